This is an optimization exercise on Yosys and OpenROAD, whose aim is small area, not a production implementation. The RTL was checked by simulation tests, not by an equivalence proof against the original design. Runs are listed by start time; runs that overlapped did not see each other's results, and the first one shown may already differ from the original design. Not every run is shown, and edits may drop behaviour that the tests do not exercise. The clock cells of runs 9 to 11 come from the design's own scripts or RTL, not from TritonCTS. No driver is modelled on the clock port, so clock power and skew are understated where the tree is cut down; a real chip needs a root buffer or a tree. No activity file was given, so power comes from the tool's default toggle rates.

<file path="run.sh">
#!/bin/bash
# synth_recipe.tcl (not shown) runs the flow's synth.tcl, then flattens the netlist and writes it again
# the make line also repeats each setting of config.mk as NAME=value (left out here)
make -C /OpenROAD-flow-scripts/flow DESIGN_CONFIG=/design/flow/config.mk WORK_HOME=/design/flow/orfs CLKGATE_MAP_FILE= SYNTH_SCRIPT=/design/flow/synth_recipe.tcl finish
</file>
<file path="config.mk">
export PLATFORM = sky130hd
export DESIGN_NAME = game_logic_top
export DESIGN_NICKNAME = game_logic_top
export VERILOG_FILES = /design/flow/design.v
export SDC_FILE = /design/flow/constraint.sdc
export NUM_CORES = 4
export LEC_CHECK = 0
export CAP_MARGIN = 20
export CORE_MARGIN = 2
export CORE_UTILIZATION = 30
export SLEW_MARGIN = 20
</file>
<file path="constraint.sdc">
create_clock -name core_clock -period 10.0 [get_ports {clk}]
set_input_delay 2.0000 -clock core_clock [delete_from_list [all_inputs] [get_ports {clk}]]
set_output_delay 2.0000 -clock core_clock [all_outputs]
set_load 0.01 [all_outputs]
</file>
<file path="design.v">
module x_register(
	input clk,		 
	input sync,		 
	input resetn,	 
	input enable,	 
	input load_x,
	input load_direction,
	input new_direction,
	input [7:0] new_x_position,
	output reg [7:0] curr_x_position
	);
	reg direction;
	localparam X_MAX = 8'b10010000,						 
		   	   LEFT  = 1'b0,							 
		   	   RIGHT = 1'b1;
	always @(posedge clk) begin
		if (!resetn) begin					             
			curr_x_position <= 8'b0;
			direction <= 1'b1;
		end
		else begin
			if (load_x)
				curr_x_position <= new_x_position;
			else 
				curr_x_position <= curr_x_position;
			if (load_direction)
				direction <= new_direction;
			else
				direction <= direction;
			if (sync) begin							 
				if (enable) begin
					if (curr_x_position == 8'b0) begin   		 
						if (direction == LEFT)
							direction <= RIGHT;
						else
							direction <= direction;
						curr_x_position <= curr_x_position + 1'b1;
					end
					else if (curr_x_position == X_MAX) begin     
						if (direction == RIGHT)
							direction <= LEFT;
						else
							direction <= direction;
						curr_x_position <= curr_x_position - 1'b1;
					end
					else begin
						if (direction == LEFT)
							curr_x_position <= curr_x_position - 1'b1;
						else
							curr_x_position <= curr_x_position + 1'b1;
					end
				end
				else begin
					curr_x_position <= curr_x_position;
					direction <= direction;
				end
			end
		end
	end
endmodule
module y_register(
    input clk,                       
    input resetn,                    
    input load,                      
    input [6:0] new_y_position,      
    output reg [6:0] curr_y_position
    );
    localparam Y_INIT     = 7'b1101000,   
               UNIT_BLOCK = 5'b10000;     
    always @(posedge clk) begin
        if (!resetn)
            curr_y_position <= Y_INIT;
        else if (load)
            curr_y_position <= new_y_position;
        else
            curr_y_position <= curr_y_position;
    end
endmodule  
module overlap_detector(
	input clk,
	input resetn,
	input [7:0] curr_x_position,
	input [7:0] prev_x_position,
	output reg q
	);
	always @(posedge clk) begin
		if (!resetn)
			q <= 1'b0;
		else begin
			if (curr_x_position > prev_x_position) begin
				if ((curr_x_position - prev_x_position) <= 10)
					q <= 1'b1;
				else
					q <= 1'b0;
			end
			else if (prev_x_position > curr_x_position) begin
				if ((prev_x_position - curr_x_position) <= 10)
					q <= 1'b1;
				else
					q <= 1'b0;
			end
			else 
				if (prev_x_position == curr_x_position)
					q <= 1'b1;
				else
					q <= 1'b0;
		end
	end
endmodule  
module row_counter(
    input clk,
    input resetn,
    input inc_row,
    output reg [2:0] difficulty,
    output reg new_direction,
    output reg [6:0] new_y_position,
    output reg [7:0] new_x_position
    );
    reg [4:0] r;
    localparam Y_ROW_0 = 7'd104,
               Y_ROW_1 = 7'd88,
               Y_ROW_2 = 7'd72,
               Y_ROW_3 = 7'd56,
               Y_ROW_4 = 7'd40,
               Y_ROW_5 = 7'd24,
               Y_ROW_6 = 7'd8;
    localparam LOW_DIFF  = 3'd4,
               MID_DIFF  = 3'd3,
               HIGH_DIFF = 3'd2,
               MAX_DIFF  = 3'd1;
    localparam X_INIT   = 8'b0,
               X_END    = 8'd144,
               GO_LEFT  = 1'b0,
               GO_RIGHT = 1'b1;
    always @(posedge clk) begin
        if (!resetn)
            r <= 5'b0;
        else begin
            if (inc_row)
                r <= r + 1'b1;
            else
                r <= r;
        end
    end
    always @(*) begin
        case (r)
            5'd0: begin
                    new_y_position = Y_ROW_0;
                    new_x_position = X_INIT;
                    new_direction  = GO_RIGHT;
                    difficulty     = MID_DIFF;
                  end
            5'd1: begin
                    new_direction  = GO_LEFT;
                    new_x_position = X_END;
                    new_y_position = Y_ROW_1;
                    difficulty     = MID_DIFF;
                  end
            5'd2: begin
                    new_direction  = GO_RIGHT;
                    new_x_position = X_INIT;
                    new_y_position = Y_ROW_2;
                    difficulty     = MID_DIFF;
                  end
            5'd3: begin
                    new_direction  = GO_LEFT;                            
                    new_x_position = X_END;
                    new_y_position = Y_ROW_3;
                    difficulty     = MID_DIFF;
                  end
            5'd4: begin
                    new_direction  = GO_RIGHT;                            
                    new_x_position = X_INIT;
                    new_y_position = Y_ROW_4;
                    difficulty     = MID_DIFF;
                  end
            5'd5: begin
                    new_direction  = GO_LEFT;                            
                    new_x_position = X_END;
                    new_y_position = Y_ROW_5;
                    difficulty     = MID_DIFF;
                  end
            5'd6: begin
                    new_direction  = GO_RIGHT;                            
                    new_x_position = X_INIT;
                    new_y_position = Y_ROW_6;
                    difficulty     = MID_DIFF;
                  end
            default: begin
				        new_direction  = GO_RIGHT;                            
                    new_x_position = X_INIT;
						  new_y_position = Y_ROW_0;
                    difficulty     = MID_DIFF;
						end
        endcase
    end
endmodule  
module game_speed_counter(
	input clk,
	input resetn,
   input load,
   input [2:0] difficulty,
	output q
	);
	localparam D = 26'd199;
	reg [25:0] count;
	always @(posedge clk) begin
		if (!resetn)
			count <= D;
		else if (load)
			count <= difficulty * D;
		else begin
			if (count == 5'b0)
				count <= difficulty * D;
			else
				count <= count - 1'b1;
		end
	end
	assign q = ~{|count};
endmodule  
module gameplay_control(
    input  clk,
    input  resetn,
    input  s,
    input  c,
    input  p,
    input  o,
    output reg ld_x,
    output reg ld_y,
    output reg ld_d,
    output reg ld_df,
    output reg enable,
    output reg save_x,
    output reg inc_row,
    output reg inc_score,
    output reg dec_chances,
    output reg [1:0] game_status
    );
    reg [4:0] curr_state, next_state;
    localparam ROW_0_PREP = 4'd0,
               ROW_0      = 4'd1,
               ROW_0_HOLD = 4'd2,
               PREP_NEXT  = 4'd3,
               NEXT_ROW   = 4'd4,
               ROW_HOLD   = 4'd5,
               JUDGE      = 4'd6,
               ROW_FAIL   = 4'd7,
               END        = 4'd8,
					ROW_SUCCESS= 4'd9;
    always @(*) begin
        case (curr_state)
            ROW_0_PREP : next_state = ROW_0;
            ROW_0      : next_state = s ? ROW_0 : ROW_0_HOLD;
            ROW_0_HOLD : next_state = s ? ROW_SUCCESS : ROW_0_HOLD;
            PREP_NEXT  : next_state = NEXT_ROW;
            NEXT_ROW   : begin
                            if (~c)
                                next_state = END;
                            else
                                next_state = s ? NEXT_ROW : ROW_HOLD;
                         end
            ROW_HOLD   : next_state = s ? JUDGE : ROW_HOLD;
            JUDGE      : next_state = o ? ROW_SUCCESS : ROW_FAIL;
            ROW_FAIL   : next_state = NEXT_ROW;
				ROW_SUCCESS: next_state = PREP_NEXT;
				END 	     : next_state = END;
            default    : next_state = ROW_0_PREP;
        endcase
    end  
    always @(*) begin
        ld_x        = 0;                     
        ld_y        = 0;                     
        ld_d        = 0;                     
		  ld_df		  = 0;
        enable      = 0;                     
        save_x      = 0;                     
        inc_row     = 0;                     
        inc_score   = 0;                     
        dec_chances = 0;                     
        game_status = 2'b01;
        case (curr_state)
            ROW_0_PREP : begin
                            ld_x = 1'b1;
                            ld_y = 1'b1;
                            ld_d = 1'b1;
                            ld_df = 1'b1;
                         end
            ROW_0      : enable = 1'b1;
            ROW_0_HOLD : enable = 1'b1;
            PREP_NEXT  : begin
                            ld_x = 1'b1;
                            ld_y = 1'b1;
                            ld_d = 1'b1;
                            ld_df = 1'b1;
                         end
            NEXT_ROW   : enable = 1'b1;
            ROW_HOLD   : enable = 1'b1;
            ROW_FAIL   : begin
                            ld_x = 1'b1;
                            ld_y = 1'b1;
                            ld_d = 1'b1;
                            dec_chances = 1'b1;
                         end
            ROW_SUCCESS: begin
                            save_x = 1'b1;
                            inc_row = 1'b1;
                            inc_score = 1'b1;
                            dec_chances = 1'b1;
                         end
            END        : game_status = 2'b10;
			default    : game_status = 2'b10;
        endcase
    end
    always @(posedge clk) begin
        if (!resetn)
            curr_state <= ROW_0_PREP;
        else
            curr_state <= next_state;
    end
endmodule  
module gameplay_datapath(
    input clk,                           
    input resetn,                        
    input enable,                        
    input save_x,
    input ld_x,                          
    input ld_y,                          
    input ld_d,
	 input ld_df,
    input inc_row,
    input inc_score,
    input dec_chances,
    output sync,
    output o,                            
    output reg c,                        
    output [7:0] curr_x_position,        
    output [7:0] out_prev_x_position,    
    output [6:0] curr_y_position,        
    output reg [3:0] chances,
    output reg [3:0] score
    );
    wire new_direction;
    wire difficulty;
    wire [7:0] new_x_position;
    wire [6:0] new_y_position;
    reg [7:0] prev_x_position;
    assign out_prev_x_position = prev_x_position;
    localparam CHANCES = 4'b1010;
    x_register x(
        .clk(clk),
        .sync(sync),
        .resetn(resetn),
        .enable(enable),
        .load_x(ld_x),
        .load_direction(ld_d),
        .new_direction(new_direction),
        .new_x_position(new_x_position),
        .curr_x_position(curr_x_position)
    );
    y_register y(
        .clk(clk),                               
        .resetn(resetn),                         
        .load(ld_y),
        .new_y_position(new_y_position),
        .curr_y_position(curr_y_position)
    );
    overlap_detector o0(
        .clk(clk),
        .resetn(resetn),
        .curr_x_position(curr_x_position),
        .prev_x_position(prev_x_position),
        .q(o)
	);
    row_counter r0(
        .clk(clk),
        .resetn(resetn),
        .inc_row(inc_row),
        .new_y_position(new_y_position),
        .new_x_position(new_x_position),
        .new_direction(new_direction),
        .difficulty(difficulty)
    );
    game_speed_counter g0(
        .clk(clk),
        .resetn(resetn),
        .load(ld_df),
        .difficulty(difficulty),
        .q(sync)
    );
    always @(posedge clk) begin
        if (!resetn) begin
            prev_x_position <= 0;
            chances <= CHANCES;
            score <= 0;
        end
        else begin
            if (save_x)
                prev_x_position <= curr_x_position;
            else
                prev_x_position <= prev_x_position;
            if (dec_chances) begin
                if (chances > 0)
                    chances <= chances - 1'b1;
                else
                    chances <= 0;
            end
            else chances <= chances;
            if (inc_score)
                score <= score + 1'b1;         
            else
                score <= score;
            if (chances > 0)
                c <= 1;
            else
                c <= 0;
        end
    end
endmodule  
module game_logic_top(
    input clk,
    input resetn,
    input KEY,
    output sync,
    output w_o,
	output bypass_erase,
    output [7:0] prev_x,
    output [7:0] x,
    output [6:0] y,
    output [3:0] score,
    output [3:0] chances,
    output [1:0] game_status
    );
    wire w_c, w_p;
    wire w_ld_x, w_ld_y, w_ld_d, w_ld_df;
    wire w_enable, w_save_x;
    wire w_inc_row, w_inc_score, w_dec_chances;
	assign bypass_erase = w_inc_row;
    gameplay_control c0(
        .clk(clk),
        .resetn(resetn),
        .s(KEY),
        .c(w_c),
        .p(w_p),
        .o(w_o),
        .ld_x(w_ld_x),
        .ld_y(w_ld_y),
        .ld_d(w_ld_d),
		  .ld_df(w_ld_df),
        .enable(w_enable),
        .save_x(w_save_x),
        .inc_row(w_inc_row),
        .inc_score(w_inc_score),
        .dec_chances(w_dec_chances),
        .game_status(game_status)
    );
    gameplay_datapath d0(
        .clk(clk),
        .resetn(resetn),
        .enable(w_enable),
        .save_x(w_save_x),
        .ld_x(w_ld_x),
        .ld_y(w_ld_y),
        .ld_d(w_ld_d),
		  .ld_df(w_ld_df),
        .inc_row(w_inc_row),
        .inc_score(w_inc_score),
        .dec_chances(w_dec_chances),
        .sync(sync),
        .o(w_o),    
        .c(w_c),
        .curr_x_position(x),
        .out_prev_x_position(prev_x),                
        .curr_y_position(y),
        .chances(chances),
        .score(score)
    );
endmodule  
</file>
==> summary.txt, run 1 <==
Power and ir drop
  • Sequential share of power: 0.447
  • Maximum vdd ir drop: slightly above 80 uV
  • Combinational group share of total power: 0.052
  • Total net switching power: between 150 and 200 uW
  • Internal Dissipation: 525 uW
  • Leakage power summed over all cells: 0.00187 uW
  • Proportion of power drawn by the clock network: 0.501
  • Power density over cell area: between 100 and 150 mW/mm^2
  • Final Power: a little under 700 uW
  • Switching share of power: 0.223

Synth
  • Share of flip-flops with an asynchronous set or reset: 0
  • Avg Cell Area, Syn: between 8 and 9 um^2
  • Sequential cell area fraction in the yosys report: 0.338
  • Primary FF master, synth: sky130_fd_sc_hd__dfxtp_1
  • Dominant cell by count in the synthesized netlist: sky130_fd_sc_hd__dfxtp_1
  • Number of flops mapped to enable cells by yosys: 1
  • List of most frequent post-synthesis cells: sky130_fd_sc_hd__dfxtp_1, sky130_fd_sc_hd__nor2_1, sky130_fd_sc_hd__nand2_1
  • Combined area of all synthesized cells: roughly 0.0043 mm^2
  • Total number of yosys warnings: 9
  • Cells taking the most area after synthesis: sky130_fd_sc_hd__dfxtp_1, sky130_fd_sc_hd__ha_1, sky130_fd_sc_hd__nor2_1, sky130_fd_sc_hd__mux2i_1, sky130_fd_sc_hd__xnor2_1
  • Number of storage elements in the synthesis netlist: 72
  • Post-synthesis cell type count: slightly above 60
  • Portion of synthesized cell area occupied by the leading cell type: 0.331
  • Post-synthesis instance total: around 520
  • Yosys top cell by area: sky130_fd_sc_hd__dfxtp_1

Finish
  • Fill cell instance count of the final layout: 1,388
  • Number of diodes: 0
  • Multi-input logic area: 0.00259 mm^2
  • Total area of sequential cells: between 0.001 and 0.0015 mm^2
  • Number of standard cells in the layout, taps in and fillers out: approximately 720
  • Fraction of final layout cells sized beyond drive strength 1: 0.0551
  • Area Overhead vs Synth: 17.4%
  • Final nets: 573

Global routing
  • Aggregate global routing overflow: 0
  • Pin count of the biggest net entering global routing: 28
  • Number of antenna violations at the first check in global routing: 0
  • Number of global-route vias before repair: about 3,400
  • Overall global routing resource usage: 0.132
  • Wire length of the first global-routing pass: 16.1 mm

Floorplanning
  • Core outline area: ~0.014 mm^2
  • Die width: approximately 120 um
  • DIE AREA: 0.0153 mm^2
  • Effective utilization at floorplan: 0.308
  • Total number of placement rows: 43
  • Die span in y: 124 um
  • IO Pins: 39

Timing
  • Final max-slew violation count: 0
  • Slew margin rel.: 0.354
  • Final clock period utilization by the worst path: 0.493
  • Max Clk Rate: just over 200 MHz
  • Clock Skews: 0.00474 ns
  • Final setup violation count: 0
  • Setup repair after global routing missed its margin: false
  • Worst setup slack after layout: 5.07 ns
  • Final count of hold timing violations: 0
  • Total Negative Setup Slacks: 0 ns
  • Tmin final: ~4.9 ns
  • Transition time at the pin with the least slew margin: roughly 0.97 ns

Worst hold path
  • Hold Crit Start: d0.g0.count[0]
  • Worst Hold Class: reg -> reg

CTS
  • Longest Clk Path Bufs: 2
  • Count of H-tree levels built during CTS: 3
  • CTS Buf Count: 9
  • Worst skew pair latency: 0.33 ns
  • Buffers inserted by post-CTS timing repair: 0
  • Clock sink total: roughly 70
  • Post-cts resize count: 0
  • Clock-pin slew reported for the worst setup and hold paths after clock tree synthesis: 0.06 ns
  • Clock root buffer master: sky130_fd_sc_hd__clkbuf_16
  • TritonCTS clock tree: yes
  • CTS hold repair buffers: 0

Setup path
  • WP data required: between 10 and 15 ns
  • Beginning of the critical path: resetn
  • Sort of element at the end of the critical path: flop
  • Largest fanout on the critical path: 27
  • Worst reg2reg path startpoint: d0.g0.count[19]
  • Worst setup SP type: primary input
  • CP arrival: slightly above 5 ns
  • Category of the critical setup timing path: in -> reg

Routing
  • Number of vias per cell: roughly 5
  • WL final: 9.65 mm
  • Average wire length per cell after detail routing: 13.3 um
  • Number of design-rule violations left by the first detailed-router iteration: 161
  • Number of DRC violations after detailed routing: 0
  • Final ANT Viol Nets: 0
  • 1st-pass router iterations: 4
  • Number of vias after detailed routing: 3,576

Placement
  • Gpl congestion: 0.931
  • Port Buffers: 34
  • Placed insts: approximately 710
  • Worst slack, placed: around 4.7 ns
  • HPWL reported at the end of detailed placement: between 6 and 7 mm

Job
  • Max-cap violations: 0

Run status
  • Run status: complete, no violations
==> final timing paths <==
| path | endpoint | slack [ns] | cells past startpoint |
|---|---|---|---|
| max | d0.g0.count[14] | 5.07 | 4 |
| max reg2reg | d0.g0.count[10] | 7.36 | 5 |
| min | d0.g0.count[0] | 0.39 | 1 |
| min reg2reg | d0.g0.count[0] | 0.39 | 1 |
==> state kept, by name, summed over array words and instances (netlist names) <==
name,flops
d0.x.direction,1
c0.enable,1
c0.curr_state,4
d0.prev_x_position,8
c0.dec_chances,1
c0.ld_df,1
c0.inc_score,1
d0.y.curr_y_position,3
d0.score,4
d0.c,1
game_status,2
d0.chances,4
d0.r0.r,5
c0.ld_y,1
d0.o0.q,1
d0.g0.count,26
d0.x.curr_x_position,8
==> worst max-delay path: stages <==
cell and delay (ns):
sky130_fd_sc_hd__clkdlybuf4s50_1 1.05, sky130_fd_sc_hd__clkinv_1 0.94, sky130_fd_sc_hd__or3_1 0.93, sky130_fd_sc_hd__a21oi_1 0.25
==> per-layer routing <==
layer	wire length, um	vias up	GRT usage	part of all wire
li1	-	1839	-	-
met1	4570	1668	0.171	0.47
met2	4620	60	0.216	0.48
met3	355	9	0.0302	0.037
met4	108	0	0.0469	0.011
met5	0	-	0	0
==> cells by family (layout without fill, tap and decap cells) <==
group                      after synthesis  count (layout)  share of synthesized area
AOI/OAI and AO/OA                       94              94                      0.141
xor gates and xnor gates                33              33                     0.0674
adders and majority gates               31              31                     0.0939
buffers and inverters                   62              82                     0.0604
DFF                                     72              72                      0.338
muxes                                   18              18                     0.0420
other                                    2               4                    0.00175
and+or+nand+nor                        210             210                      0.255
==> through the flow <==
step | utilization | hold slack [ns] | cell area, um^2
after floorplan | - | 0.366 | 4300
after global placement | 0.339 | 0.372 | 4720
final | 0.362 | 0.395 | 5040
after detailed placement | 0.339 | 0.380 | 4720
after CTS | 0.362 | 0.394 | 5040
after global routing | 0.362 | 0.414 | 5040
==> cell usage in the layout, fill, tap and decap left out, types with 9 or more instances in the layout <==
master | synthesis | routed
sky130_fd_sc_hd__dfxtp_1 | 71 | 71
sky130_fd_sc_hd__nor2_1 | 67 | 67
sky130_fd_sc_hd__nand2_1 | 34 | 34
sky130_fd_sc_hd__clkdlybuf4s50_1 | 0 | 34
sky130_fd_sc_hd__inv_1 | 31 | 31
sky130_fd_sc_hd__ha_1 | 29 | 29
sky130_fd_sc_hd__a21oi_1 | 25 | 25
sky130_fd_sc_hd__nor3_1 | 20 | 20
sky130_fd_sc_hd__xnor2_1 | 20 | 20
sky130_fd_sc_hd__o21ai_0 | 19 | 19
sky130_fd_sc_hd__mux2i_1 | 18 | 18
sky130_fd_sc_hd__nand3_1 | 15 | 15
sky130_fd_sc_hd__xor2_1 | 13 | 13
sky130_fd_sc_hd__nor2b_1 | 12 | 12
sky130_fd_sc_hd__clkbuf_16 | 0 | 9
==> power groups by stage <==
| stage | Sequential, uW | Combinational, uW | Clock, uW |
|---|---|---|---|
| 2_1_floorplan | 304 | 30.4 | 0 |
| 3_3_place_gp | 308 | 34.4 | 0 |
| 3_5_place_dp | 308 | 35.3 | 0 |
| 4_1_cts | 302 | 35.5 | 347 |
| 5_1_grt | 303 | 40.4 | 360 |
| 6_report | 302 | 35.3 | 338 |
==> area by class of cell <==
class,instances,area share
Timing Repair Buffer,34,0.0675
Sequential cell,72,0.288
Tap cell,180,0.0447
Clock buffer,11,0.0462
Inverter,32,0.0238
Clock inverter,5,0.0161
Multi-Input combinational cell,390,0.514
==> run 2: changes to the inputs <==
==> design.v (replaced) <==
module game_logic_top(
    input clk,
    input resetn,
    input KEY,
    output sync,
    output w_o,
    output bypass_erase,
    output [7:0] prev_x,
    output [7:0] x,
    output [6:0] y,
    output [3:0] score,
    output [3:0] chances,
    output [1:0] game_status
    );
    localparam PREP  = 3'd0,
               ROW   = 3'd1,
               ROWX  = 3'd3,
               HOLD  = 3'd5,
               JUDGE = 3'd4,
               FAIL  = 3'd2,
               SUCC  = 3'd6,
               DONE  = 3'd7;
    localparam [7:0] FR_START = 8'd9,
                     FR_END   = 8'd10;
    reg [2:0] st;
    reg [7:0] xr;
    reg       dir;
    reg       ov;
    reg [7:0] fr;
    reg [7:0] px;
    reg [3:0] ch;
    reg [3:0] sc;
    wire first   = ch[3] & ch[1];           
    wire tick    = (fr == FR_END);
    wire s_prep  = (st == PREP);
    wire s_fail  = (st == FAIL);
    wire s_succ  = (st == SUCC);
    wire moving  = (st == ROW) | (st == ROWX) | (st == HOLD);
    wire ld_odd  = sc[0] & ~sc[3] & ~(sc[2] & sc[1]);
    wire [3:0] yr = (s_prep & (sc != 4'd0)) ? sc - 4'd1 : sc;
    wire [2:0] yk = (yr > 4'd6) ? 3'd6 : 3'd6 - yr[2:0];
    wire at1     = (xr == 8'd1);
    wire at143   = xr[7] & xr[3] & xr[2] & xr[1] & xr[0];
    wire [8:0] cc;
    wire [7:0] zz;
    wire [7:0] pn = ~px;
    assign cc[0] = 1'b1;
    genvar gi;
    generate
        for (gi = 0; gi < 8; gi = gi + 1) begin : gsub
            assign zz[gi]     = xr[gi] ^ pn[gi] ^ cc[gi];
            assign cc[gi + 1] = (xr[gi] & pn[gi]) | ((xr[gi] ^ pn[gi]) & cc[gi]);
        end
    endgenerate
    wire near = (cc[8] & ~|zz[7:4] & (zz[3:0] <= 4'd10)) |
                (~cc[8] & &zz[7:4] & (zz[3:0] >= 4'd6));
    always @(posedge clk) begin
        if (!resetn) begin
            st  <= PREP;
            xr  <= 8'd0;
            dir <= 1'b1;
            ov  <= 1'b0;
            fr  <= FR_START;
            px  <= 8'd0;
            ch  <= 4'd10;
            sc  <= 4'd0;
        end else begin
            ov <= near;
            fr <= (s_prep | tick) ? FR_START : {fr[6:0], fr[7] ^ fr[2]};
            case (st)
                PREP:  st <= ROW;
                ROW:   st <= (ch == 4'd0) ? DONE : (KEY ? ROW : HOLD);
                ROWX:  st <= KEY ? ROW : HOLD;
                HOLD:  st <= KEY ? (first ? SUCC : JUDGE) : HOLD;
                JUDGE: st <= ov ? SUCC : FAIL;
                FAIL:  st <= (ch == 4'd1) ? ROWX : ROW;
                SUCC:  st <= PREP;
                default: st <= DONE;
            endcase
            if ((s_prep | s_fail) & ~tick) begin
                xr  <= {ld_odd, 2'b00, ld_odd, 4'b0000};
                dir <= ~ld_odd;
            end else if (moving & tick) begin
                xr  <= dir ? xr + 8'd1 : xr - 8'd1;
                dir <= dir ? ~at143 : at1;
            end
            if (s_succ) begin
                px <= xr;
                sc <= sc + 4'd1;
            end
            if ((s_succ | s_fail) & (ch != 4'd0))
                ch <= ch - 4'd1;
        end
    end
    assign sync         = tick;
    assign w_o          = ov;
    assign bypass_erase = s_succ;
    assign prev_x       = px;
    assign x            = xr;
    assign y            = {yk, 4'b1000};
    assign score        = sc;
    assign chances      = ch;
    assign game_status  = ((st == JUDGE) | (st == DONE)) ? 2'b10 : 2'b01;
endmodule
==> flow/run.sh (new file) <==
#!/bin/bash
# Standard layout, with these changes:
#  - synthesis maps the logic with an area-oriented ABC script and no
#    full/half-adder extraction (registers are mapped exactly as in the
#    standard synthesis);
#  - the port buffers are the smallest buffer cell;
#  - clock tree synthesis adds no dummy loads.
set -o pipefail
here=$(pwd)
export AREA_ABC_SCRIPT=$here/flow/abc.script
bash standard.sh \
  "SYNTH_SCRIPT=$here/flow/synth.tcl" \
  "ADDER_MAP_FILE=" \
  "BUFFER_PORTS_ARGS=-buffer_cell sky130_fd_sc_hd__buf_1" \
  "CTS_ARGS=-sink_clustering_enable -repair_clock_nets -dont_use_dummy_load -sink_clustering_size 30 -buf_list sky130_fd_sc_hd__clkbuf_4" \
  finish > standard.log 2>&1
==> flow/abc.script (new file) <==
strash
&get -n
&deepsyn -T 60
&put
dch -f
amap
==> flow/synth.tcl (new file) <==
# The standard flow's synthesis script (synth_recipe.tcl), except that the ABC step runs
# an area-oriented script (abc.script beside this file) in place of ORFS's.
proc synth {args} { yosys synth -nofsm -noshare {*}$args }
proc abc {args} {
  set i [lsearch -exact $args -script]
  if { $i >= 0 } { lset args [expr { $i + 1 }] $::env(AREA_ABC_SCRIPT) }
  yosys abc {*}$args
}
source $::env(SCRIPTS_DIR)/synth.tcl
# left out here: clear keep_hierarchy, flatten, clean up, hide names made inside functions, write 1_2_yosys.v
==> standard.sh (new file) <==
#!/bin/bash
# synth_recipe.tcl (not shown) runs the flow's synth.tcl, then flattens the netlist and writes it again
# the make line also repeats each setting of config.mk as NAME=value (left out here)
make -C /OpenROAD-flow-scripts/flow DESIGN_CONFIG=/design/flow/config.mk WORK_HOME=/design/flow/orfs CLKGATE_MAP_FILE= SYNTH_SCRIPT=/design/flow/synth_recipe.tcl "${@:-finish}"
--- a/config.mk
+++ b/config.mk
@@ -6,6 +6,7 @@
 export NUM_CORES = 4
 export LEC_CHECK = 0
+export ABC_AREA = 1
 export CAP_MARGIN = 20
-export CORE_MARGIN = 2
-export CORE_UTILIZATION = 30
+export CORE_AREA = 2 2 60 60
+export DIE_AREA = 0 0 62 62
 export SLEW_MARGIN = 20
removed: run.sh
==> run 2 against run 1 <==
Utilization increased by 23 points. Sequential power decreased by 49%. Clock skew is 0.040 ns higher. Combinational power decreased by 45%. Critical path depth is 1 higher. Design area down 61%. Die area is 75% lower. Synthesized cell count is 54% lower.
==> summary.txt, run 2 <==
Run status
  • Run status: complete, no violations (unchanged)

CTS
  • CTS Buf Count: 5 (was 9)
  • Clock-pin slew reported for the worst setup and hold paths after clock tree synthesis: 0.12 ns (was 0.06 ns)
  • CTS hold repair buffers: 0 (unchanged)
  • Clock root buffer master: sky130_fd_sc_hd__clkbuf_4 (was sky130_fd_sc_hd__clkbuf_16)
  • TritonCTS clock tree: yes (unchanged)
  • Count of H-tree levels built during CTS: 2 (was 3)
  • Post-cts resize count: 0 (unchanged)
  • Longest Clk Path Bufs: 2 (unchanged)
  • Clock sink total: 37 (was 72)
  • Worst skew pair latency: 0.35 ns (was 0.33 ns)
  • Buffers inserted by post-CTS timing repair: 0 (unchanged)

Synth
  • Share of flip-flops with an asynchronous set or reset: 0 (unchanged)
  • Sequential cell area fraction in the yosys report: 0.423 (was 0.338)
  • Yosys top cell by area: sky130_fd_sc_hd__dfxtp_1 (unchanged)
  • Post-synthesis cell type count: 27 (was 61)
  • Dominant cell by count in the synthesized netlist: sky130_fd_sc_hd__nor2_1 (was sky130_fd_sc_hd__dfxtp_1)
  • Portion of synthesized cell area occupied by the leading cell type: 0.423 (was 0.331)
  • Number of storage elements in the synthesis netlist: 37 (was 72)
  • Combined area of all synthesized cells: 0.00175 mm^2 (was 0.00429 mm^2)
  • Cells taking the most area after synthesis: sky130_fd_sc_hd__dfxtp_1, sky130_fd_sc_hd__nor2_1, sky130_fd_sc_hd__clkinv_1, sky130_fd_sc_hd__o22ai_1, sky130_fd_sc_hd__o21ai_0 (was sky130_fd_sc_hd__dfxtp_1, sky130_fd_sc_hd__ha_1, sky130_fd_sc_hd__nor2_1, sky130_fd_sc_hd__mux2i_1, sky130_fd_sc_hd__xnor2_1)
  • List of most frequent post-synthesis cells: sky130_fd_sc_hd__nor2_1, sky130_fd_sc_hd__clkinv_1, sky130_fd_sc_hd__dfxtp_1 (was sky130_fd_sc_hd__dfxtp_1, sky130_fd_sc_hd__nor2_1, sky130_fd_sc_hd__nand2_1)
  • Total number of yosys warnings: 1 (was 9)
  • Number of flops mapped to enable cells by yosys: 0 (was 1)
  • Avg Cell Area, Syn: 7.30 um^2 (was 8.22 um^2)
  • Primary FF master, synth: sky130_fd_sc_hd__dfxtp_1 (unchanged)
  • Post-synthesis instance total: 240 (was 522)

Power and ir drop
  • Internal Dissipation: 181 uW (was 525 uW)
  • Final Power: 243 uW (was 675 uW)
  • Maximum vdd ir drop: 70.8 uV (was 81.0 uV)
  • Switching share of power: 0.253 (was 0.223)
  • Combinational group share of total power: 0.079 (was 0.052)
  • Total net switching power: 61.6 uW (was 151 uW)
  • Power density over cell area: 124 mW/mm^2 (was 134 mW/mm^2)
  • Sequential share of power: 0.639 (was 0.447)
  • Leakage power summed over all cells: 0.000661 uW (was 0.00187 uW)
  • Proportion of power drawn by the clock network: 0.281 (was 0.501)

Setup path
  • Endpoint of the worst setup timing path: y[4] (was d0.g0.count[14])
  • WP data required: 8.00 ns (was 10.25 ns)
  • Worst reg2reg setup slack: 7.61 ns (was 7.36 ns)
  • Maximum single-stage delay on the critical path: 0.48 ns (was 1.05 ns)
  • CP arrival: 1.78 ns (was 5.18 ns)
  • Sort of element at the end of the critical path: output pin (was flop)
  • Worst setup SP type: flop (was primary input)
  • Beginning of the critical path: st[0] (was resetn)
  • Category of the critical setup timing path: reg -> out (was in -> reg)
  • Largest fanout on the critical path: 6 (was 27)
  • Worst reg2reg path startpoint: fr[7] (was d0.g0.count[19])
  • Slowest CP cell: sky130_fd_sc_hd__nor3_1 (was sky130_fd_sc_hd__clkdlybuf4s50_1)
  • Critical path, cell by cell: nor3_1 > o21a_1 > nor2_1 > a211oi_1 > buf_1 (was clkdlybuf4s50_1 > clkinv_1 > or3_1 > a21oi_1)
  • Endpoint of the worst register-to-register path: xr[5] (was d0.g0.count[10])
  • R2r worst-path depth: 8 (was 5)

Global routing
  • Number of global-route vias before repair: 1,342 (was 3,408)
  • Overall global routing resource usage: 0.213 (was 0.132)
  • Number of antenna violations at the first check in global routing: 0 (unchanged)
  • Pin count of the biggest net entering global routing: 14 (was 28)
  • Wire length of the first global-routing pass: 5.98 mm (was 16.1 mm)
  • Aggregate global routing overflow: 0 (unchanged)

Finish
  • Largest registers ranked by flip-flop count: fr: 8 flops, px: 8 flops, xr: 8 flops (was d0.g0.count: 26 flops, d0.prev_x_position: 8 flops, d0.x.curr_x_position: 8 flops)
  • Number of diodes: 0 (unchanged)
  • Final std cell area, no fill: 0.00195 mm^2 (was 0.00504 mm^2)
  • Fraction of final layout cells sized beyond drive strength 1: 0.0181 (was 0.0551)
  • Final nets: 282 (was 573)
  • Number of standard cells in the layout, taps in and fillers out: 323 (was 724)
  • Most common library cell in the layout ignoring fill and taps: sky130_fd_sc_hd__nor2_1 (was sky130_fd_sc_hd__dfxtp_1)
  • Area Overhead vs Synth: 11.4% (was 17.4%)
  • Leading cell types in the layout, fill and taps excluded: sky130_fd_sc_hd__nor2_1, sky130_fd_sc_hd__clkinv_1, sky130_fd_sc_hd__dfxtp_1 (was sky130_fd_sc_hd__dfxtp_1, sky130_fd_sc_hd__nor2_1, sky130_fd_sc_hd__nand2_1, sky130_fd_sc_hd__clkdlybuf4s50_1, sky130_fd_sc_hd__inv_1)
  • Fill cell instance count of the final layout: 318 (was 1,388)

Floorplanning
  • IO Pins: 39 (unchanged)
  • Core outline area: 0.00328 mm^2 (was 0.0139 mm^2)
  • Total number of placement rows: 21 (was 43)
  • DIE AREA: 0.00384 mm^2 (was 0.0153 mm^2)
  • Effective utilization at floorplan: 0.533 (was 0.308)
  • Die span in y: 62 um (was 124 um)
  • Die width: 62 um (was 124 um)

Routing
  • Average wire length per cell after detail routing: 11.7 um (was 13.3 um)
  • 1st-pass router iterations: 4 (unchanged)
  • Number of design-rule violations left by the first detailed-router iteration: 131 (was 161)
  • Number of vias per cell: 5.33 (was 4.94)
  • WL final: 3.80 mm (was 9.65 mm)
  • Number of vias after detailed routing: 1,721 (was 3,576)
  • Final ANT Viol Nets: 0 (unchanged)
  • Number of DRC violations after detailed routing: 0 (unchanged)

Timing
  • Final max-slew violation count: 0 (unchanged)
  • Final setup violation count: 0 (unchanged)
  • Setup repair after global routing missed its margin: false (unchanged)
  • Clock Skews: 0.0445 ns (was 0.00474 ns)
  • Final count of hold timing violations: 0 (unchanged)
  • Total Negative Setup Slacks: 0 ns (unchanged)
  • Transition time at the pin with the least slew margin: 0.755 ns (was 0.968 ns)
  • Max Clk Rate: 264 MHz (was 203 MHz)
  • Slew margin rel.: 0.492 (was 0.354)
  • Tmin final: 3.78 ns (was 4.93 ns)
  • Final clock period utilization by the worst path: 0.378 (was 0.493)

Placement
  • Cell area reported after detailed placement: 0.00191 mm^2 (was 0.00472 mm^2)
  • HPWL reported at the end of detailed placement: 2.85 mm (was 6.97 mm)
  • Placed insts: 318 (was 708)
  • Gpl congestion: 0.796 (was 0.931)
  • Port Buffers: 34 (unchanged)

Job
  • Max-cap violations: 0 (unchanged)

Worst hold path
  • Worst Hold Class: reg -> reg (unchanged)
## run 2: power groups by stage
stage,registers [uW],logic (uW),clock network (uW)
final,155,19.3,68.4
after global routing,156,21.7,76.4
after CTS,155,19.5,70.2
after detailed placement,158,19.4,0
after global placement,159,19.4,0
after floorplan,159,14.4,0
## run 2: worst min path at each step
stage / from / end / cells past startpoint
floorplan: fr[5] / fr[6] / 2
global route: fr[1] / fr[2] / 2
global placement: fr[4] / fr[5] / 2
CTS: fr[1] / fr[2] / 2
detailed placement: fr[4] / fr[5] / 2
finish: fr[1] / fr[2] / 2
## run 2: worst max-delay path, delay by kind of cell, from the launching register on
family	cells	cell delay, ns
simple gates	2	0.52
flops	1	0.39
compound gates	2	0.36
buf+inv	1	0.17
## run 2: cells by family (layout without fill, tap and decap cells)
group / Yosys count / count (layout) / share of synthesized area
AOI/OAI and AO/OA: 62 / 62 / 0.226
buffers and inverters: 43 / 78 / 0.101
DFF: 37 / 37 / 0.423
other: 2 / 4 / 0.00429
and+or+nand+nor: 96 / 96 / 0.246
## run 2: area by class of cell
class	count	area, um^2	area share
well taps	46	57.6	0.0295
inverters	39	146	0.0750
clock buffers	5	37.5	0.0192
flip-flops and latches	37	741	0.379
repair buffers	34	128	0.0654
multi-input cells	162	842	0.431
## run 2: per-layer routing
layer,routed length (um),global-route usage
met5,0,0
met4,33,0.0669
met3,200,0.0621
met2,1580,0.301
met1,1990,0.312
## run 2: metrics by stage
stage / utilization / hold WS [ns] / setup slack, ns
after detailed placement: 0.583 / 0.419 / 6.16
after CTS: 0.594 / 0.407 / 6.18
final: 0.594 / 0.406 / 6.22
after global placement: 0.583 / 0.412 / 6.22
after floorplan: - / 0.403 / 6.82
after global routing: 0.594 / 0.424 / 6.02
==> run 3: changes to the inputs <==
--- a/flow/run.sh
+++ b/flow/run.sh
@@ -13,4 +13,4 @@
   "ADDER_MAP_FILE=" \
   "BUFFER_PORTS_ARGS=-buffer_cell sky130_fd_sc_hd__buf_1" \
-  "CTS_ARGS=-sink_clustering_enable -repair_clock_nets -dont_use_dummy_load -sink_clustering_size 30 -buf_list sky130_fd_sc_hd__clkbuf_4" \
+  "CTS_ARGS=-sink_clustering_enable -repair_clock_nets -dont_use_dummy_load -sink_clustering_size 40 -sink_clustering_max_diameter 100 -buf_list sky130_fd_sc_hd__clkbuf_8" \
   finish > standard.log 2>&1
==> run 3 against run 2 <==
Clock power grew 34%. Register-to-register slack gained 0.03 ns. Total power grew 9.7%. Die area is the same. Sequential share of layout area shrank 0.60 points. First-iteration DRC count shrank 20%. Via count grew 0.52%. Critical path depth is the same. Synthesized cell count is the same. Setup slack gained 0.074 ns. Sequential cell count is the same. Largest power group unchanged.
==> summary.txt, run 3 <==
Setup path
  • Worst setup SP type: flop (unchanged)
  • WP data required: 8.00 ns (about the same)
  • Worst reg2reg setup slack: 7.64 ns (was 7.61 ns)
  • Worst reg2reg path startpoint: fr[1] (was fr[7])
  • Category of the critical setup timing path: reg -> out (unchanged)
  • CP arrival: 1.71 ns (was 1.78 ns)
  • Sort of element at the end of the critical path: output pin (unchanged)
  • Largest fanout on the critical path: 6 (unchanged)
  • R2r worst-path depth: 7 (was 8)
  • Endpoint of the worst register-to-register path: xr[5] (unchanged)

Timing
  • Max Clk Rate: 270 MHz (was 264 MHz)
  • Total Negative Setup Slacks: 0 ns (unchanged)
  • Final setup violation count: 0 (unchanged)
  • Setup repair after global routing missed its margin: false (unchanged)
  • Final max-slew violation count: 0 (unchanged)
  • Worst hold slack: 0.416 ns (was 0.406 ns)
  • Slew margin rel.: 0.496 (was 0.492)
  • Transition time at the pin with the least slew margin: 0.750 ns (was 0.755 ns)
  • Tmin final: 3.71 ns (was 3.78 ns)
  • Final clock period utilization by the worst path: 0.371 (was 0.378)
  • Final count of hold timing violations: 0 (unchanged)
  • Clock Skews: 0.0270 ns (was 0.0445 ns)

Power and ir drop
  • Maximum vdd ir drop: 68.7 uV (was 70.8 uV)
  • Power density over cell area: 134 mW/mm^2 (was 124 mW/mm^2)
  • Leakage power summed over all cells: 0.000674 uW (was 0.000661 uW)

Synth
  • Simple logic cell fraction of the synthesized area: 0.246 (unchanged)
  • Number of storage elements in the synthesis netlist: 37 (unchanged)
  • Compound-gate portion of the synthesized area: 0.226 (unchanged)
  • Combinational family with the most area after synthesis: simple AND/OR/NAND/NOR gates (unchanged)
  • Share of synthesized area spent on multiplexers: 0 (unchanged)
  • Post-synthesis cell type count: 27 (unchanged)
  • Portion of synthesized cell area occupied by the leading cell type: 0.423 (unchanged)
  • Yosys top cell by area: sky130_fd_sc_hd__dfxtp_1 (unchanged)
  • Dominant cell by count in the synthesized netlist: sky130_fd_sc_hd__nor2_1 (unchanged)
  • Number of flops mapped to enable cells by yosys: 0 (unchanged)
  • Cells taking the most area after synthesis: sky130_fd_sc_hd__dfxtp_1, sky130_fd_sc_hd__nor2_1, sky130_fd_sc_hd__clkinv_1, sky130_fd_sc_hd__o22ai_1, sky130_fd_sc_hd__o21ai_0 (unchanged)
  • Synth Area in Adders: 0 (unchanged)
  • Share of flip-flops with an asynchronous set or reset: 0 (unchanged)
  • Post-synthesis instance total: 240 (unchanged)
  • Combined area of all synthesized cells: 0.00175 mm^2 (unchanged)
  • List of most frequent post-synthesis cells: sky130_fd_sc_hd__nor2_1, sky130_fd_sc_hd__clkinv_1, sky130_fd_sc_hd__dfxtp_1 (unchanged)
  • Avg Cell Area, Syn: 7.30 um^2 (unchanged)
  • Xor and xnor area share after synthesis: 0 (unchanged)
  • Sequential cell area fraction in the yosys report: 0.423 (unchanged)
  • Primary FF master, synth: sky130_fd_sc_hd__dfxtp_1 (unchanged)
  • Total number of yosys warnings: 1 (unchanged)

Placement
  • Gpl congestion: 0.796 (unchanged)
  • HPWL reported at the end of detailed placement: 2.85 mm (unchanged)
  • Port Buffers: 34 (unchanged)

Worst hold path
  • Worst Hold Path EP: fr[2] (unchanged)
  • Hold Crit Start: fr[1] (unchanged)
  • Worst Hold Class: reg -> reg (unchanged)
  • Worst hold stages: 2 (unchanged)

Finish
  • Leading cell types in the layout, fill and taps excluded: sky130_fd_sc_hd__nor2_1, sky130_fd_sc_hd__clkinv_1, sky130_fd_sc_hd__dfxtp_1 (unchanged)
  • Number of diodes: 0 (unchanged)
  • Area Overhead vs Synth: 13.2% (was 11.4%)
  • Largest registers ranked by flip-flop count: fr: 8 flops, px: 8 flops, xr: 8 flops (unchanged)
  • Final nets: 282 (unchanged)
  • Most common library cell in the layout ignoring fill and taps: sky130_fd_sc_hd__nor2_1 (unchanged)
  • Fraction of final layout cells sized beyond drive strength 1: 0.0181 (unchanged)

Floorplanning
  • DIE AREA: 0.00384 mm^2 (unchanged)
  • Die width: 62 um (unchanged)
  • IO Pins: 39 (unchanged)
  • Total number of placement rows: 21 (unchanged)
  • Die span in y: 62 um (unchanged)
  • Core outline area: 0.00328 mm^2 (unchanged)
  • Effective utilization at floorplan: 0.533 (unchanged)

Global routing
  • Routing usage on met3: 0.0559 (was 0.0621)
  • Wire length of the first global-routing pass: 6.01 mm (was 5.98 mm)
  • Pin count of the biggest net entering global routing: 14 (unchanged)
  • Met2 usage in global routing: 0.304 (was 0.301)
  • Aggregate global routing overflow: 0 (unchanged)
  • Overall global routing resource usage: 0.213 (about the same)
  • Highest-utilization routing layer at the global route stage: met1 (unchanged)
  • Grt met1 use: 0.312 (unchanged)
  • Number of antenna violations at the first check in global routing: 0 (unchanged)
  • Number of global-route vias before repair: 1,349 (was 1,342)

Routing
  • WL final: 3.80 mm (about the same)
  • Number of DRC violations after detailed routing: 0 (unchanged)
  • Final ANT Viol Nets: 0 (unchanged)
  • Number of design-rule violations left by the first detailed-router iteration: 105 (was 131)
  • Average wire length per cell after detail routing: 11.8 um (was 11.7 um)
  • Number of vias per cell: 5.36 (was 5.33)
  • 1st-pass router iterations: 4 (unchanged)
  • Number of vias after detailed routing: 1,730 (was 1,721)

CTS
  • Clock-pin slew reported for the worst setup and hold paths after clock tree synthesis: 0.08 ns (was 0.12 ns)
  • Buffers inserted by post-CTS timing repair: 0 (unchanged)
  • Clock root buffer master: sky130_fd_sc_hd__clkbuf_8 (was sky130_fd_sc_hd__clkbuf_4)
  • TritonCTS clock tree: yes (unchanged)
  • Post-cts resize count: 0 (unchanged)
  • Clock sink total: 37 (unchanged)
  • CTS Buf Count: 5 (unchanged)
  • Longest Clk Path Bufs: 2 (unchanged)
  • CTS hold repair buffers: 0 (unchanged)
  • Count of H-tree levels built during CTS: 2 (unchanged)
  • Worst skew pair latency: 0.29 ns (was 0.35 ns)

Run status
  • Run status: complete, no violations (unchanged)

Job
  • Max-cap violations: 0 (unchanged)
-- run 3: cell counts after synthesis --
Identical to the previous run, type by type.
-- run 3: worst max-delay path, cell delays in order, from the launching register on --
cell,delay (ns)
sky130_fd_sc_hd__dfxtp_1,0.37
sky130_fd_sc_hd__nor3_1,0.48
sky130_fd_sc_hd__o21a_1,0.20
sky130_fd_sc_hd__nor2_1,0.04
sky130_fd_sc_hd__a211oi_1,0.17
sky130_fd_sc_hd__buf_1,0.17
-- run 3: kinds of logic after synthesis --
| family | count (synthesis) |
|---|---|
| other cells | 2 |
| compound gates | 62 |
| buf+inv | 43 |
| simple gates | 96 |
| flops | 37 |
-- run 3: how the worst max path moves through the flow --
stage                      start     to  depth (start not counted)
after floorplan            st[2]   y[4]                          4
after global placement    resetn  sc[3]                          8
after detailed placement  resetn  sc[3]                          8
after CTS                  st[0]   y[4]                          5
after global routing       st[0]   y[4]                          5
final                      st[0]   y[4]                          5
-- run 3: metrics by stage --
stage	instance area, um^2	power (uW)	instances	setup slack [ns]	utilization
5_1_grt	1980	278	323	6.11	0.604
6_report	1980	266	323	6.29	0.604
2_1_floorplan	1760	173	242	6.82	-
3_3_place_gp	1910	178	318	6.22	0.583
4_1_cts	1980	268	323	6.27	0.604
3_5_place_dp	1910	178	318	6.16	0.583
-- run 3: final cells by class --
| class | instances | area [um^2] |
|---|---|---|
| clock buffer | 5 | 68.8 |
| timing repair buffer | 34 | 128 |
| tap | 46 | 57.6 |
| inverter | 39 | 146 |
| fill | 315 | 1300 |
| sequential | 37 | 741 |
| multi-input combinational | 162 | 842 |
-- run 3: where the power goes --
| part | switching [uW] | internal (uW) | total [uW] |
|---|---|---|---|
| logic | 13.4 | 5.86 | 19.3 |
| clock network | 47.1 | 44.8 | 91.9 |
| registers | 3.27 | 152 | 155 |
| total | 63.8 | 203 | 266 |
-- run 3: layer usage --
| layer | wire length [um] | vias to the layer above |
|---|---|---|
| met5 | 0 | - |
| met2 | 1590 | 42 |
| li1 | - | 913 |
| met4 | 49 | 0 |
| met3 | 203 | 5 |
| met1 | 1960 | 770 |
==> run 4: changes to the inputs <==
--- a/flow/run.sh
+++ b/flow/run.sh
@@ -13,4 +13,4 @@
   "ADDER_MAP_FILE=" \
   "BUFFER_PORTS_ARGS=-buffer_cell sky130_fd_sc_hd__buf_1" \
-  "CTS_ARGS=-sink_clustering_enable -repair_clock_nets -dont_use_dummy_load -sink_clustering_size 40 -sink_clustering_max_diameter 100 -buf_list sky130_fd_sc_hd__clkbuf_8" \
+  "CTS_ARGS=-sink_clustering_enable -repair_clock_nets -dont_use_dummy_load -sink_clustering_size 20 -root_buf sky130_fd_sc_hd__clkbuf_8 -buf_list sky130_fd_sc_hd__clkbuf_4" \
   finish > standard.log 2>&1
==> flow/abc.script (replaced) <==
strash
&get -n
&deepsyn -T 120
&put
dch -f
amap
==> run 4 against run 3 <==
Largest cell class unchanged. Die area unchanged. Clock skew is 0.0038 ns lower. Sequential cell count is the same. Setup slack better by 0.031 ns. Sequential share of layout area barely moved. Synthesized cell count increased by 0.83%. Largest power group unchanged. Clock-buffer cell count did not move. Area after synthesis hardly changed. Register-to-register slack worse by 0.03 ns. Via count decreased by 2.3%. Total power decreased by 2.7%.
==> summary.txt, run 4 <==
Run status
  • Run status: complete, no violations (unchanged)

Worst hold path
  • Worst Hold Class: reg -> reg (unchanged)

Placement
  • Cell area reported after detailed placement: 0.00192 mm^2 (was 0.00191 mm^2)
  • Worst slack, placed: 6.39 ns (was 6.16 ns)
  • Gpl congestion: 0.822 (was 0.796)
  • HPWL reported at the end of detailed placement: 2.86 mm (was 2.85 mm)
  • Port Buffers: 34 (unchanged)

Synth
  • Number of storage elements in the synthesis netlist: 37 (unchanged)
  • Primary FF master, synth: sky130_fd_sc_hd__dfxtp_1 (unchanged)
  • Portion of synthesized cell area occupied by the leading cell type: 0.423 (about the same)
  • Combined area of all synthesized cells: 0.00175 mm^2 (about the same)
  • Number of flops mapped to enable cells by yosys: 0 (unchanged)
  • Sequential cell area fraction in the yosys report: 0.423 (about the same)
  • Share of flip-flops with an asynchronous set or reset: 0 (unchanged)
  • Cells taking the most area after synthesis: sky130_fd_sc_hd__dfxtp_1, sky130_fd_sc_hd__nor2_1, sky130_fd_sc_hd__clkinv_1, sky130_fd_sc_hd__o21ai_0, sky130_fd_sc_hd__o22ai_1 (was sky130_fd_sc_hd__dfxtp_1, sky130_fd_sc_hd__nor2_1, sky130_fd_sc_hd__clkinv_1, sky130_fd_sc_hd__o22ai_1, sky130_fd_sc_hd__o21ai_0)
  • Post-synthesis cell type count: 28 (was 27)
  • Yosys top cell by area: sky130_fd_sc_hd__dfxtp_1 (unchanged)
  • List of most frequent post-synthesis cells: sky130_fd_sc_hd__nor2_1, sky130_fd_sc_hd__clkinv_1, sky130_fd_sc_hd__dfxtp_1 (unchanged)
  • Post-synthesis instance total: 242 (was 240)
  • Total number of yosys warnings: 1 (unchanged)
  • Dominant cell by count in the synthesized netlist: sky130_fd_sc_hd__nor2_1 (unchanged)
  • Avg Cell Area, Syn: 7.24 um^2 (was 7.30 um^2)

Routing
  • Number of vias after detailed routing: 1,690 (was 1,730)
  • 1st-pass router iterations: 4 (unchanged)
  • WL final: 3.72 mm (was 3.80 mm)
  • Number of design-rule violations left by the first detailed-router iteration: 133 (was 105)
  • Final ANT Viol Nets: 0 (unchanged)
  • Average wire length per cell after detail routing: 11.5 um (was 11.8 um)
  • Number of DRC violations after detailed routing: 0 (unchanged)
  • Number of vias per cell: 5.20 (was 5.36)

Timing
  • Final setup violation count: 0 (unchanged)
  • Max Clk Rate: 272 MHz (was 270 MHz)
  • Tmin final: 3.68 ns (was 3.71 ns)
  • Total Negative Setup Slacks: 0 ns (unchanged)
  • Worst setup slack after layout: 6.32 ns (was 6.29 ns)
  • Final clock period utilization by the worst path: 0.368 (was 0.371)
  • Slew margin rel.: 0.562 (was 0.496)
  • Transition time at the pin with the least slew margin: 0.650 ns (was 0.750 ns)
  • Clock Skews: 0.0232 ns (was 0.0270 ns)
  • Final max-slew violation count: 0 (unchanged)
  • Final count of hold timing violations: 0 (unchanged)
  • Setup repair after global routing missed its margin: false (unchanged)

Finish
  • Final std cell area, no fill: 0.00198 mm^2 (about the same)
  • Area Overhead vs Synth: 13.2% (about the same)
  • Number of diodes: 0 (unchanged)
  • Largest registers ranked by flip-flop count: fr: 8 flops, px: 8 flops, xr: 8 flops (unchanged)
  • Most common library cell in the layout ignoring fill and taps: sky130_fd_sc_hd__nor2_1 (unchanged)
  • Core Util, Final: 0.604 (about the same)
  • Final nets: 284 (was 282)
  • Leading cell types in the layout, fill and taps excluded: sky130_fd_sc_hd__nor2_1, sky130_fd_sc_hd__clkinv_1, sky130_fd_sc_hd__dfxtp_1 (unchanged)
  • Fraction of final layout cells sized beyond drive strength 1: 0.0179 (was 0.0181)

Global routing
  • Overall global routing resource usage: 0.221 (was 0.213)
  • Wire length of the first global-routing pass: 6.17 mm (was 6.01 mm)
  • Pin count of the biggest net entering global routing: 12 (was 14)
  • Number of global-route vias before repair: 1,362 (was 1,349)
  • Aggregate global routing overflow: 0 (unchanged)
  • Number of antenna violations at the first check in global routing: 0 (unchanged)

Floorplanning
  • Effective utilization at floorplan: 0.534 (was 0.533)
  • Core outline area: 0.00328 mm^2 (unchanged)
  • Total number of placement rows: 21 (unchanged)
  • Die span in y: 62 um (unchanged)
  • DIE AREA: 0.00384 mm^2 (unchanged)
  • Die width: 62 um (unchanged)
  • IO Pins: 39 (unchanged)

Setup path
  • Cell type with the highest occurrence count on the critical path: sky130_fd_sc_hd__clkinv_1
  • Maximum single-stage delay on the critical path: 0.40 ns (was 0.48 ns)
  • Largest fanout on the critical path: 5 (was 6)
  • Sort of element at the end of the critical path: output pin (unchanged)
  • WP data required: 8.00 ns (about the same)
  • Category of the critical setup timing path: reg -> out (unchanged)
  • Worst setup SP type: flop (unchanged)
  • Critical path, cell by cell: clkinv_1 > nand2_1 > clkinv_1 > nor3_1 > clkinv_1 > buf_1 (was nor3_1 > o21a_1 > nor2_1 > a211oi_1 > buf_1)
  • CP arrival: 1.68 ns (was 1.71 ns)
  • Slowest CP cell: sky130_fd_sc_hd__dfxtp_1 (was sky130_fd_sc_hd__nor3_1)

Power and ir drop
  • Maximum vdd ir drop: 122 uV (was 68.7 uV)
  • Total net switching power: 58.6 uW (was 63.8 uW)
  • Switching share of power: 0.226 (was 0.239)
  • Proportion of power drawn by the clock network: 0.349 (was 0.345)
  • Sequential share of power: 0.592 (was 0.583)
  • Leakage power summed over all cells: 0.000661 uW (was 0.000674 uW)
  • Internal Dissipation: 201 uW (was 203 uW)
  • Final Power: 259 uW (was 266 uW)
  • Power density over cell area: 131 mW/mm^2 (was 134 mW/mm^2)
  • Combinational group share of total power: 0.059 (was 0.072)

CTS
  • CTS Buf Count: 5 (unchanged)
  • Clock root buffer master: sky130_fd_sc_hd__clkbuf_8 (unchanged)
  • Longest Clk Path Bufs: 2 (unchanged)
  • TritonCTS clock tree: yes (unchanged)
  • Clock sink total: 37 (unchanged)
  • Post-cts resize count: 0 (unchanged)
  • Count of H-tree levels built during CTS: 2 (unchanged)
  • Buffers inserted by post-CTS timing repair: 0 (unchanged)
  • CTS hold repair buffers: 0 (unchanged)
  • Worst skew pair latency: 0.29 ns (about the same)
  • Clock-pin slew reported for the worst setup and hold paths after clock tree synthesis: 0.07 ns (was 0.08 ns)

Job
  • Max-cap violations: 0 (unchanged)
[run 4: per-stage QoR]
step,hold WS [ns],cells
after floorplan,0.403,244
after global placement,0.412,320
after detailed placement,0.413,320
after CTS,0.422,325
after global routing,0.435,325
final,0.419,325
[run 4: layer usage]
| metal | part of all wire | GRT usage | routed length, um |
|---|---|---|---|
| met1 | 0.47 | 0.287 | 1750 |
| met2 | 0.47 | 0.339 | 1740 |
| met4 | 0.012 | 0.0851 | 44 |
| met3 | 0.050 | 0.0725 | 187 |
| met5 | 0 | 0 | 0 |
[run 4: worst paths after layout]
path,startpoint,to,slack [ns],depth (start not counted)
worst max-delay path,st[0],game_status[0],6.32,6
worst min-delay path,fr[5],fr[6],0.42,2
worst max register to register,fr[3],xr[6],7.61,8
worst min register to register,fr[5],fr[6],0.42,2
[run 4: layout make-up]
class | count | area [um^2]
fill | 323 | 1300
multi-input combinational | 159 | 825
sequential | 37 | 741
inverter | 44 | 165
timing repair buffer | 34 | 128
clock buffer | 5 | 68.8
tap | 46 | 57.6
[run 4: cell families after synthesis]
group,count (synthesis),share of synthesized area
other,2,0.00428
flip-flops,37,0.423
AND/OR/NAND/NOR,95,0.241
AO/OA/AOI/OAI,60,0.221
buffers and inverters,48,0.111
[run 4: worst max-delay path: cells and delay by family (launching register included)]
family	cells	cell delay (ns)
DFF	1	0.40
buffers and inverters	4	0.57
and+or+nand+nor	2	0.42
[run 4: power by group through the flow]
stage / registers (uW) / logic [uW] / clock network [uW]
2_1_floorplan: 157 / 11.9 / 0
3_3_place_gp: 157 / 15.2 / 0
3_5_place_dp: 157 / 15.3 / 0
4_1_cts: 153 / 15.4 / 93.1
5_1_grt: 154 / 17.3 / 100
6_report: 153 / 15.2 / 90.5
==> run 5: changes to the inputs <==
--- a/flow/run.sh
+++ b/flow/run.sh
@@ -13,4 +13,4 @@
   "ADDER_MAP_FILE=" \
   "BUFFER_PORTS_ARGS=-buffer_cell sky130_fd_sc_hd__buf_1" \
-  "CTS_ARGS=-sink_clustering_enable -repair_clock_nets -dont_use_dummy_load -sink_clustering_size 20 -root_buf sky130_fd_sc_hd__clkbuf_8 -buf_list sky130_fd_sc_hd__clkbuf_4" \
+  "CTS_ARGS=-repair_clock_nets -dont_use_dummy_load -buf_list sky130_fd_sc_hd__clkbuf_4" \
   finish > standard.log 2>&1
==> run 5 against run 4 <==
Sequential power about the same. Register-to-register slack gained 0.02 ns. Final cell count unchanged. Still clean on timing, DRC and antenna. Clock-buffer cell count unchanged. Critical endpoint unchanged.
==> summary.txt, run 5 <==
CTS
  • Longest Clk Path Bufs: 2 (unchanged)
  • TritonCTS clock tree: yes (unchanged)
  • Post-cts resize count: 0 (unchanged)
  • Clock-pin slew reported for the worst setup and hold paths after clock tree synthesis: 0.10 ns (was 0.07 ns)
  • Count of H-tree levels built during CTS: 2 (unchanged)
  • Buffers inserted by post-CTS timing repair: 0 (unchanged)
  • Worst skew pair latency: 0.34 ns (was 0.29 ns)
  • CTS hold repair buffers: 0 (unchanged)
  • Clock sink total: 37 (unchanged)
  • Clock root buffer master: sky130_fd_sc_hd__clkbuf_4 (was sky130_fd_sc_hd__clkbuf_8)
  • CTS Buf Count: 5 (unchanged)

Power and ir drop
  • Final Power: 234 uW (was 259 uW)
  • Maximum vdd ir drop: 67.4 uV (was 122 uV)
  • Power density over cell area: 120 mW/mm^2 (was 131 mW/mm^2)
  • Leakage power summed over all cells: 0.000648 uW (was 0.000661 uW)

Setup path
  • CP arrival: 1.74 ns (was 1.68 ns)
  • Beginning of the critical path: st[0] (unchanged)
  • Category of the critical setup timing path: reg -> out (unchanged)
  • Worst reg2reg path startpoint: fr[3] (unchanged)
  • Largest fanout on the critical path: 5 (unchanged)
  • Sort of element at the end of the critical path: output pin (unchanged)
  • Worst setup SP type: flop (unchanged)
  • WP data required: 8.00 ns (about the same)

Routing
  • Final ANT Viol Nets: 0 (unchanged)
  • Number of DRC violations after detailed routing: 0 (unchanged)
  • Average wire length per cell after detail routing: 11.4 um (was 11.5 um)
  • Number of design-rule violations left by the first detailed-router iteration: 158 (was 133)
  • Number of vias after detailed routing: 1,701 (was 1,690)
  • WL final: 3.69 mm (was 3.72 mm)
  • 1st-pass router iterations: 4 (unchanged)
  • Number of vias per cell: 5.23 (was 5.20)

Floorplanning
  • Effective utilization at floorplan: 0.534 (unchanged)
  • Die span in y: 62 um (unchanged)
  • DIE AREA: 0.00384 mm^2 (unchanged)
  • Total number of placement rows: 21 (unchanged)
  • Die width: 62 um (unchanged)
  • IO Pins: 39 (unchanged)
  • Core outline area: 0.00328 mm^2 (unchanged)

Synth
  • Combined area of all synthesized cells: 0.00175 mm^2 (unchanged)
  • Post-synthesis cell type count: 28 (unchanged)
  • Share of flip-flops with an asynchronous set or reset: 0 (unchanged)
  • Avg Cell Area, Syn: 7.24 um^2 (unchanged)
  • Sequential cell area fraction in the yosys report: 0.423 (unchanged)
  • Total number of yosys warnings: 1 (unchanged)
  • Portion of synthesized cell area occupied by the leading cell type: 0.423 (unchanged)
  • Cells taking the most area after synthesis: sky130_fd_sc_hd__dfxtp_1, sky130_fd_sc_hd__nor2_1, sky130_fd_sc_hd__clkinv_1, sky130_fd_sc_hd__o21ai_0, sky130_fd_sc_hd__o22ai_1 (unchanged)
  • Number of flops mapped to enable cells by yosys: 0 (unchanged)
  • Primary FF master, synth: sky130_fd_sc_hd__dfxtp_1 (unchanged)
  • Number of storage elements in the synthesis netlist: 37 (unchanged)
  • Yosys top cell by area: sky130_fd_sc_hd__dfxtp_1 (unchanged)
  • Post-synthesis instance total: 242 (unchanged)
  • List of most frequent post-synthesis cells: sky130_fd_sc_hd__nor2_1, sky130_fd_sc_hd__clkinv_1, sky130_fd_sc_hd__dfxtp_1 (unchanged)
  • Dominant cell by count in the synthesized netlist: sky130_fd_sc_hd__nor2_1 (unchanged)

Finish
  • Number of diodes: 0 (unchanged)
  • Final nets: 284 (unchanged)
  • Fill cell instance count of the final layout: 326 (was 323)
  • Leading cell types in the layout, fill and taps excluded: sky130_fd_sc_hd__nor2_1, sky130_fd_sc_hd__clkinv_1, sky130_fd_sc_hd__dfxtp_1 (unchanged)
  • Largest registers ranked by flip-flop count: fr: 8 flops, px: 8 flops, xr: 8 flops (unchanged)
  • Most common library cell in the layout ignoring fill and taps: sky130_fd_sc_hd__nor2_1 (unchanged)
  • Area Overhead vs Synth: 11.4% (was 13.2%)
  • Fraction of final layout cells sized beyond drive strength 1: 0.0179 (unchanged)
  • Number of standard cells in the layout, taps in and fillers out: 325 (unchanged)
  • Core Util, Final: 0.595 (was 0.604)

Timing
  • Final count of hold timing violations: 0 (unchanged)
  • Total Negative Setup Slacks: 0 ns (unchanged)
  • Worst setup slack after layout: 6.26 ns (was 6.32 ns)
  • Final clock period utilization by the worst path: 0.374 (was 0.368)
  • Max Clk Rate: 267 MHz (was 272 MHz)
  • Clock Skews: 0.0381 ns (was 0.0232 ns)
  • Slew margin rel.: 0.566 (was 0.562)
  • Final max-slew violation count: 0 (unchanged)
  • Final setup violation count: 0 (unchanged)
  • Transition time at the pin with the least slew margin: 0.644 ns (was 0.650 ns)
  • Setup repair after global routing missed its margin: false (unchanged)
  • Tmin final: 3.74 ns (was 3.68 ns)

Placement
  • HPWL reported at the end of detailed placement: 2.86 mm (unchanged)
  • Placed insts: 320 (unchanged)
  • Gpl congestion: 0.822 (unchanged)
  • Worst slack, placed: 6.39 ns (unchanged)
  • Port Buffers: 34 (unchanged)

Global routing
  • Number of antenna violations at the first check in global routing: 0 (unchanged)
  • Aggregate global routing overflow: 0 (unchanged)
  • Wire length of the first global-routing pass: 6.15 mm (was 6.17 mm)
  • Overall global routing resource usage: 0.219 (was 0.221)
  • Number of global-route vias before repair: 1,361 (was 1,362)
  • Pin count of the biggest net entering global routing: 12 (unchanged)

Job
  • Max-cap violations: 0 (unchanged)

Worst hold path
  • Hold Crit Start: fr[5] (unchanged)
  • Worst Hold Class: reg -> reg (unchanged)

Run status
  • Run status: complete, no violations (unchanged)
## run 5: power breakdown
group | internal, uW | total, uW | switching [uW] | leakage (uW)
clock network | 23.5 | 65.6 | 42.1 | 0.0000230
registers | 151 | 153 | 2.37 | 0.000300
logic | 4.77 | 15.2 | 10.4 | 0.000324
## run 5: per-layer routing
metal	global-route usage	share of wire	up-vias
met5	0	0	-
met4	0.0821	0.013	0
met3	0.0663	0.049	7
met2	0.345	0.47	35
met1	0.282	0.47	753
li1	-	-	906
## run 5: cells by family (layout without fill, tap and decap cells)
family | Yosys count | count (layout) | synth area share
other cells | 2 | 4 | 0.00428
flops | 37 | 37 | 0.423
compound gates | 60 | 60 | 0.221
buf+inv | 48 | 83 | 0.111
simple gates | 95 | 95 | 0.241
## run 5: metrics by stage
stage               hold WS [ns]  instance area, um^2
global placement           0.412                 1920
detailed placement         0.413                 1920
floorplan                  0.403                 1760
CTS                        0.428                 1950
finish                     0.423                 1950
global route               0.441                 1950
## run 5: final timing paths
check | endpoint | slack (ns) | cells past startpoint
worst min register to register | fr[6] | 0.42 | 2
worst min-delay path | fr[6] | 0.42 | 2
worst max-delay path | game_status[0] | 6.26 | 6
worst max register to register | xr[6] | 7.63 | 8
## run 5: final cells by class
cell class / instances / area [um^2] / area share
Sequential cell: 37 / 741 / 0.379
Clock buffer: 5 / 37.5 / 0.0192
Inverter: 44 / 165 / 0.0846
Tap cell: 46 / 57.6 / 0.0295
Multi-Input combinational cell: 159 / 825 / 0.422
Timing Repair Buffer: 34 / 128 / 0.0653
## run 5: worst max-delay path: stages, from the launching register on
cell and delay (ns):
sky130_fd_sc_hd__dfxtp_1 0.41, sky130_fd_sc_hd__clkinv_1 0.14, sky130_fd_sc_hd__nand2_1 0.16, sky130_fd_sc_hd__clkinv_1 0.10, sky130_fd_sc_hd__nor3_1 0.27, sky130_fd_sc_hd__clkinv_1 0.17, sky130_fd_sc_hd__buf_1 0.16
==> run 6: changes to the inputs <==
--- a/design.v
+++ b/design.v
@@ -38,5 +38,5 @@
     wire moving  = (st == ROW) | (st == ROWX) | (st == HOLD);
     wire ld_odd  = sc[0] & ~sc[3] & ~(sc[2] & sc[1]);
-    wire [3:0] yr = (s_prep & (sc != 4'd0)) ? sc - 4'd1 : sc;
+    wire [3:0] yr = s_prep ? sc - 4'd1 : sc;
     wire [2:0] yk = (yr > 4'd6) ? 3'd6 : 3'd6 - yr[2:0];
     wire at1     = (xr == 8'd1);
@@ -59,5 +59,4 @@
             st  <= PREP;
             xr  <= 8'd0;
-            dir <= 1'b1;
             ov  <= 1'b0;
             fr  <= FR_START;
==> flow/run.sh (replaced) <==
#!/bin/bash
# Standard layout, with these changes:
#  - synthesis maps the logic with area-oriented ABC scripts (the smallest
#    result is kept), no full/half-adder extraction and no Kogge-Stone carry
#    lookahead; registers are mapped exactly as in the standard synthesis;
#  - the port buffers are the smallest buffer cell;
#  - clock tree synthesis adds no dummy loads.
set -o pipefail
here=$(pwd)
export AREA_ABC_SCRIPTS="$here/flow/abc1.script $here/flow/abc2.script $here/flow/abc3.script $here/flow/abc4.script"
bash standard.sh \
  "SYNTH_SCRIPT=$here/flow/synth.tcl" \
  "ADDER_MAP_FILE=" \
  "SYNTH_OPERATIONS_ARGS=-noshare" \
  "BUFFER_PORTS_ARGS=-buffer_cell sky130_fd_sc_hd__buf_1" \
  "CTS_ARGS=-sink_clustering_enable -repair_clock_nets -dont_use_dummy_load -sink_clustering_size 30 -buf_list sky130_fd_sc_hd__clkbuf_4" \
  finish > standard.log 2>&1
==> flow/abc1.script (new file) <==
strash
&get -n
&deepsyn -J 1000 -S 1
&put
dch -f
amap
==> flow/abc2.script (new file) <==
strash
&get -n
&deepsyn -I 20 -J 50 -S 1
&put
dch -f
amap
==> flow/abc3.script (new file) <==
strash
&get -n
&deepsyn -J 1000 -S 2
&put
dch -f
amap
==> flow/abc4.script (new file) <==
strash
&get -n
&deepsyn -J 300 -S 3
&put
dch -f
amap
==> flow/synth.tcl (replaced) <==
# The standard flow's synthesis script (synth_recipe.tcl), except for the ABC step: it
# maps the logic with each of the area-oriented ABC scripts listed in
# AREA_ABC_SCRIPTS (all deterministic) and keeps the smallest result.
# Registers are mapped before ABC runs, exactly as in the standard synthesis.
proc synth {args} { yosys synth -nofsm -noshare {*}$args }
proc abc {args} {
  set i [lsearch -exact $args -script]
  set lib [lindex $args [expr { [lsearch -exact $args -liberty] + 1 }]]
  yosys design -save pre_abc
  set best ""
  set best_area 0
  set k 0
  foreach script $::env(AREA_ABC_SCRIPTS) {
    yosys design -load pre_abc
    lset args [expr { $i + 1 }] $script
    yosys abc {*}$args
    set st [yosys tee -q -s result.string stat -liberty $lib]
    regexp {Chip area for module[^:]*:\s*([0-9.]+)} $st -> area
    puts "ABC script $script: area $area"
    yosys design -save abc_try_$k
    if { $best eq "" || $area < $best_area } {
      set best $k
      set best_area $area
    }
    incr k
  }
  puts "Keeping ABC result $best (area $best_area)"
  yosys design -load abc_try_$best
}
source $::env(SCRIPTS_DIR)/synth.tcl
# left out here: clear keep_hierarchy, flatten, clean up, hide names made inside functions, write 1_2_yosys.v
removed: flow/abc.script
==> run 6 against run 5 <==
Critical path depth decreased by 1. Total power increased by 1.8%. Design area decreased by 0.19%. Global-route usage unchanged. Sequential cell count unchanged. Largest cell class unchanged. Highest routed layer unchanged.
==> summary.txt, run 6 <==
Synth
  • Total number of yosys warnings: 1 (unchanged)
  • Portion of synthesized cell area occupied by the leading cell type: 0.414 (was 0.423)
  • Share of synthesized area spent on multiplexers: 0 (unchanged)
  • Yosys top cell by area: sky130_fd_sc_hd__dfxtp_1 (unchanged)
  • Sequential cell area fraction in the yosys report: 0.431 (was 0.423)
  • Xor and xnor area share after synthesis: 0 (unchanged)
  • Number of storage elements in the synthesis netlist: 37 (unchanged)
  • Cells taking the most area after synthesis: sky130_fd_sc_hd__dfxtp_1, sky130_fd_sc_hd__nor2_1, sky130_fd_sc_hd__clkinv_1, sky130_fd_sc_hd__o22ai_1, sky130_fd_sc_hd__o21ai_0 (was sky130_fd_sc_hd__dfxtp_1, sky130_fd_sc_hd__nor2_1, sky130_fd_sc_hd__clkinv_1, sky130_fd_sc_hd__o21ai_0, sky130_fd_sc_hd__o22ai_1)
  • Number of flops mapped to enable cells by yosys: 1 (was 0)
  • Combined area of all synthesized cells: 0.00174 mm^2 (was 0.00175 mm^2)
  • Post-synthesis instance total: 237 (was 242)
  • Synth Area in Adders: 0 (unchanged)
  • Combinational family with the most area after synthesis: simple AND/OR/NAND/NOR gates (unchanged)
  • Simple logic cell fraction of the synthesized area: 0.237 (was 0.241)
  • Share of flip-flops with an asynchronous set or reset: 0 (unchanged)
  • Dominant cell by count in the synthesized netlist: sky130_fd_sc_hd__nor2_1 (unchanged)
  • Primary FF master, synth: sky130_fd_sc_hd__dfxtp_1 (unchanged)
  • Avg Cell Area, Syn: 7.35 um^2 (was 7.24 um^2)
  • Post-synthesis cell type count: 33 (was 28)
  • Compound-gate portion of the synthesized area: 0.226 (was 0.221)
  • List of most frequent post-synthesis cells: sky130_fd_sc_hd__nor2_1, sky130_fd_sc_hd__clkinv_1, sky130_fd_sc_hd__dfxtp_1 (unchanged)

Floorplanning
  • Total number of placement rows: 21 (unchanged)
  • Die width: 62 um (unchanged)
  • Effective utilization at floorplan: 0.530 (was 0.534)
  • Core outline area: 0.00328 mm^2 (unchanged)
  • Die span in y: 62 um (unchanged)
  • IO Pins: 39 (unchanged)
  • DIE AREA: 0.00384 mm^2 (unchanged)

Setup path
  • Beginning of the critical path: st[0] (unchanged)
  • R2r worst-path depth: 8 (unchanged)
  • Top cell family by delay on the critical path: simple AND/OR/NAND/NOR gates (was buffers and inverters)
  • Largest fanout on the critical path: 6 (was 5)
  • Critical path, cell by cell: nor3_1 > nor3_1 > nor2_1 > o21ai_0 > buf_1 (was clkinv_1 > nand2_1 > clkinv_1 > nor3_1 > clkinv_1 > buf_1)
  • Category of the critical setup timing path: reg -> out (unchanged)
  • CP arrival: 1.69 ns (was 1.74 ns)
  • Worst reg2reg setup slack: 7.85 ns (was 7.63 ns)
  • Bufs and invs on worst path: 1 (was 4)
  • Sort of element at the end of the critical path: output pin (unchanged)
  • Worst setup SP type: flop (unchanged)
  • WP data required: 8.00 ns (about the same)
  • Cell type with the highest occurrence count on the critical path: sky130_fd_sc_hd__nor3_1 (was sky130_fd_sc_hd__clkinv_1)
  • Maximum single-stage delay on the critical path: 0.50 ns (was 0.41 ns)
  • Slowest CP cell: sky130_fd_sc_hd__nor3_1 (was sky130_fd_sc_hd__dfxtp_1)
  • Endpoint of the worst register-to-register path: xr[6] (unchanged)
  • Worst reg2reg path startpoint: fr[1] (was fr[3])

Finish
  • Largest registers ranked by flip-flop count: fr: 8 flops, px: 8 flops, xr: 8 flops (unchanged)
  • Final nets: 280 (was 284)
  • Fraction of final layout cells sized beyond drive strength 1: 0.0218 (was 0.0179)
  • Most common library cell in the layout ignoring fill and taps: sky130_fd_sc_hd__nor2_1 (unchanged)
  • Leading cell types in the layout, fill and taps excluded: sky130_fd_sc_hd__nor2_1, sky130_fd_sc_hd__clkinv_1, sky130_fd_sc_hd__dfxtp_1 (unchanged)
  • Number of diodes: 0 (unchanged)
  • Area Overhead vs Synth: 11.9% (was 11.4%)
  • Fill cell instance count of the final layout: 337 (was 326)
  • Final std cell area, no fill: 0.00195 mm^2 (about the same)

Placement
  • Port Buffers: 34 (unchanged)
  • HPWL reported at the end of detailed placement: 2.87 mm (was 2.86 mm)
  • Gpl congestion: 0.793 (was 0.822)
  • Cell area reported after detailed placement: 0.00191 mm^2 (was 0.00192 mm^2)

Timing
  • Final clock period utilization by the worst path: 0.369 (was 0.374)
  • Tmin final: 3.69 ns (was 3.74 ns)
  • Total Negative Setup Slacks: 0 ns (unchanged)
  • Final max-slew violation count: 0 (unchanged)
  • Transition time at the pin with the least slew margin: 0.670 ns (was 0.644 ns)
  • Final setup violation count: 0 (unchanged)
  • Final count of hold timing violations: 0 (unchanged)
  • Clock Skews: 0.0286 ns (was 0.0381 ns)
  • Setup repair after global routing missed its margin: false (unchanged)
  • Max Clk Rate: 271 MHz (was 267 MHz)
  • Slew margin rel.: 0.549 (was 0.566)

Routing
  • Number of vias per cell: 5.23 (about the same)
  • Final ANT Viol Nets: 0 (unchanged)
  • Number of DRC violations after detailed routing: 0 (unchanged)
  • WL final: 3.72 mm (was 3.69 mm)
  • Number of design-rule violations left by the first detailed-router iteration: 96 (was 158)
  • Number of vias after detailed routing: 1,678 (was 1,701)
  • 1st-pass router iterations: 4 (unchanged)
  • Average wire length per cell after detail routing: 11.6 um (was 11.4 um)

Power and ir drop
  • Maximum vdd ir drop: 79.5 uV (was 67.4 uV)
  • Combinational group share of total power: 0.072 (was 0.065)
  • Switching share of power: 0.242 (was 0.235)
  • Proportion of power drawn by the clock network: 0.281 (was 0.280)
  • Leakage power summed over all cells: 0.000674 uW (was 0.000648 uW)
  • Total net switching power: 57.7 uW (was 54.9 uW)
  • Sequential share of power: 0.646 (was 0.655)
  • Power density over cell area: 122 mW/mm^2 (was 120 mW/mm^2)
  • Internal Dissipation: 181 uW (was 179 uW)

CTS
  • CTS hold repair buffers: 0 (unchanged)
  • Clock-pin slew reported for the worst setup and hold paths after clock tree synthesis: 0.11 ns (was 0.10 ns)
  • Buffers inserted by post-CTS timing repair: 0 (unchanged)
  • Clock sink total: 37 (unchanged)
  • Longest Clk Path Bufs: 2 (unchanged)
  • Clock root buffer master: sky130_fd_sc_hd__clkbuf_4 (unchanged)
  • Post-cts resize count: 0 (unchanged)
  • Count of H-tree levels built during CTS: 2 (unchanged)
  • Worst skew pair latency: 0.34 ns (about the same)
  • CTS Buf Count: 5 (unchanged)
  • TritonCTS clock tree: yes (unchanged)

Global routing
  • Pin count of the biggest net entering global routing: 13 (was 12)
  • Number of antenna violations at the first check in global routing: 0 (unchanged)
  • Wire length of the first global-routing pass: 6.23 mm (was 6.15 mm)
  • Aggregate global routing overflow: 0 (unchanged)
  • Number of global-route vias before repair: 1,472 (was 1,361)
  • Overall global routing resource usage: 0.219 (unchanged)

Worst hold path
  • Worst Hold Path EP: fr[2] (was fr[6])
  • Worst hold stages: 2 (unchanged)
  • Hold Crit Start: fr[1] (was fr[5])
  • Worst Hold Class: reg -> reg (unchanged)

Job
  • Max-cap violations: 0 (unchanged)

Run status
  • Run status: complete, no violations (unchanged)
run 6: worst max-delay path by stage:
stage | end | slack (ns) | depth (start not counted)
2_1_floorplan | game_status[0] | 6.86 | 5
3_3_place_gp | fr[0] | 6.45 | 4
3_5_place_dp | fr[0] | 6.41 | 4
4_1_cts | y[5] | 6.27 | 5
5_1_grt | y[6] | 5.97 | 5
6_report | y[5] | 6.31 | 5
run 6: cells by family after synthesis:
logic type | after synthesis
buffers and inverters | 43
flip-flops | 37
AO/OA/AOI/OAI | 60
other | 2
AND/OR/NAND/NOR | 95
run 6: power by group through the flow:
| stage | Clock [uW] | Sequential, uW | Combinational, uW |
|---|---|---|---|
| floorplan | 0 | 157 | 13.5 |
| global placement | 0 | 157 | 17.4 |
| detailed placement | 0 | 157 | 17.3 |
| CTS | 70.8 | 154 | 17.4 |
| global route | 74.4 | 155 | 20.2 |
| finish | 67.0 | 154 | 17.2 |
run 6: per-stage QoR:
| stage | worst slack, ns | std cells | total power, uW | hold slack [ns] | util |
|---|---|---|---|---|---|
| after floorplan | 6.86 | 239 | 171 | 0.403 | - |
| after global placement | 6.45 | 316 | 175 | 0.418 | 0.582 |
| after detailed placement | 6.41 | 316 | 175 | 0.416 | 0.582 |
| after CTS | 6.27 | 321 | 242 | 0.421 | 0.594 |
| after global routing | 5.97 | 321 | 249 | 0.443 | 0.594 |
| final | 6.31 | 321 | 238 | 0.421 | 0.594 |
run 6: area by class of cell:
type                            count  area, um^2  share of cell area
Multi-Input combinational cell    159         822               0.422
Sequential cell                    37         751               0.385
Inverter                           39         146              0.0751
Timing Repair Buffer               35         135              0.0693
Tap cell                           46        57.6              0.0295
Clock buffer                        5        37.5              0.0193
run 6: routing by layer:
metal	track usage	vias to the layer above	part of all wire
li1	-	892	-
met1	0.277	738	0.47
met2	0.363	41	0.46
met3	0.0455	7	0.055
met4	0.0881	0	0.015
met5	0	-	0
run 6: worst register-to-register path: cells and delay by family, from the launching register on:
kind            cells  cell delay (ns)
simple gates        4             1.22
buf+inv             2             0.20
flops               1             0.33
compound gates      2             0.34
==> run 7: changes to the inputs <==
--- a/flow/run.sh
+++ b/flow/run.sh
@@ -8,5 +8,5 @@
 set -o pipefail
 here=$(pwd)
-export AREA_ABC_SCRIPTS="$here/flow/abc1.script $here/flow/abc2.script $here/flow/abc3.script $here/flow/abc4.script"
+export AREA_ABC_SCRIPTS="$(ls $here/flow/abc*.script | tr "\n" " ")"
 bash standard.sh \
   "SYNTH_SCRIPT=$here/flow/synth.tcl" \
==> flow/abc5.script (new file) <==
strash
&get -n
&deepsyn -J 300 -S 1
&put
dch -f
amap
==> flow/abc6.script (new file) <==
strash
&get -n
&deepsyn -J 1000 -S 3
&put
dch -f
amap
==> flow/abc7.script (new file) <==
strash
&get -n
&deepsyn -J 500 -S 4
&put
dch -f
amap
==> flow/abc8.script (new file) <==
strash
&get -n
&deepsyn -I 10 -J 100 -S 2
&put
dch -f
amap
==> flow/synth.tcl (replaced) <==
# The standard flow's synthesis script (synth_recipe.tcl), except for the ABC step: the
# logic is mapped with each of the area-oriented ABC scripts listed in
# AREA_ABC_SCRIPTS (all deterministic), run side by side in separate Yosys
# processes on a copy of the design, and the smallest result is kept.
# Registers are mapped before ABC runs, exactly as in the standard synthesis.
proc synth {args} { yosys synth -nofsm -noshare {*}$args }
proc abc {args} {
  set i [lsearch -exact $args -script]
  set lib [lindex $args [expr { [lsearch -exact $args -liberty] + 1 }]]
  set top $::env(DESIGN_NAME)
  set dir $::env(OBJECTS_DIR)/abc_tries
  file mkdir $dir
  yosys write_rtlil $dir/pre.il
  set k 0
  foreach script $::env(AREA_ABC_SCRIPTS) {
    set a $args
    lset a [expr { $i + 1 }] $script
    set f [open $dir/try_$k.ys w]
    puts $f "read_rtlil $dir/pre.il"
    puts $f "abc [join $a]"
    puts $f "tee -q -o $dir/area_$k.txt stat -liberty $lib"
    puts $f "select $top"
    puts $f "write_rtlil -selected $dir/res_$k.il"
    close $f
    incr k
  }
  set yosys_exe yosys
  if { [info exists ::env(YOSYS_EXE)] } { set yosys_exe $::env(YOSYS_EXE) }
  exec bash -c "for t in $dir/try_*.ys; do $yosys_exe -q -s \$t > \$t.log 2>&1 & done; wait"
  set best -1
  set best_area 0
  for { set j 0 } { $j < $k } { incr j } {
    if { ![file exists $dir/res_$j.il] } { puts "ABC try $j failed"; continue }
    set f [open $dir/area_$j.txt r]
    set st [read $f]
    close $f
    if { ![regexp {Chip area for module[^:]*:\s*([0-9.]+)} $st -> area] } { continue }
    puts "ABC try $j ([lindex $::env(AREA_ABC_SCRIPTS) $j]): area $area"
    if { $best < 0 || $area < $best_area } {
      set best $j
      set best_area $area
    }
  }
  if { $best < 0 } { error "no ABC try succeeded" }
  puts "Keeping ABC try $best (area $best_area)"
  yosys delete $top
  yosys read_rtlil $dir/res_$best.il
  yosys hierarchy -top $top
}
source $::env(SCRIPTS_DIR)/synth.tcl
# left out here: clear keep_hierarchy, flatten, clean up, hide names made inside functions, write 1_2_yosys.v
==> run 7 against run 6 <==
Still clean on timing, DRC and antenna. Fmax down 6.4%. Final cell count down 1.2%. Setup slack worse by 0.25 ns. Synthesized cell count down 1.7%. Die area unchanged. Global-route usage down 0.47 points.
==> summary.txt, run 7 <==
Run status
  • Run status: complete, no violations (unchanged)

Finish
  • Largest registers ranked by flip-flop count: fr: 8 flops, px: 8 flops, xr: 8 flops (unchanged)
  • Most common library cell in the layout ignoring fill and taps: sky130_fd_sc_hd__nor2_1 (unchanged)
  • Leading cell types in the layout, fill and taps excluded: sky130_fd_sc_hd__nor2_1, sky130_fd_sc_hd__clkinv_1, sky130_fd_sc_hd__dfxtp_1 (unchanged)
  • Number of diodes: 0 (unchanged)
  • Final std cell area, no fill: 0.00194 mm^2 (was 0.00195 mm^2)
  • Final nets: 276 (was 280)
  • Fill cell instance count of the final layout: 329 (was 337)
  • Fraction of final layout cells sized beyond drive strength 1: 0.0221 (was 0.0218)
  • Area Overhead vs Synth: 12.0% (was 11.9%)
  • Multi-input logic area: 816 um^2 (was 822 um^2)
  • Total area of sequential cells: 751 um^2 (unchanged)

Power and ir drop
  • Sequential share of power: 0.642 (was 0.646)
  • Power density over cell area: 124 mW/mm^2 (was 122 mW/mm^2)
  • Total net switching power: 59.7 uW (was 57.7 uW)
  • Internal Dissipation: 181 uW (about the same)
  • Maximum vdd ir drop: 45.6 uV (was 79.5 uV)
  • Switching share of power: 0.248 (was 0.242)
  • Proportion of power drawn by the clock network: 0.282 (was 0.281)
  • Leakage power summed over all cells: 0.000665 uW (was 0.000674 uW)
  • Combinational group share of total power: 0.076 (was 0.072)

Global routing
  • Wire length of the first global-routing pass: 5.90 mm (was 6.23 mm)
  • Overall global routing resource usage: 0.214 (was 0.219)
  • Pin count of the biggest net entering global routing: 13 (unchanged)
  • Number of global-route vias before repair: 1,361 (was 1,472)
  • Aggregate global routing overflow: 0 (unchanged)
  • Number of antenna violations at the first check in global routing: 0 (unchanged)

Synth
  • Sequential cell area fraction in the yosys report: 0.434 (was 0.431)
  • Share of flip-flops with an asynchronous set or reset: 0 (unchanged)
  • Portion of synthesized cell area occupied by the leading cell type: 0.416 (was 0.414)
  • Total number of yosys warnings: 1 (unchanged)
  • Avg Cell Area, Syn: 7.43 um^2 (was 7.35 um^2)
  • Post-synthesis cell type count: 31 (was 33)
  • Combined area of all synthesized cells: 0.00173 mm^2 (was 0.00174 mm^2)
  • Number of flops mapped to enable cells by yosys: 1 (unchanged)
  • Primary FF master, synth: sky130_fd_sc_hd__dfxtp_1 (unchanged)
  • Dominant cell by count in the synthesized netlist: sky130_fd_sc_hd__nor2_1 (unchanged)
  • Yosys top cell by area: sky130_fd_sc_hd__dfxtp_1 (unchanged)
  • Cells taking the most area after synthesis: sky130_fd_sc_hd__dfxtp_1, sky130_fd_sc_hd__nor2_1, sky130_fd_sc_hd__clkinv_1, sky130_fd_sc_hd__o22ai_1, sky130_fd_sc_hd__o21ai_0 (unchanged)
  • List of most frequent post-synthesis cells: sky130_fd_sc_hd__nor2_1, sky130_fd_sc_hd__clkinv_1, sky130_fd_sc_hd__dfxtp_1 (unchanged)
  • Post-synthesis instance total: 233 (was 237)
  • Number of storage elements in the synthesis netlist: 37 (unchanged)

Setup path
  • Critical path, cell by cell: nor3_1 > o21ai_0 > a221oi_1 > o22ai_1 > buf_1 (was nor3_1 > nor3_1 > nor2_1 > o21ai_0 > buf_1)
  • Bufs and invs on worst path: 1 (unchanged)
  • Largest fanout on the critical path: 6 (unchanged)
  • Worst setup SP type: flop (unchanged)
  • Worst reg2reg path startpoint: fr[3] (was fr[1])
  • Beginning of the critical path: st[2] (was st[0])
  • Slowest CP cell: sky130_fd_sc_hd__nor3_1 (unchanged)
  • Sort of element at the end of the critical path: output pin (unchanged)
  • Category of the critical setup timing path: reg -> out (unchanged)
  • CP arrival: 1.95 ns (was 1.69 ns)
  • Maximum single-stage delay on the critical path: 0.43 ns (was 0.50 ns)
  • Top cell family by delay on the critical path: compound AO/OA/AOI/OAI gates (was simple AND/OR/NAND/NOR gates)
  • WP data required: 8.00 ns (about the same)

Timing
  • Slew margin rel.: 0.577 (was 0.549)
  • Transition time at the pin with the least slew margin: 0.629 ns (was 0.670 ns)
  • Final clock period utilization by the worst path: 0.395 (was 0.369)
  • Tmin final: 3.95 ns (was 3.69 ns)
  • Clock Skews: 0.0279 ns (was 0.0286 ns)
  • Setup repair after global routing missed its margin: false (unchanged)
  • Final count of hold timing violations: 0 (unchanged)
  • Final setup violation count: 0 (unchanged)
  • Final max-slew violation count: 0 (unchanged)
  • Total Negative Setup Slacks: 0 ns (unchanged)
  • Max Clk Rate: 253 MHz (was 271 MHz)

Routing
  • Number of design-rule violations left by the first detailed-router iteration: 104 (was 96)
  • Final ANT Viol Nets: 0 (unchanged)
  • WL final: 3.76 mm (was 3.72 mm)
  • Number of DRC violations after detailed routing: 0 (unchanged)
  • 1st-pass router iterations: 4 (unchanged)
  • Number of vias after detailed routing: 1,681 (was 1,678)
  • Number of vias per cell: 5.30 (was 5.23)
  • Average wire length per cell after detail routing: 11.9 um (was 11.6 um)

CTS
  • TritonCTS clock tree: yes (unchanged)
  • Worst skew pair latency: 0.35 ns (was 0.34 ns)
  • CTS hold repair buffers: 0 (unchanged)
  • Clock root buffer master: sky130_fd_sc_hd__clkbuf_4 (unchanged)
  • Count of H-tree levels built during CTS: 2 (unchanged)
  • CTS Buf Count: 5 (unchanged)
  • Clock-pin slew reported for the worst setup and hold paths after clock tree synthesis: 0.11 ns (about the same)
  • Longest Clk Path Bufs: 2 (unchanged)
  • Buffers inserted by post-CTS timing repair: 0 (unchanged)
  • Post-cts resize count: 0 (unchanged)
  • Clock sink total: 37 (unchanged)

Floorplanning
  • Die width: 62 um (unchanged)
  • Effective utilization at floorplan: 0.527 (was 0.530)
  • DIE AREA: 0.00384 mm^2 (unchanged)
  • Total number of placement rows: 21 (unchanged)
  • IO Pins: 39 (unchanged)
  • Core outline area: 0.00328 mm^2 (unchanged)
  • Die span in y: 62 um (unchanged)

Placement
  • HPWL reported at the end of detailed placement: 2.85 mm (was 2.87 mm)
  • Port Buffers: 34 (unchanged)
  • Gpl congestion: 0.780 (was 0.793)
  • Cell area reported after detailed placement: 0.00190 mm^2 (was 0.00191 mm^2)

Job
  • Max-cap violations: 0 (unchanged)

Worst hold path
  • Hold Crit Start: fr[3] (was fr[1])
  • Worst Hold Class: reg -> reg (unchanged)
## run 7: area by class of cell
cell class	count	area share
Clock buffer	5	0.0194
Sequential cell	37	0.387
Inverter	38	0.0735
Tap cell	46	0.0297
Multi-Input combinational cell	156	0.421
Timing Repair Buffer	35	0.0697
## run 7: per-layer routing
metal  routed length (um)  track usage  share of wire
met1                 1760        0.252           0.47
met2                 1810        0.366           0.48
met3                  138       0.0621          0.037
met4                   54       0.0821          0.014
met5                    0            0              0
## run 7: worst paths after layout
check | slack (ns) | endpoint | cells past startpoint
max | 6.05 | y[6] | 5
max reg2reg | 7.71 | xr[7] | 10
min reg2reg | 0.44 | fr[4] | 2
min | 0.44 | fr[4] | 2
## run 7: worst register-to-register path, stage by stage, from the launching register on
cell and delay [ns]:
sky130_fd_sc_hd__dfxtp_1 0.33, sky130_fd_sc_hd__clkinv_1 0.07, sky130_fd_sc_hd__nor4_1 0.59, sky130_fd_sc_hd__nand2_1 0.23, sky130_fd_sc_hd__clkinv_1 0.14, sky130_fd_sc_hd__o221ai_1 0.14, sky130_fd_sc_hd__clkinv_1 0.09, sky130_fd_sc_hd__o21ai_0 0.13
sky130_fd_sc_hd__clkinv_1 0.11, sky130_fd_sc_hd__o221ai_1 0.14, sky130_fd_sc_hd__a211oi_1 0.24
## run 7: cell families (layout without fill, tap and decap cells)
kind of cell    count (synthesis)  count (layout)  synth area share
compound gates                 62              62             0.234
buf+inv                        42              78            0.0997
flops                          37              37             0.434
other cells                     2               4           0.00434
simple gates                   90              90             0.228
## run 7: stage by stage
step                utilization  hold slack, ns  worst slack [ns]  cells  total power (uW)
floorplan                     -           0.403              6.53    235               172
global placement          0.579           0.416              6.43    312               176
detailed placement        0.579           0.420              6.39    312               176
CTS                       0.590           0.437              6.02    317               245
global route              0.590           0.468              5.84    317               254
finish                    0.590           0.436              6.05    317               241
## run 7: power groups by stage
stage	Combinational (uW)	Sequential [uW]	Clock, uW
5_1_grt	21.0	155	77.7
3_5_place_dp	18.4	158	0
4_1_cts	18.4	155	71.7
6_report	18.2	155	68.0
2_1_floorplan	13.8	158	0
3_3_place_gp	18.3	158	0
==> run 8: changes to the inputs <==
==> flow/run.sh (replaced) <==
#!/bin/bash
# Standard layout, with these changes:
#  - synthesis maps the logic with area-oriented ABC scripts (the smallest
#    result is kept), no full/half-adder extraction and no Kogge-Stone carry
#    lookahead; registers are mapped exactly as in the standard synthesis;
#  - the port buffers are the smallest buffer cell;
#  - the clock tree is one level of four clkbuf_4 buffers driven by the
#    clock port (cts_hook.tcl), in place of TritonCTS's two-level tree.
set -o pipefail
here=$(pwd)
export AREA_ABC_SCRIPTS="$(ls $here/flow/abc*.script | tr "\n" " ")"
export CLOCK_BUF_CELL=sky130_fd_sc_hd__clkbuf_4
export CLOCK_GROUPS=4
bash standard.sh \
  "PRE_CTS_TCL=$here/flow/cts_hook.tcl" \
  "SYNTH_SCRIPT=$here/flow/synth.tcl" \
  "ADDER_MAP_FILE=" \
  "SYNTH_OPERATIONS_ARGS=-noshare" \
  "BUFFER_PORTS_ARGS=-buffer_cell sky130_fd_sc_hd__buf_1" \
  finish > standard.log 2>&1
==> flow/cts_hook.tcl (new file) <==
# Sourced before clock tree synthesis (PRE_CTS_TCL). Replaces TritonCTS with a
# one-level clock tree: the register clock pins are split by position into
# CLOCK_GROUPS groups and each group gets one CLOCK_BUF_CELL buffer, placed at
# its centre and driven by the clock port (so the port drives CLOCK_GROUPS
# pins). Every register sees the same kind of path: port -> buffer -> CLK.
rename clock_tree_synthesis tritoncts_clock_tree_synthesis
proc clock_tree_synthesis { args } {
  set cell $::env(CLOCK_BUF_CELL)
  set ngroups $::env(CLOCK_GROUPS)
  set block [ord::get_db_block]
  set net [$block findNet clk]
  set pins {}
  foreach it [$net getITerms] {
    set inst [$it getInst]
    set box [$inst getBBox]
    lappend pins [list [expr { ([$box xMin] + [$box xMax]) / 2 }] \
                       [expr { ([$box yMin] + [$box yMax]) / 2 }] \
                       [$inst getName]/[[$it getMTerm] getName]]
  }
  set xs [lmap p $pins { lindex $p 0 }]
  set ys [lmap p $pins { lindex $p 1 }]
  set w [expr { [tcl::mathfunc::max {*}$xs] - [tcl::mathfunc::min {*}$xs] }]
  set h [expr { [tcl::mathfunc::max {*}$ys] - [tcl::mathfunc::min {*}$ys] }]
  set key [expr { $w >= $h ? 0 : 1 }]
  set pins [lsort -integer -index $key $pins]
  set n [llength $pins]
  set dbu [$block getDbUnitsPerMicron]
  for { set g 0 } { $g < $ngroups } { incr g } {
    set grp [lrange $pins [expr { $g * $n / $ngroups }] [expr { ($g + 1) * $n / $ngroups - 1 }]]
    set sx 0
    set sy 0
    foreach p $grp {
      set sx [expr { $sx + [lindex $p 0] }]
      set sy [expr { $sy + [lindex $p 1] }]
    }
    set cx [expr { double($sx) / [llength $grp] / $dbu }]
    set cy [expr { double($sy) / [llength $grp] / $dbu }]
    set loads [lmap p $grp { get_pins [lindex $p 2] }]
    insert_buffer -buffer_cell $cell -net clk -load_pins $loads \
      -location [list $cx $cy] -buffer_name clkbuf_leaf_$g -net_name clk_leaf_$g
    set leaf [$block findNet clk_leaf_$g]
    $leaf setSigType CLOCK
    [$block findInst clkbuf_leaf_$g] setDoNotTouch 1
    $leaf setDoNotTouch 1
  }
  $net setSigType CLOCK
  puts "Clock tree: $ngroups $cell buffers driven by the clock port"
}
==> run 8 against run 7 <==
The run now fails in 4_1_cts. Area after synthesis unchanged. Synthesized cell count did not move.
==> summary.txt, run 8 <==
Synth
  • Portion of synthesized cell area occupied by the leading cell type: 0.416 (unchanged)
  • Combined area of all synthesized cells: 0.00173 mm^2 (unchanged)
  • Yosys top cell by area: sky130_fd_sc_hd__dfxtp_1 (unchanged)
  • Number of flops mapped to enable cells by yosys: 1 (unchanged)
  • Post-synthesis instance total: 233 (unchanged)
  • Sequential cell area fraction in the yosys report: 0.434 (unchanged)
  • Avg Cell Area, Syn: 7.43 um^2 (unchanged)
  • Primary FF master, synth: sky130_fd_sc_hd__dfxtp_1 (unchanged)
  • Total number of yosys warnings: 1 (unchanged)
  • Post-synthesis cell type count: 31 (unchanged)
  • List of most frequent post-synthesis cells: sky130_fd_sc_hd__nor2_1, sky130_fd_sc_hd__clkinv_1, sky130_fd_sc_hd__dfxtp_1 (unchanged)
  • Share of flip-flops with an asynchronous set or reset: 0 (unchanged)
  • Dominant cell by count in the synthesized netlist: sky130_fd_sc_hd__nor2_1 (unchanged)
  • Number of storage elements in the synthesis netlist: 37 (unchanged)
  • Cells taking the most area after synthesis: sky130_fd_sc_hd__dfxtp_1, sky130_fd_sc_hd__nor2_1, sky130_fd_sc_hd__clkinv_1, sky130_fd_sc_hd__o22ai_1, sky130_fd_sc_hd__o21ai_0 (unchanged)

Run status
  • Run status: did not finish (was complete, no violations)
  • Stopping stage: 4_1_cts
  • Run Error: Error: cts.tcl, 36 invalid command name "NULL"

Floorplanning
  • Die span in y: 62 um (unchanged)
  • Die width: 62 um (unchanged)
  • Effective utilization at floorplan: 0.527 (unchanged)
  • Total number of placement rows: 21 (unchanged)
  • IO Pins: 39 (unchanged)

Placement
  • Gpl congestion: 0.780 (unchanged)
  • Port Buffers: 34 (unchanged)
  • HPWL reported at the end of detailed placement: 2.85 mm (unchanged)
## run 8: cell counts after synthesis
Identical to the previous run, type by type.
## run 8: power by group through the flow
stage               logic [uW]  registers, uW  clock network (uW)
detailed placement        18.4            158                   0
floorplan                 13.8            158                   0
global placement          18.3            158                   0
## run 8: worst max path at each step
stage / slack (ns) / cells past startpoint / end
2_1_floorplan: 6.53 / 4 / y[6]
3_3_place_gp: 6.43 / 4 / fr[0]
3_5_place_dp: 6.39 / 4 / fr[0]
## run 8: cells by family after synthesis
group / count (synthesis) / share of synthesized area
simple gates: 90 / 0.228
compound gates: 62 / 0.234
buf+inv: 42 / 0.0997
flops: 37 / 0.434
other cells: 2 / 0.00434
## run 8: stage by stage
step	hold WS, ns	cells	setup WS, ns	instance area (um^2)
detailed placement	0.420	312	6.39	1900
global placement	0.416	312	6.43	1900
floorplan	0.403	235	6.53	1740
==> run 9: changes to the inputs <==
--- a/design.v
+++ b/design.v
@@ -27,5 +27,6 @@
     reg       dir;
     reg       ov;
-    reg [7:0] fr;
+    reg [7:0] frq;                          
+    wire [7:0] fr = frq ^ 8'b10101010;
     reg [7:0] px;
     reg [3:0] ch;
@@ -60,5 +61,5 @@
             xr  <= 8'd0;
             ov  <= 1'b0;
-            fr  <= FR_START;
+            frq <= FR_START ^ 8'b10101010;
             px  <= 8'd0;
             ch  <= 4'd10;
@@ -66,5 +67,5 @@
         end else begin
             ov <= near;
-            fr <= (s_prep | tick) ? FR_START : {fr[6:0], fr[7] ^ fr[2]};
+            frq <= ((s_prep | tick) ? FR_START : {fr[6:0], fr[7] ^ fr[2]}) ^ 8'b10101010;
             case (st)
                 PREP:  st <= ROW;
==> flow/abc01.script (new file) <==
strash
&get -n
&deepsyn -J 1000 -S 1
&put
dch -f
amap
==> flow/abc02.script (new file) <==
strash
&get -n
&deepsyn -I 20 -J 50 -S 1
&put
dch -f
amap
==> flow/abc03.script (new file) <==
strash
&get -n
&deepsyn -J 1000 -S 2
&put
dch -f
amap
==> flow/abc04.script (new file) <==
strash
&get -n
&deepsyn -J 300 -S 3
&put
dch -f
amap
==> flow/abc05.script (new file) <==
strash
&get -n
&deepsyn -J 300 -S 1
&put
dch -f
amap
==> flow/abc06.script (new file) <==
strash
&get -n
&deepsyn -J 1000 -S 3
&put
dch -f
amap
==> flow/abc07.script (new file) <==
strash
&get -n
&deepsyn -J 500 -S 4
&put
dch -f
amap
==> flow/abc08.script (new file) <==
strash
&get -n
&deepsyn -I 10 -J 100 -S 2
&put
dch -f
amap
==> flow/abc09.script (new file) <==
strash
&get -n
&deepsyn -J 1000 -S 5
&put
dch -f
amap
==> flow/abc10.script (new file) <==
strash
&get -n
&deepsyn -J 1000 -S 6
&put
dch -f
amap
==> flow/abc11.script (new file) <==
strash
&get -n
&deepsyn -J 500 -S 7
&put
dch -f
amap
==> flow/abc12.script (new file) <==
strash
&get -n
&deepsyn -J 500 -S 8
&put
dch -f
amap
==> flow/abc13.script (new file) <==
strash
&get -n
&deepsyn -I 10 -J 100 -S 3
&put
dch -f
amap
==> flow/abc14.script (new file) <==
strash
&get -n
&deepsyn -I 20 -J 50 -S 4
&put
dch -f
amap
==> flow/abc15.script (new file) <==
strash
&get -n
&deepsyn -J 2000 -S 9
&put
dch -f
amap
==> flow/abc16.script (new file) <==
strash
&get -n
&deepsyn -J 300 -S 10
&put
dch -f
amap
--- a/flow/cts_hook.tcl
+++ b/flow/cts_hook.tcl
@@ -26,4 +26,5 @@
   set n [llength $pins]
   set dbu [$block getDbUnitsPerMicron]
+  set leaves {}
   for { set g 0 } { $g < $ngroups } { incr g } {
     set grp [lrange $pins [expr { $g * $n / $ngroups }] [expr { ($g + 1) * $n / $ngroups - 1 }]]
@@ -39,10 +40,30 @@
     insert_buffer -buffer_cell $cell -net clk -load_pins $loads \
       -location [list $cx $cy] -buffer_name clkbuf_leaf_$g -net_name clk_leaf_$g
-    set leaf [$block findNet clk_leaf_$g]
+    # insert_buffer may add a suffix to the names; find the new net from a load
+    set first [lindex $grp 0 2]
+    set slash [string last / $first]
+    set load_inst [$block findInst [string range $first 0 [expr { $slash - 1 }]]]
+    set leaf [[$load_inst findITerm [string range $first [expr { $slash + 1 }] end]] getNet]
     $leaf setSigType CLOCK
-    [$block findInst clkbuf_leaf_$g] setDoNotTouch 1
+    lappend leaves $leaf
+  }
+  $net setSigType CLOCK
+  # connect the new buffers' power and ground pins to the supply nets
+  # and keep the later repair steps from changing the tree
+  set vdd [$block findNet VDD]
+  set vss [$block findNet VSS]
+  foreach leaf $leaves {
+    foreach it [$leaf getITerms] {
+      if { ![$it isOutputSignal] } { continue }
+      set inst [$it getInst]
+      foreach pin [$inst getITerms] {
+        set type [[$pin getMTerm] getSigType]
+        if { $type eq "POWER" } { $pin connect $vdd }
+        if { $type eq "GROUND" } { $pin connect $vss }
+      }
+      $inst setDoNotTouch 1
+    }
     $leaf setDoNotTouch 1
   }
-  $net setSigType CLOCK
   puts "Clock tree: $ngroups $cell buffers driven by the clock port"
 }
removed: flow/abc1.script
removed: flow/abc2.script
removed: flow/abc3.script
removed: flow/abc4.script
removed: flow/abc5.script
removed: flow/abc6.script
removed: flow/abc7.script
removed: flow/abc8.script
==> run 9 against run 8 <==
The run now finishes clean. Synthesized cell count is 2.6% lower. Area after synthesis shrank 2.1%.
==> summary.txt, run 9 <==
Timing
  • Tmin final: about 3.8 ns
  • Setup repair after global routing missed its margin: false
  • Clock Skews: between 0.015 and 0.02 ns
  • Final setup violation count: 0
  • Worst hold slack: about 0.38 ns
  • Transition time at the pin with the least slew margin: 0.779 ns
  • Slew margin rel.: 0.477
  • Total Negative Setup Slacks: 0 ns
  • Final count of hold timing violations: 0
  • Max Clk Rate: between 200 and 300 MHz
  • Final max-slew violation count: 0
  • Final clock period utilization by the worst path: 0.378

Synth
  • Synth Area in Adders: 0 (unchanged)
  • Post-synthesis cell type count: 31 (unchanged)
  • Dominant cell by count in the synthesized netlist: sky130_fd_sc_hd__nor2_1 (unchanged)
  • Share of flip-flops with an asynchronous set or reset: 0 (unchanged)
  • Compound-gate portion of the synthesized area: 0.258 (was 0.234)
  • Xor and xnor area share after synthesis: 0 (unchanged)
  • Combined area of all synthesized cells: 0.00170 mm^2 (was 0.00173 mm^2)
  • Number of flops mapped to enable cells by yosys: 1 (unchanged)
  • Post-synthesis instance total: 227 (was 233)
  • Avg Cell Area, Syn: 7.47 um^2 (was 7.43 um^2)
  • Combinational family with the most area after synthesis: compound AO/OA/AOI/OAI gates (unchanged)
  • List of most frequent post-synthesis cells: sky130_fd_sc_hd__nor2_1, sky130_fd_sc_hd__dfxtp_1, sky130_fd_sc_hd__clkinv_1 (was sky130_fd_sc_hd__nor2_1, sky130_fd_sc_hd__clkinv_1, sky130_fd_sc_hd__dfxtp_1)
  • Cells taking the most area after synthesis: sky130_fd_sc_hd__dfxtp_1, sky130_fd_sc_hd__nor2_1, sky130_fd_sc_hd__clkinv_1, sky130_fd_sc_hd__o22ai_1, sky130_fd_sc_hd__a21oi_1 (was sky130_fd_sc_hd__dfxtp_1, sky130_fd_sc_hd__nor2_1, sky130_fd_sc_hd__clkinv_1, sky130_fd_sc_hd__o22ai_1, sky130_fd_sc_hd__o21ai_0)
  • Primary FF master, synth: sky130_fd_sc_hd__dfxtp_1 (unchanged)
  • Sequential cell area fraction in the yosys report: 0.443 (was 0.434)
  • Total number of yosys warnings: 1 (unchanged)
  • Simple logic cell fraction of the synthesized area: 0.207 (was 0.228)
  • Yosys top cell by area: sky130_fd_sc_hd__dfxtp_1 (unchanged)
  • Number of storage elements in the synthesis netlist: 37 (unchanged)
  • Portion of synthesized cell area occupied by the leading cell type: 0.425 (was 0.416)
  • Share of synthesized area spent on multiplexers: 0 (unchanged)

Setup path
  • Bufs and invs on worst path: 1
  • Category of the critical setup timing path: reg -> out
  • Maximum single-stage delay on the critical path: about 0.6 ns
  • CP arrival: between 1.5 and 2 ns
  • Top cell family by delay on the critical path: simple AND/OR/NAND/NOR gates
  • WP data required: approximately 8.0 ns
  • Critical path, cell by cell: or4_1 > nor4b_1 > buf_1
  • Sort of element at the end of the critical path: output pin
  • Worst reg2reg setup slack: ~7.3 ns
  • Largest fanout on the critical path: 4
  • Slowest CP cell: sky130_fd_sc_hd__nor4b_1
  • Worst setup SP type: flop

Power and ir drop
  • Combinational group share of total power: 0.100
  • Total net switching power: around 56 uW
  • Maximum vdd ir drop: 111 uV
  • Proportion of power drawn by the clock network: 0.232
  • Internal Dissipation: around 180 uW
  • Sequential share of power: 0.669
  • Leakage power summed over all cells: roughly 0.00065 uW
  • Switching share of power: 0.236
  • Power density over cell area: between 100 and 150 mW/mm^2

Routing
  • Number of design-rule violations left by the first detailed-router iteration: roughly 110
  • Number of vias after detailed routing: between 1,500 and 2,000
  • Number of DRC violations after detailed routing: 0
  • WL final: about 3.6 mm
  • Final ANT Viol Nets: 0
  • Number of vias per cell: approximately 5.3
  • Average wire length per cell after detail routing: roughly 12 um
  • 1st-pass router iterations: 4

Global routing
  • Aggregate global routing overflow: 0
  • Overall global routing resource usage: 0.196
  • Number of antenna violations at the first check in global routing: 0
  • Wire length of the first global-routing pass: 5.93 mm
  • Pin count of the biggest net entering global routing: 11
  • Number of global-route vias before repair: 1,393

CTS
  • Worst skew pair latency: 0.16 ns
  • Buffers inserted by post-CTS timing repair: 0
  • Clock-pin slew reported for the worst setup and hold paths after clock tree synthesis: about 0.10 ns
  • Post-cts resize count: 0
  • CTS hold repair buffers: 0

Job
  • Max-cap violations: 0

Finish
  • Largest registers ranked by flip-flop count: frq: 8 flops, px: 8 flops, xr: 8 flops
  • Fill cell instance count of the final layout: 340
  • Total area of sequential cells: 751 um^2
  • Multi-input logic area: 802 um^2
  • Number of standard cells in the layout, taps in and fillers out: between 300 and 400
  • Fraction of final layout cells sized beyond drive strength 1: 0.0152
  • Area Overhead vs Synth: 11.4%
  • Number of diodes: 0
  • Most common library cell in the layout ignoring fill and taps: sky130_fd_sc_hd__nor2_1
  • Final nets: between 200 and 300
  • Leading cell types in the layout, fill and taps excluded: sky130_fd_sc_hd__nor2_1, sky130_fd_sc_hd__dfxtp_1, sky130_fd_sc_hd__buf_1

Floorplanning
  • Effective utilization at floorplan: 0.516 (was 0.527)
  • IO Pins: 39 (unchanged)
  • Die width: 62 um (unchanged)
  • Core outline area: 0.00328 mm^2
  • Die span in y: 62 um (unchanged)
  • DIE AREA: approximately 0.0038 mm^2
  • Total number of placement rows: 21 (unchanged)

Placement
  • Placed insts: 305 (was 312)
  • HPWL reported at the end of detailed placement: 2.79 mm (was 2.85 mm)
  • Gpl congestion: 0.754 (was 0.780)
  • Port Buffers: 34 (unchanged)

Worst hold path
  • Worst Hold Class: reg -> reg

Run status
  • Run status: complete, no violations (was did not finish)
[run 9: final timing paths]
check / from / to / cells after the start
worst max register to register: frq[0] / xr[7] / 8
worst max-delay path: frq[0] / sync / 3
worst min-delay path: frq[6] / frq[7] / 1
worst min register to register: frq[6] / frq[7] / 1
[run 9: logic make-up (layout without fill, tap and decap cells)]
logic type             count (synthesis)  after routing
AO/OA/AOI/OAI                         70             70
other                                  2              4
AND/OR/NAND/NOR                       82             82
flip-flops                            37             37
buffers and inverters                 36             70
[run 9: power groups by stage]
stage                     Sequential (uW)  Combinational (uW)  Clock [uW]
after floorplan                       161                17.8           0
after global placement                162                23.5           0
after detailed placement              162                23.6           0
after CTS                             162                23.7        41.5
after global routing                  159                27.6        60.4
final                                 158                23.6        54.8
[run 9: cell type report, clock buffers not listed]
cell class | count | share of cell area
multi-input combinational | 156 | 0.425
sequential | 37 | 0.398
timing repair buffer | 34 | 0.0676
inverter | 32 | 0.0636
tap | 46 | 0.0305
[run 9: routing by layer]
metal / GRT usage / wire [um] / vias up
met5: 0 / 0 / -
met4: 0.0122 / 16 / 0
met3: 0.0145 / 105 / 2
met2: 0.368 / 1780 / 26
met1: 0.254 / 1720 / 747
li1: - / - / 863
[run 9: worst register-to-register path: cells and delay by family, from the launching register on]
kind,cells,cell delay (ns)
buffers and inverters,1,0.11
flip-flops,1,0.31
AND/OR/NAND/NOR,3,1.33
AO/OA/AOI/OAI,4,0.90
[run 9: per-stage QoR]
| step | cell area [um^2] | total power (uW) | worst slack, ns | util |
|---|---|---|---|---|
| global route | 1890 | 247 | 6.07 | 0.575 |
| floorplan | 1700 | 179 | 6.54 | - |
| global placement | 1860 | 185 | 6.45 | 0.566 |
| finish | 1890 | 237 | 6.22 | 0.575 |
| CTS | 1890 | 227 | 6.40 | 0.575 |
| detailed placement | 1860 | 185 | 6.40 | 0.566 |
==> run 10: changes to the inputs <==
--- a/design.v
+++ b/design.v
@@ -21,6 +21,7 @@
                SUCC  = 3'd6,
                DONE  = 3'd7;
-    localparam [7:0] FR_START = 8'd9,
-                     FR_END   = 8'd10;
+    localparam [7:0] FR_START = 8'd71,
+                     FR_END   = 8'd126,
+                     FR_MASK  = 8'b10111011;    
     reg [2:0] st;
     reg [7:0] xr;
@@ -28,10 +29,10 @@
     reg       ov;
     reg [7:0] frq;                          
-    wire [7:0] fr = frq ^ 8'b10101010;
+    wire [7:0] fr = frq ^ 8'b01010101;
     reg [7:0] px;
     reg [3:0] ch;
     reg [3:0] sc;
     wire first   = ch[3] & ch[1];           
-    wire tick    = (fr == FR_END);
+    wire tick    = ((fr & FR_MASK) == (FR_END & FR_MASK));
     wire s_prep  = (st == PREP);
     wire s_fail  = (st == FAIL);
@@ -61,5 +62,5 @@
             xr  <= 8'd0;
             ov  <= 1'b0;
-            frq <= FR_START ^ 8'b10101010;
+            frq <= FR_START ^ 8'b01010101;
             px  <= 8'd0;
             ch  <= 4'd10;
@@ -67,5 +68,5 @@
         end else begin
             ov <= near;
-            frq <= ((s_prep | tick) ? FR_START : {fr[6:0], fr[7] ^ fr[2]}) ^ 8'b10101010;
+            frq <= ((s_prep | tick) ? FR_START : {fr[6:0], fr[7] ^ fr[2]}) ^ 8'b01010101;
             case (st)
                 PREP:  st <= ROW;
==> flow/abc17.script (new file) <==
strash
&get -n
&deepsyn -J 1000 -S 11
&put
dch -f
amap
==> flow/abc18.script (new file) <==
strash
&get -n
&deepsyn -J 500 -S 12
&put
dch -f
amap
==> flow/abc19.script (new file) <==
strash
&get -n
&deepsyn -I 20 -J 50 -S 13
&put
dch -f
amap
==> flow/abc20.script (new file) <==
strash
&get -n
&deepsyn -J 300 -S 14
&put
dch -f
amap
==> flow/abc21.script (new file) <==
strash
&get -n
&deepsyn -J 1000 -S 15
&put
dch -f
amap
==> flow/abc22.script (new file) <==
strash
&get -n
&deepsyn -I 10 -J 100 -S 16
&put
dch -f
amap
==> flow/abc23.script (new file) <==
strash
&get -n
&deepsyn -J 2000 -S 17
&put
dch -f
amap
==> flow/abc24.script (new file) <==
strash
&get -n
&deepsyn -J 500 -S 18
&put
dch -f
amap
==> run 10 against run 9 <==
Still clean on timing, DRC and antenna. Synthesized cell count decreased by 2.6%. Worst hold slack better by 0.017 ns. Clock power up 3%. Clock skew shrank 0.0070 ns. First-iteration DRC count decreased by 30%. Critical path depth increased by 1. Die area is the same. Area after synthesis shrank 0.74%. Design area shrank 0.66%. Largest power group unchanged. Highest routed layer unchanged.
==> summary.txt, run 10 <==
Run status
  • Run status: complete, no violations (unchanged)

Finish
  • Number of standard cells in the layout, taps in and fillers out: 303 (was 309)
  • Leading cell types in the layout, fill and taps excluded: sky130_fd_sc_hd__nor2_1, sky130_fd_sc_hd__dfxtp_1, sky130_fd_sc_hd__buf_1 (unchanged)
  • Largest registers ranked by flip-flop count: frq: 8 flops, px: 8 flops, xr: 8 flops (unchanged)
  • Final nets: 262 (was 268)
  • Most common library cell in the layout ignoring fill and taps: sky130_fd_sc_hd__nor2_1 (unchanged)
  • Number of diodes: 0 (unchanged)
  • Fraction of final layout cells sized beyond drive strength 1: 0.0156 (was 0.0152)
  • Area Overhead vs Synth: 11.4% (about the same)
  • Fill cell instance count of the final layout: 346 (was 340)

Floorplanning
  • Total number of placement rows: 21 (unchanged)
  • Die width: 62 um (unchanged)
  • IO Pins: 39 (unchanged)
  • DIE AREA: 0.00384 mm^2 (unchanged)
  • Effective utilization at floorplan: 0.512 (was 0.516)
  • Die span in y: 62 um (unchanged)
  • Core outline area: 0.00328 mm^2 (unchanged)

Synth
  • Yosys top cell by area: sky130_fd_sc_hd__dfxtp_1 (unchanged)
  • Post-synthesis instance total: 221 (was 227)
  • Avg Cell Area, Syn: 7.61 um^2 (was 7.47 um^2)
  • Number of storage elements in the synthesis netlist: 37 (unchanged)
  • Post-synthesis cell type count: 30 (was 31)
  • Combined area of all synthesized cells: 0.00168 mm^2 (was 0.00170 mm^2)
  • List of most frequent post-synthesis cells: sky130_fd_sc_hd__nor2_1, sky130_fd_sc_hd__dfxtp_1, sky130_fd_sc_hd__clkinv_1 (unchanged)
  • Sequential cell area fraction in the yosys report: 0.446 (was 0.443)
  • Dominant cell by count in the synthesized netlist: sky130_fd_sc_hd__nor2_1 (unchanged)
  • Portion of synthesized cell area occupied by the leading cell type: 0.428 (was 0.425)
  • Primary FF master, synth: sky130_fd_sc_hd__dfxtp_1 (unchanged)
  • Cells taking the most area after synthesis: sky130_fd_sc_hd__dfxtp_1, sky130_fd_sc_hd__nor2_1, sky130_fd_sc_hd__clkinv_1, sky130_fd_sc_hd__o22ai_1, sky130_fd_sc_hd__o21ai_0 (was sky130_fd_sc_hd__dfxtp_1, sky130_fd_sc_hd__nor2_1, sky130_fd_sc_hd__clkinv_1, sky130_fd_sc_hd__o22ai_1, sky130_fd_sc_hd__a21oi_1)
  • Share of flip-flops with an asynchronous set or reset: 0 (unchanged)
  • Total number of yosys warnings: 1 (unchanged)
  • Number of flops mapped to enable cells by yosys: 1 (unchanged)

CTS
  • Buffers inserted by post-CTS timing repair: 0 (unchanged)
  • Worst skew pair latency: 0.17 ns (was 0.16 ns)
  • Post-cts resize count: 0 (unchanged)
  • CTS hold repair buffers: 0 (unchanged)
  • Clock-pin slew reported for the worst setup and hold paths after clock tree synthesis: 0.11 ns (was 0.10 ns)

Routing
  • Number of vias per cell: 5.38 (was 5.30)
  • Number of DRC violations after detailed routing: 0 (unchanged)
  • 1st-pass router iterations: 4 (unchanged)
  • Number of design-rule violations left by the first detailed-router iteration: 76 (was 109)
  • Final ANT Viol Nets: 0 (unchanged)
  • WL final: 3.73 mm (was 3.62 mm)
  • Number of vias after detailed routing: 1,629 (was 1,638)
  • Average wire length per cell after detail routing: 12.3 um (was 11.7 um)

Timing
  • Worst setup slack after layout: 6.38 ns (was 6.22 ns)
  • Final clock period utilization by the worst path: 0.362 (was 0.378)
  • Slew margin rel.: 0.506 (was 0.477)
  • Final max-slew violation count: 0 (unchanged)
  • Transition time at the pin with the least slew margin: 0.737 ns (was 0.779 ns)
  • Max Clk Rate: 276 MHz (was 264 MHz)
  • Worst hold slack: 0.394 ns (was 0.377 ns)
  • Total Negative Setup Slacks: 0 ns (unchanged)
  • Setup repair after global routing missed its margin: false (unchanged)
  • Final count of hold timing violations: 0 (unchanged)
  • Clock Skews: 0.0110 ns (was 0.0181 ns)
  • Final setup violation count: 0 (unchanged)
  • Tmin final: 3.62 ns (was 3.78 ns)

Global routing
  • Wire length of the first global-routing pass: 5.89 mm (was 5.93 mm)
  • Pin count of the biggest net entering global routing: 12 (was 11)
  • Overall global routing resource usage: 0.197 (was 0.196)
  • Aggregate global routing overflow: 0 (unchanged)
  • Number of global-route vias before repair: 1,363 (was 1,393)
  • Number of antenna violations at the first check in global routing: 0 (unchanged)

Setup path
  • Category of the critical setup timing path: reg -> out (unchanged)
  • Worst setup SP type: flop (unchanged)
  • Largest fanout on the critical path: 5 (was 4)
  • CP arrival: 1.62 ns (was 1.78 ns)
  • WP data required: 8.00 ns (about the same)
  • Sort of element at the end of the critical path: output pin (unchanged)

Power and ir drop
  • Leakage power summed over all cells: 0.000613 uW (was 0.000649 uW)
  • Power density over cell area: 119 mW/mm^2 (was 125 mW/mm^2)
  • Maximum vdd ir drop: 57.8 uV (was 111 uV)

Job
  • Max-cap violations: 0 (unchanged)

Worst hold path
  • Worst Hold Class: reg -> reg (unchanged)

Placement
  • Worst slack, placed: 6.37 ns (was 6.40 ns)
  • HPWL reported at the end of detailed placement: 2.85 mm (was 2.79 mm)
  • Placed insts: 299 (was 305)
  • Port Buffers: 34 (unchanged)
  • Gpl congestion: 0.816 (was 0.754)
run 10: changes by cell type in the layout (fill, tap and decap cells not counted), sizes merged, moves of 3 or more:
cell	previous run	this run
a21oi	16	11
nand2b	3	0
nor2	47	39
nor3	6	11
or3	3	0
run 10: final cells by class, clock buffers not listed:
cell class	count	area [um^2]	area share
inverter	32	120	0.0640
tap	46	57.6	0.0307
timing repair buffer	34	128	0.0680
sequential	37	751	0.400
multi-input combinational	150	790	0.421
run 10: worst paths after layout:
path	cells past startpoint	slack, ns	start	end
worst max register to register	14	7.58	st[0]	xr[6]
worst max-delay path	4	6.38	st[0]	y[4]
worst min-delay path	1	0.39	frq[3]	frq[4]
worst min register to register	1	0.39	frq[3]	frq[4]
run 10: layer usage:
layer,track usage,vias to the layer above,share of wire,wire length (um)
li1,-,857,-,-
met1,0.276,734,0.47,1770
met2,0.347,36,0.47,1760
met3,0.0104,2,0.044,164
met4,0.0182,0,0.0070,26
met5,0,-,0,0
run 10: logic make-up (layout without fill, tap and decap cells):
logic type             count (synthesis)  after routing  share of synthesized area
AOI/OAI and AO/OA                     71             71                      0.270
buffers and inverters                 36             70                     0.0892
DFF                                   37             37                      0.446
other                                  2              4                    0.00446
and+or+nand+nor                       75             75                      0.190
run 10: metrics by stage:
stage,area (um^2),power [uW],utilization
2_1_floorplan,1690,167,-
3_3_place_gp,1850,170,0.562
3_5_place_dp,1850,170,0.562
4_1_cts,1880,212,0.571
5_1_grt,1880,234,0.571
6_report,1880,223,0.571
run 10: power breakdown:
group / internal, uW / switching (uW)
Sequential: 151 / 2.25
Clock: 19.2 / 37.4
Combinational: 3.97 / 9.49
Total: 174 / 49.2
run 10: worst max-delay path, stage by stage, from the launching register on:
cell	delay (ns)
sky130_fd_sc_hd__dfxtp_1	0.37
sky130_fd_sc_hd__nor3_1	0.46
sky130_fd_sc_hd__o21ai_0	0.16
sky130_fd_sc_hd__a221oi_1	0.28
sky130_fd_sc_hd__buf_1	0.18
==> run 11: changes to the inputs <==
--- a/design.v
+++ b/design.v
@@ -14,10 +14,10 @@
     );
     localparam PREP  = 3'd0,
-               ROW   = 3'd1,
-               ROWX  = 3'd3,
-               HOLD  = 3'd5,
-               JUDGE = 3'd4,
-               FAIL  = 3'd2,
-               SUCC  = 3'd6,
+               ROW   = 3'd3,
+               ROWX  = 3'd1,
+               HOLD  = 3'd2,
+               JUDGE = 3'd6,
+               FAIL  = 3'd5,
+               SUCC  = 3'd4,
                DONE  = 3'd7;
     localparam [7:0] FR_START = 8'd71,
==> run 11 against run 10 <==
Design area rose by 0.73%. Still clean on timing, DRC and antenna. Critical endpoint is now y[6]. Sequential cell count stayed put. Setup slack better by 0.0045 ns.
==> summary.txt, run 11 <==
Finish
  • Area Overhead vs Synth: 11.9% (was 11.4%)
  • Number of diodes: 0 (unchanged)
  • Fraction of final layout cells sized beyond drive strength 1: 0.0192 (was 0.0156)
  • Leading cell types in the layout, fill and taps excluded: sky130_fd_sc_hd__nor2_1, sky130_fd_sc_hd__dfxtp_1, sky130_fd_sc_hd__clkinv_1 (was sky130_fd_sc_hd__nor2_1, sky130_fd_sc_hd__dfxtp_1, sky130_fd_sc_hd__buf_1)
  • Largest registers ranked by flip-flop count: frq: 8 flops, px: 8 flops, xr: 8 flops (unchanged)
  • Most common library cell in the layout ignoring fill and taps: sky130_fd_sc_hd__nor2_1 (unchanged)
  • Final nets: 266 (was 262)

Global routing
  • Overall global routing resource usage: 0.186 (was 0.197)
  • Wire length of the first global-routing pass: 5.61 mm (was 5.89 mm)
  • Aggregate global routing overflow: 0 (unchanged)
  • Number of global-route vias before repair: 1,278 (was 1,363)
  • Number of antenna violations at the first check in global routing: 0 (unchanged)
  • Pin count of the biggest net entering global routing: 11 (was 12)

Floorplanning
  • DIE AREA: 0.00384 mm^2 (unchanged)
  • Die span in y: 62 um (unchanged)
  • Total number of placement rows: 21 (unchanged)
  • Die width: 62 um (unchanged)
  • Effective utilization at floorplan: 0.514 (was 0.512)
  • Core outline area: 0.00328 mm^2 (unchanged)
  • IO Pins: 39 (unchanged)

Synth
  • Compound-gate portion of the synthesized area: 0.262 (was 0.270)
  • Avg Cell Area, Syn: 7.54 um^2 (was 7.61 um^2)
  • Primary FF master, synth: sky130_fd_sc_hd__dfxtp_1 (unchanged)
  • Post-synthesis instance total: 224 (was 221)
  • Dominant cell by count in the synthesized netlist: sky130_fd_sc_hd__nor2_1 (unchanged)
  • Simple logic cell fraction of the synthesized area: 0.193 (was 0.190)
  • Share of flip-flops with an asynchronous set or reset: 0 (unchanged)
  • Combinational family with the most area after synthesis: compound AO/OA/AOI/OAI gates (unchanged)
  • Total number of yosys warnings: 1 (unchanged)
  • Share of synthesized area spent on multiplexers: 0 (unchanged)
  • Synth Area in Adders: 0 (unchanged)
  • Yosys top cell by area: sky130_fd_sc_hd__dfxtp_1 (unchanged)
  • Cells taking the most area after synthesis: sky130_fd_sc_hd__dfxtp_1, sky130_fd_sc_hd__nor2_1, sky130_fd_sc_hd__clkinv_1, sky130_fd_sc_hd__o21ai_0, sky130_fd_sc_hd__o22ai_1 (was sky130_fd_sc_hd__dfxtp_1, sky130_fd_sc_hd__nor2_1, sky130_fd_sc_hd__clkinv_1, sky130_fd_sc_hd__o22ai_1, sky130_fd_sc_hd__o21ai_0)
  • Post-synthesis cell type count: 31 (was 30)
  • Sequential cell area fraction in the yosys report: 0.444 (was 0.446)
  • Xor and xnor area share after synthesis: 0 (unchanged)
  • Portion of synthesized cell area occupied by the leading cell type: 0.427 (was 0.428)
  • Combined area of all synthesized cells: 0.00169 mm^2 (was 0.00168 mm^2)
  • List of most frequent post-synthesis cells: sky130_fd_sc_hd__nor2_1, sky130_fd_sc_hd__dfxtp_1, sky130_fd_sc_hd__clkinv_1 (unchanged)
  • Number of storage elements in the synthesis netlist: 37 (unchanged)
  • Number of flops mapped to enable cells by yosys: 1 (unchanged)

Setup path
  • Slowest CP cell: sky130_fd_sc_hd__dfxtp_1 (was sky130_fd_sc_hd__nor3_1)
  • Critical path, cell by cell: clkinv_1 > nand2_1 > clkinv_1 > nor2_1 > nand2_1 > a31oi_1 > buf_1 (was nor3_1 > o21ai_0 > a221oi_1 > buf_1)
  • WP data required: 8.00 ns (about the same)
  • Worst setup SP type: flop (unchanged)
  • CP arrival: 1.62 ns (about the same)
  • Maximum single-stage delay on the critical path: 0.44 ns (was 0.46 ns)
  • Largest fanout on the critical path: 6 (was 5)
  • Category of the critical setup timing path: reg -> out (unchanged)
  • Bufs and invs on worst path: 3 (was 1)
  • Top cell family by delay on the critical path: buffers and inverters (was simple AND/OR/NAND/NOR gates)
  • Sort of element at the end of the critical path: output pin (unchanged)

Timing
  • Max Clk Rate: 276 MHz (about the same)
  • Final clock period utilization by the worst path: 0.362 (about the same)
  • Clock Skews: 0.0109 ns (was 0.0110 ns)
  • Tmin final: 3.62 ns (about the same)
  • Final setup violation count: 0 (unchanged)
  • Total Negative Setup Slacks: 0 ns (unchanged)
  • Transition time at the pin with the least slew margin: 0.626 ns (was 0.737 ns)
  • Slew margin rel.: 0.578 (was 0.506)
  • Final count of hold timing violations: 0 (unchanged)
  • Final max-slew violation count: 0 (unchanged)
  • Setup repair after global routing missed its margin: false (unchanged)

CTS
  • Clock-pin slew reported for the worst setup and hold paths after clock tree synthesis: 0.11 ns (about the same)
  • CTS hold repair buffers: 0 (unchanged)
  • Buffers inserted by post-CTS timing repair: 0 (unchanged)
  • Worst skew pair latency: 0.17 ns (about the same)
  • Post-cts resize count: 0 (unchanged)

Power and ir drop
  • Final Power: 241 uW (was 223 uW)
  • Power density over cell area: 127 mW/mm^2 (was 119 mW/mm^2)
  • Maximum vdd ir drop: 73.9 uV (was 57.8 uV)
  • Leakage power summed over all cells: 0.000636 uW (was 0.000613 uW)

Job
  • Max-cap violations: 0 (unchanged)

Routing
  • Number of design-rule violations left by the first detailed-router iteration: 132 (was 76)
  • 1st-pass router iterations: 4 (unchanged)
  • Number of DRC violations after detailed routing: 0 (unchanged)
  • Number of vias per cell: 5.26 (was 5.38)
  • Average wire length per cell after detail routing: 11.7 um (was 12.3 um)
  • Final ANT Viol Nets: 0 (unchanged)
  • Number of vias after detailed routing: 1,616 (was 1,629)
  • WL final: 3.59 mm (was 3.73 mm)

Placement
  • Gpl congestion: 0.775 (was 0.816)
  • HPWL reported at the end of detailed placement: 2.77 mm (was 2.85 mm)
  • Port Buffers: 34 (unchanged)

Run status
  • Run status: complete, no violations (unchanged)

Worst hold path
  • Worst Hold Class: reg -> reg (unchanged)
## run 11: changes by cell type after synthesis, sizes merged, moves of 2 or more
| cell | change |
|---|---|
| o22ai | -4 |
| a21oi | -3 |
| nor3 | -5 |
| a22oi | -3 |
| o32ai | +3 |
| clkinv | +3 |
| nor2 | +8 |
| o221a | +2 |
| nand2 | +3 |
| or3 | +2 |
## run 11: area by class of cell, clock buffers not listed
type | instances | area [um^2]
Fill cell | 339 | 1400
Multi-Input combinational cell | 150 | 785
Sequential cell | 37 | 751
Timing Repair Buffer | 35 | 135
Inverter | 35 | 131
Tap cell | 46 | 57.6
## run 11: layer usage
metal | wire length [um] | vias to the layer above | track usage
li1 | - | 866 | -
met1 | 1810 | 714 | 0.280
met2 | 1610 | 32 | 0.301
met3 | 138 | 4 | 0.0145
met4 | 34 | 0 | 0.0182
met5 | 0 | - | 0
## run 11: report_power, final
group	leakage, uW	switching [uW]	internal [uW]	total [uW]
Sequential	0.000299	4.87	153	158
Clock	0.0000184	38.9	19.2	58.1
Combinational	0.000318	16.2	8.15	24.4
Total	0.000636	60.0	181	241
## run 11: worst paths after layout
| check | startpoint | to | slack, ns | cells after the start |
|---|---|---|---|---|
| setup / recovery | st[2] | y[6] | 6.38 | 7 |
| hold / removal | frq[0] | frq[1] | 0.38 | 1 |
| setup reg to reg | frq[5] | xr[4] | 7.61 | 11 |
| hold reg to reg | frq[0] | frq[1] | 0.38 | 1 |
## run 11: per-stage QoR
| step | area, um^2 | std cells | hold slack (ns) | utilization | setup WS [ns] |
|---|---|---|---|---|---|
| detailed placement | 1860 | 303 | 0.370 | 0.566 | 6.47 |
| floorplan | 1700 | 226 | 0.358 | - | 6.82 |
| CTS | 1890 | 307 | 0.366 | 0.575 | 6.47 |
| global placement | 1860 | 303 | 0.368 | 0.566 | 6.51 |
| global route | 1890 | 307 | 0.412 | 0.575 | 6.20 |
| finish | 1890 | 307 | 0.377 | 0.575 | 6.38 |
## run 11: logic make-up after synthesis
kind of cell,Yosys count
flops,37
compound gates,66
simple gates,80
buf+inv,39
other cells,2

==> static timing again, ports no longer ideal <==
How much do the figures lean on ideal ports? The routed layouts below were timed once more, with nothing changed but the port constraints.
Step 1: set_driving_cell puts a clkbuf_16 on clk and a buf_2 on each other input, an assumption about the parent block.
Step 2 adds t to the input delays and takes it off the output delays; t is the mean of the earliest and latest rising clock arrival at the registers after step 1. Input paths then give back, and output paths get back, about the clock's delay inside the block.
a / b / c = ideal ports / drivers / drivers and shift; a / b = the first two.
run | t (ns) | setup WS [ns] | worst setup path at the end | slew at the worst register clock pin (ns) | worst slew at a driven data input, ns
run 1 | 0.366 | 5.071 / 5.087 / 4.720 | input to register | 0.06 / 0.06 | 0.03
run 2 | 0.350 | 6.218 / 6.194 / 6.147 | input to register | 0.12 / 0.12 | 0.03
run 3 | 0.302 | 6.292 / 6.265 / 6.146 | input to register | 0.08 / 0.08 | 0.03
run 4 | 0.303 | 6.323 / 6.298 / 6.431 | input to register | 0.07 / 0.07 | 0.03
run 5 | 0.347 | 6.259 / 6.237 / 6.446 | input to register | 0.11 / 0.11 | 0.03
run 6 | 0.350 | 6.305 / 6.280 / 6.431 | input to register | 0.11 / 0.11 | 0.03
run 7 | 0.359 | 6.053 / 6.030 / 6.389 | register to output | 0.11 / 0.11 | 0.03
run 9 | 0.193 | 6.217 / 6.180 / 6.373 | register to output | 0.11 / 0.11 | 0.03
run 10 | 0.197 | 6.378 / 6.341 / 6.343 | input to register | 0.11 / 0.11 | 0.03
run 11 | 0.201 | 6.382 / 6.343 / 6.450 | input to register | 0.11 / 0.11 | 0.03
After both steps setup and hold are still met in every run listed. For run 1, which loses most, drivers alone change the setup slack by +0.016 ns; drivers and shift together by -0.351 ns.
